What follows belongs to an exercise in optimizing a design on an open flow for small area, a short achievable clock period and few clock cycles; a production flow would make more cautious choices. In this exercise RTL edits were held to simulation tests only and were not proved equivalent to the original. Runs are listed by start time; runs that overlapped did not see each other's results, and the first one shown may already differ from the original design. Not every run is shown, and edits may drop behaviour that the tests do not exercise.

--- flow/design.v ---
`timescale 1ns / 1ps
module mux2_32(
	 input [31:0] In1,
	 input [31:0] In2,
	 input Op,
	 output [31:0] Out
	 );
	 assign Out=(Op==0)? In1 :In2;
endmodule
module mux3_5(
	 input [4:0] In1,
	 input [4:0] In2,
	 input [4:0] In3,
	 input [1:0] Op,
	 output [4:0] Out
	 );
	 assign Out=(Op==0)? In1 :
					(Op==1)? In2 : In3;
endmodule
module mux3_32(
	 input [31:0] In1,
	 input [31:0] In2,
	 input [31:0] In3,
	 input [1:0] Op,
	 output [31:0] Out
	 );
	 assign Out=(Op==0)? In1 :
					(Op==1)? In2 : In3;
endmodule
module mux4_32(
	 input [31:0] In1,
	 input [31:0] In2,
	 input [31:0] In3,
	 input [31:0] In4,
	 input [1:0] Op,
	 output [31:0] Out
	 );
	 assign Out=(Op==0)? In1 :
					(Op==1)? In2 :
					(Op==2)? In3 : In4;
endmodule
module mux5_32(
	 input [31:0] In1,
	 input [31:0] In2,
	 input [31:0] In3,
	 input [31:0] In4,
	 input [31:0] In5,
	 input [2:0] Op,
	 output [31:0] Out
	 );
	 assign Out=(Op==0)? In1 :
					(Op==1)? In2 :
					(Op==2)? In3 :
					(Op==3)? In4 : In5;
endmodule
`timescale 1ns / 1ps
module ext(
	 input [15:0] In,
    input SignOp,
    output [31:0] Out
    );
	 assign Out = (SignOp==1'b0) ? {{16{1'b0}},In}:{{16{In[15]}},In};
endmodule
`timescale 1ns / 1ps
module ext_dm(
    input [1:0] Addrlow,
    input [31:0] Din,
    input [2:0] LDsel,
    output [31:0] Dout
    );
	 wire [7:0] Byte;
	 wire [15:0] Half;
	 assign Byte= (Addrlow==2'b11) ? Din[31:24] :
					  (Addrlow==2'b10) ? Din[23:16] :
					  (Addrlow==2'b01) ? Din[15:8]  :
					  Din[7:0];
	 assign Half= (Addrlow==2'b10) ? Din[31:16] : Din[15:0];
	 assign Dout= (LDsel==3'b100) ? {{16{Half[15]}},Half} :
					  (LDsel==3'b011) ? {16'b0,Half} :
					  (LDsel==3'b010) ? {{24{Byte[7]}},Byte} :
					  (LDsel==3'b001) ? {24'b0,Byte} :
					  Din;
endmodule
`timescale 1ns / 1ps
module alu(
    input [31:0] A,
    input [31:0] B,
    input [3:0] ALUOp,
    output reg [31:0] C
    );
	 always @(*) begin
		 case(ALUOp)
			4'b0000: C = A + B;
			4'b0001: C = A - B;
			4'b0010: C = A & B;
			4'b0011: C = A | B;
			4'b0100: C = A ^ B;
			4'b0101: C = ~(A | B);
			4'b0110: C = B << 32'd16;
			4'b0111: C = B << A[4:0];
			4'b1000: C = B >> A[4:0];
			4'b1001: C = $signed(B) >>> A[4:0];
			4'b1010: C = $signed(A)<$signed(B) ? 32'b1 : 32'b0;
			4'b1011: C = A < B ? 32'b1 : 32'b0;
			default: C = 32'b0;
		 endcase
	 end
endmodule
`timescale 1ns / 1ps
module cmp(
    input [31:0] Instr,
    input [31:0] Data1,
    input [31:0] Data2,
    output reg cmpout
    );
	 wire [5:0]op;
	 assign op = Instr[31:26];
	 always @(*) begin 
		case(op)
			6'b000100: cmpout <= Data1==Data2; 
			6'b000101: cmpout <= Data1!=Data2;
			6'b000110: cmpout <= (Data1[31]==1'b1 || Data1==32'b0);
			6'b000111: cmpout <= (Data1[31]==1'b0 &&  Data1!=32'b0);
			6'b000001: begin
				case(Instr[20:16])
					5'b10001: cmpout <= Data1[31]==1'b0;
					5'b00001: cmpout <= Data1[31]==1'b0;
					5'b00000: cmpout <= Data1[31]==1'b1;
					default: cmpout <=0;
				endcase
			end
			6'b000000:begin
				case(Instr[5:0])
					6'b001010: cmpout <= Data2==32'b0;
					default: cmpout <= 0;
				endcase
			end
			default: cmpout <= 0;
		endcase
	 end	
endmodule
`timescale 1ns / 1ps
module npc(
    input [31:0] Instr,
    input [31:0] PC4,
    input NPCsel,
	 input cmpout,
    output [31:0] npcout
    );
	 assign npcout = (NPCsel==1)? {{PC4[31:28]},Instr[25:0],2'b00}:
						  (cmpout==1)?	(PC4 + {{14{Instr[15]}},Instr[15:0],2'b00}):
											(PC4+4); 
endmodule
`timescale 1ns / 1ps
module grf(
    input clk,
	 input reset,
	 input [31:0] PrePC,
    input [31:0] busW,
    input WE,
    input [4:0] RA,
    input [4:0] RB,
    input [4:0] RW,
    output [31:0] busA,
    output [31:0] busB
    );
	 reg [31:0] rf[31:0];
	 integer i;
	 assign busA = rf[RA];
	 assign busB = rf[RB];
	 always @(posedge clk) begin
		if (reset) begin
			for(i=0;i<=31;i=i+1) begin
				rf[i]<=0;
			end
		end
		else if (WE && RW!=5'b0) begin
			rf[RW] <= busW;
		end
	 end
endmodule
`timescale 1ns / 1ps
module mdpart(
	 input clk,
	 input reset,
	 input [31:0] A,
	 input [31:0] B,
	 input Start,
	 input [2:0] MDOp,
	 output Busy,
	 output reg [31:0] hi,
	 output reg [31:0] lo
    );
	 reg [3:0] state;
	 assign Busy= state > 0;
	 always @(posedge clk) begin
		if(reset) begin 
			hi <= 32'b0;
			lo <= 32'b0;
			state <= 4'b0;
		end
		else if (Start) begin 
			case(MDOp)
				3'b000:begin
					state <= 4'd5;
					{hi,lo} <= A * B;
				end
				3'b001:begin
					state <= 4'd5;
					{hi,lo} <= $signed(A) * $signed(B);
				end
				3'b010:begin
					state <=4'd10;
					if(B!=32'b0) {hi,lo} <= {A % B,A / B};
				end
				3'b011:begin
					state <=4'd10;
					if(B!=32'b0) {hi,lo} <= {$signed(A)%$signed(B),$signed(A)/$signed(B)};
				end
				3'b110:begin
					state <=4'd5;
					{hi,lo} <= $signed({hi,lo}) + $signed(A) * $signed(B);
				end
				default: {hi,lo} <= 64'b0;
			endcase
		end
		else if (MDOp==3'b100) hi <= A;
		else if (MDOp==3'b101) lo <= A;
		else if (Busy) state <= state -4'b0001;
	 end
endmodule
`timescale 1ns / 1ps
module dmport(
    input MemWrite,
    input [1:0] SDsel,
    input [31:0] Address,
    input [31:0] Din,
    output [31:0] m_addr,
    output reg [3:0] m_be,
    output reg [31:0] m_wdata
    );
    assign m_addr = Address;
    always @(*) begin
        m_be = 4'b0000;
        m_wdata = Din;
        if (MemWrite) begin
            if (SDsel == 2'b10) begin
                case (Address[1:0])
                    2'b00: begin m_be = 4'b0011; m_wdata = {2{Din[15:0]}}; end
                    2'b10: begin m_be = 4'b1100; m_wdata = {2{Din[15:0]}}; end
                    default: begin m_be = 4'b1111; m_wdata = 32'b0; end
                endcase
            end
            else if (SDsel == 2'b01) begin
                m_wdata = {4{Din[7:0]}};
                case (Address[1:0])
                    2'b00: m_be = 4'b0001;
                    2'b01: m_be = 4'b0010;
                    2'b10: m_be = 4'b0100;
                    default: m_be = 4'b1000;
                endcase
            end
            else begin
                m_be = 4'b1111;
                m_wdata = Din;
            end
        end
    end
endmodule
`timescale 1ns / 1ps
module ifu(
    input clk,
    input reset,
	 input Branch,
    input [31:0] nextPC,
	 input Stall,
	 input NPCsel,
	 input CMPout,
    output [31:0] Instr,
    output [31:0] ADD4,
    output [31:0] i_addr,
    input [31:0] i_data
    );
	 reg [31:0] PC;
	 assign i_addr = PC;
	 assign Instr = i_data;
	 assign ADD4 = PC+4;
	 always @(posedge clk) begin
		if(reset) begin
			PC <= 32'h00003000;
		end
		else if(Stall) PC <= PC;
		else if(Branch) begin
			if(NPCsel==1'b0 && CMPout==1'b0) begin
				PC <= PC+4;
			end
			else begin 
				PC <= nextPC;
			end
		end
		else PC <= PC+4;
	 end
endmodule
`timescale 1ns / 1ps
module D_pipe(
    input clk,
	 input reset,
    input [31:0] Instr,
    input [31:0] ADD4,
	 input Stall,
    output reg [31:0] IR_D,
    output reg [31:0] PC4_D,
    output reg [31:0] PC8_D
    );
	 always @(posedge clk) begin
		if(reset) begin
			IR_D <= 32'b0;
			PC4_D <= 32'b0;
			PC8_D <= 32'b0;
		 end
		else if(Stall) begin
			IR_D <= IR_D;
			PC4_D <= PC4_D;
			PC8_D <= PC8_D;
		end
		else begin 
			IR_D <= Instr;
			PC4_D <= ADD4;
			PC8_D <= ADD4+4;
		end
	 end
endmodule
`timescale 1ns / 1ps
module E_pipe(
    input clk,
	 input reset,
    input [31:0] IR_D,
    input [31:0] PC4_D,
    input [31:0] PC8_D,
	 input [4:0] A3_D,
    input [31:0] RF_RD1,
    input [31:0] RF_RD2,
    input [31:0] EXT,
	 input RegWrite_D,
	 input MemWrite_D,
	 input cmpout,
	 input Stall,
    output reg [31:0] IR_E,
    output reg [31:0] PC4_E,
    output reg [31:0] PC8_E,
	 output reg [4:0] A3_E,
    output reg [31:0] RS_E,
    output reg [31:0] RT_E,
    output reg [31:0] EXT_E,
	 output reg RegWrite_E,
	 output reg MemWrite_E	 
    );
	 always @(posedge clk) begin
		if (reset) begin
			IR_E <= 32'b0;
			PC4_E <= 32'b0;
			PC8_E <= 32'b0;
			A3_E <= 5'b0;
			RS_E <= 32'b0;
			RT_E <= 32'b0;
			EXT_E <= 32'b0;
			RegWrite_E <= 1'b0;
			MemWrite_E <= 1'b0;
		end
		else if (Stall) begin
			IR_E <= 32'b0;
			PC4_E <= 32'b0;
			PC8_E <= 32'b0;
			A3_E <= 5'b0;
			RS_E <= 32'b0;
			RT_E <= 32'b0;
			EXT_E <= 32'b0;
			RegWrite_E <= 1'b0;
			MemWrite_E <= 1'b0;
		end
		else begin
			IR_E <= IR_D;
			PC4_E <= PC4_D;
			if(IR_D[31:26]==6'b000000 && IR_D[5:0]==6'b001010 && cmpout==1)begin 
				PC8_E <= RF_RD1;
			end
			else PC8_E <= PC8_D;
			if((IR_D[31:26]==6'b000000 && IR_D[5:0]==6'b001010) && cmpout==0) begin 
				A3_E <= 5'b0;
				RegWrite_E <= 1'b0;
			end
			else begin
				A3_E <= A3_D;
				RegWrite_E <= RegWrite_D;
			end
			RS_E <= RF_RD1;
			RT_E <= RF_RD2;
			EXT_E <= EXT;
			MemWrite_E <= MemWrite_D;
		end
	 end
endmodule
`timescale 1ns / 1ps
module M_pipe(
    input clk,
	 input reset,
    input [31:0] IR_E,
    input [31:0] PC4_E,
    input [31:0] PC8_E,
	 input [4:0] A3_E,
    input [31:0] AO,
	 input [31:0] HI,
	 input [31:0] LO,
    input [31:0] RT_E,
	 input RegWrite_E,
	 input MemWrite_E,
    output reg [31:0] IR_M,
    output reg [31:0] PC4_M,
    output reg [31:0] PC8_M,
	 output reg [4:0] A3_M,
    output reg [31:0] AO_M,
    output reg [31:0] RT_M,
	 output reg RegWrite_M,
	 output reg MemWrite_M	 
    );
	 always @(posedge clk) begin
		 if(reset) begin
			IR_M <= 32'b0;
			PC4_M <= 32'b0;
			PC8_M <= 32'b0;
			A3_M <= 5'b0;
			AO_M <= 32'b0;
			RT_M <= 32'b0;
			RegWrite_M <= 1'b0;
			MemWrite_M <= 1'b0;
		 end
		 else begin
			IR_M <= IR_E;
			PC4_M <= PC4_E;
			PC8_M <= PC8_E;
			A3_M <= A3_E;
			if(IR_E[31:26]==6'b000000 && IR_E[5:0]==6'b010000) AO_M <= HI;
			else if(IR_E[31:26]==6'b000000 && IR_E[5:0]==6'b010010) AO_M <= LO;
			else AO_M <= AO;
			RT_M <= RT_E;
			RegWrite_M <= RegWrite_E;
			MemWrite_M <= MemWrite_E;
		 end
	 end
endmodule
`timescale 1ns / 1ps
module W_pipe(
    input clk,
	 input reset,
    input [31:0] IR_M,
    input [31:0] PC4_M,
    input [31:0] PC8_M,
	 input [4:0] A3_M,
    input [31:0] AO_M,
    input [31:0] DM,
	 input RegWrite_M,
    output reg [31:0] IR_W,
    output reg [31:0] PC4_W,
    output reg [31:0] PC8_W,
	 output reg [4:0] A3_W,
    output reg [31:0] AO_W,
    output reg [31:0] DM_W,
	 output reg RegWrite_W
    );
	 always @(posedge clk) begin
		if (reset) begin
			IR_W <= 32'b0;
			PC4_W <= 32'b0;
			PC8_W <= 32'b0;
			A3_W <= 5'b0;
			AO_W <= 32'b0;
			DM_W <= 32'b0;
			RegWrite_W <= 1'b0;
		end
		else begin 
			IR_W <= IR_M;
			PC4_W <= PC4_M;
			PC8_W <= PC8_M;
			A3_W <= A3_M;
			AO_W <= AO_M;
			DM_W <= DM;
			RegWrite_W <= RegWrite_M;
		end
	 end
endmodule
`timescale 1ns / 1ps
module decoder(
	 input [31:0]Instr,
	 output Tuse_rs0,
	 output Tuse_rs1,
	 output Tuse_rt0,
	 output Tuse_rt1,
	 output Tuse_rt2,
	 output reg [1:0]res,
	 output [4:0]A1,
	 output [4:0]A2,
	 output mdFlag 
    );
	 wire [5:0]Op;
	 wire [5:0]Func;
	 wire Add,Addu,Sub,Subu,And,Or,Xor,Nor;
	 wire Mult,Multu,Div,Divu,Mfhi,Mflo,Mthi,Mtlo,Madd;
	 wire Sll,Srl,Sra,Sllv,Srlv,Srav;
	 wire Slt,Sltu;
	 wire Jr,Jalr;
	 wire Movz;
	 wire Addi,Addiu,Andi,Ori,Xori,Lui;
	 wire Slti,Sltiu;
	 wire Lw,Lb,Lbu,Lh,Lhu,Sw,Sb,Sh;
	 wire Beq,Bne,Blez,Bgtz;
	 wire Bgezal,Bltz,Bgez;
	 wire J,Jal;
	 assign Op=Instr[31:26];
	 assign Func=Instr[5:0];
	 assign Add= Op==6'b000000 && Func==6'b100000;
	 assign Addu= Op==6'b000000 && Func==6'b100001;
	 assign Sub= Op==6'b000000 && Func==6'b100010;
	 assign Subu= Op==6'b000000 && Func==6'b100011;
	 assign And= Op==6'b000000 && Func==6'b100100;
	 assign Or= Op==6'b000000 && Func==6'b100101;
	 assign Xor= Op==6'b000000 && Func==6'b100110;
	 assign Nor= Op==6'b000000 && Func==6'b100111;
	 assign Mult= Op==6'b000000 && Func==6'b011000;
	 assign Multu= Op==6'b000000 && Func==6'b011001;
	 assign Div= Op==6'b000000 && Func==6'b011010;
	 assign Divu= Op==6'b000000 && Func==6'b011011;
	 assign Mfhi= Op==6'b000000 && Func==6'b010000;
	 assign Mflo= Op==6'b000000 && Func==6'b010010;
	 assign Mthi= Op==6'b000000 && Func==6'b010001;
	 assign Mtlo= Op==6'b000000 && Func==6'b010011;
	 assign Madd= Op==6'b011100 && Func==6'b000000;
	 assign Sll= Op==6'b000000 && Func==6'b000000;
	 assign Srl= Op==6'b000000 && Func==6'b000010;
	 assign Sra= Op==6'b000000 && Func==6'b000011;
	 assign Sllv= Op==6'b000000 && Func==6'b000100;
	 assign Srlv= Op==6'b000000 && Func==6'b000110;
	 assign Srav= Op==6'b000000 && Func==6'b000111;
	 assign Slt= Op==6'b000000 && Func==6'b101010;
	 assign Sltu= Op==6'b000000 && Func==6'b101011;
	 assign Addi= Op==6'b001000;
	 assign Addiu= Op==6'b001001;
	 assign Andi= Op==6'b001100;
	 assign Ori= Op==6'b001101;
	 assign Xori= Op==6'b001110;
	 assign Lui= Op==6'b001111;
	 assign Slti= Op==6'b001010;
	 assign Sltiu= Op==6'b001011;
	 assign Beq= Op==6'b000100;
	 assign Bne= Op==6'b000101;
	 assign Blez= Op==6'b000110;
	 assign Bgtz= Op==6'b000111;
	 assign Bgezal= Op==6'b000001 && Instr[20:16]==5'b10001;
	 assign Bgez= Op==6'b000001 && Instr[20:16]==5'b00001;
	 assign Bltz= Op==6'b000001 && Instr[20:16]==5'b00000;
	 assign J= Op==6'b000010;
	 assign Jal= Op==6'b000011;
	 assign Jr= Op==6'b000000 && Func==6'b001000;
	 assign Jalr= Op==6'b000000 && Func==6'b001001;
	 assign Lw= Op==6'b100011;
	 assign Lb= Op==6'b100000;
	 assign Lbu= Op==6'b100100;
	 assign Lh= Op==6'b100001;
	 assign Lhu= Op==6'b100101;
	 assign Sw= Op==6'b101011;
	 assign Sb= Op==6'b101000;
	 assign Sh= Op==6'b101001;
	 assign Movz= Op==6'b000000 && Func==6'b001010;
	 assign Tuse_rs0= Beq || Jr || Jalr || Bgezal || Movz || Bltz || Bne || Blez || Bgtz || Bgez || Bltz;
	 assign Tuse_rs1= Addu || Subu || Ori || Lw || Sw || Slt || Sltu || Sb || Sh || Mult || Multu || Div || Divu || Mthi || Mtlo ||
							Sllv || Srlv || Srav || Add || Sub || And || Or || Xor || Nor || Addi || Addiu || Andi || Xori || Slti || Sltiu||
							Lb || Lbu || Lh || Lhu || Madd;
	 assign Tuse_rt0= Beq || Movz || Bne;
	 assign Tuse_rt1= Addu || Subu || Slt || Sltu || Mult || Multu || Div || Divu || Sll || Srl || Sra || Sllv || Srlv || Srav ||
							Add || Sub || And || Or || Xor || Nor || Madd;
	 assign Tuse_rt2= Sw || Sb || Sh;
	 assign mdFlag= Mult || Multu || Div || Divu || Mthi || Mtlo || Mfhi || Mflo || Madd;
	 assign A1=Instr[25:21];
	 assign A2=Instr[20:16];
	 always @(*) begin
		 case(Op)
			6'b000000: begin
				case(Func)
					6'b100000: res <= 2'b01;
					6'b100001: res <= 2'b01;
					6'b100010: res <= 2'b01;
					6'b100011: res <= 2'b01;
					6'b100100: res <= 2'b01;
					6'b100101: res <= 2'b01;
					6'b100110: res <= 2'b01;
					6'b100111: res <= 2'b01;
					6'b000000: res <= 2'b01;
					6'b000010: res <= 2'b01;
					6'b000011: res <= 2'b01;
					6'b000100: res <= 2'b01;
					6'b000110: res <= 2'b01;
					6'b000111: res <= 2'b01;
					6'b001001: res <= 2'b11;
					6'b001010: res <= 2'b11;
					6'b101010: res <= 2'b01;
					6'b101011: res <= 2'b01;
					6'b010000: res <= 2'b01;
					6'b010010: res <= 2'b01;
					default: res <= 2'b00;
				endcase
			end
			6'b000001: begin
				case(Instr[20:16])
					5'b10001: res <= 2'b11;
					default: res <= 2'b00;
				endcase
			end
			6'b001000: res <= 2'b01;
			6'b001001: res <= 2'b01;
			6'b001100: res <= 2'b01;
			6'b001110: res <= 2'b01;
			6'b001101: res <= 2'b01;
			6'b100011: res <= 2'b10;
			6'b000011: res <= 2'b11;
			6'b001111: res <= 2'b01;
			6'b100000: res <= 2'b10;
			6'b100100: res <= 2'b10;
			6'b100001: res <= 2'b10;
			6'b100101: res <= 2'b10;
			6'b001010: res <= 2'b01;
			6'b001011: res <= 2'b01;
			default: res <= 2'b00;
		 endcase
	 end
endmodule
`timescale 1ns / 1ps
module controller(
	 input [31:0] Instr,
	 output RegWrite,
	 output [1:0] RFAsel,
	 output [1:0] RFWDsel,
	 output MemWrite,
	 output Branch,
	 output NPCsel,
	 output Branchsel,
	 output EXTOp,
	 output ALUasel,
	 output ALUbsel,
	 output reg [3:0] ALUOp,
	 output [2:0] LDsel,
	 output [1:0] SDsel,
	 output Start,
	 output [2:0] MDOp
    );
	 wire [5:0]Op;
	 wire [5:0]Func;
	 wire Add,Addu,Sub,Subu,And,Or,Xor,Nor;
	 wire Mult,Multu,Div,Divu,Mfhi,Mflo,Mthi,Mtlo,Madd;
	 wire Sll,Srl,Sra,Sllv,Srlv,Srav;
	 wire Slt,Sltu;
	 wire Jr,Jalr;
	 wire Movz;
	 wire Addi,Addiu,Andi,Ori,Xori,Lui;
	 wire Slti,Sltiu;
	 wire Lw,Lb,Lbu,Lh,Lhu,Sw,Sb,Sh;
	 wire Beq,Bne,Blez,Bgtz;
	 wire Bgezal,Bltz,Bgez;
	 wire J,Jal;
	 assign Op=Instr[31:26];
	 assign Func=Instr[5:0];
	 assign Add= Op==6'b000000 && Func==6'b100000;
	 assign Addu= Op==6'b000000 && Func==6'b100001;
	 assign Sub= Op==6'b000000 && Func==6'b100010;
	 assign Subu= Op==6'b000000 && Func==6'b100011;
	 assign And= Op==6'b000000 && Func==6'b100100;
	 assign Or= Op==6'b000000 && Func==6'b100101;
	 assign Xor= Op==6'b000000 && Func==6'b100110;
	 assign Nor= Op==6'b000000 && Func==6'b100111;
	 assign Mult= Op==6'b000000 && Func==6'b011000;
	 assign Multu= Op==6'b000000 && Func==6'b011001;
	 assign Div= Op==6'b000000 && Func==6'b011010;
	 assign Divu= Op==6'b000000 && Func==6'b011011;
	 assign Mfhi= Op==6'b000000 && Func==6'b010000;
	 assign Mflo= Op==6'b000000 && Func==6'b010010;
	 assign Mthi= Op==6'b000000 && Func==6'b010001;
	 assign Mtlo= Op==6'b000000 && Func==6'b010011;
	 assign Madd= Op==6'b011100 && Func==6'b000000;
	 assign Sll= Op==6'b000000 && Func==6'b000000;
	 assign Srl= Op==6'b000000 && Func==6'b000010;
	 assign Sra= Op==6'b000000 && Func==6'b000011;
	 assign Sllv= Op==6'b000000 && Func==6'b000100;
	 assign Srlv= Op==6'b000000 && Func==6'b000110;
	 assign Srav= Op==6'b000000 && Func==6'b000111;
	 assign Slt= Op==6'b000000 && Func==6'b101010;
	 assign Sltu= Op==6'b000000 && Func==6'b101011;
	 assign Addi= Op==6'b001000;
	 assign Addiu= Op==6'b001001;
	 assign Andi= Op==6'b001100;
	 assign Ori= Op==6'b001101;
	 assign Xori= Op==6'b001110;
	 assign Lui= Op==6'b001111;
	 assign Slti= Op==6'b001010;
	 assign Sltiu= Op==6'b001011; 
	 assign Beq= Op==6'b000100;
	 assign Bne= Op==6'b000101;
	 assign Blez= Op==6'b000110;
	 assign Bgtz= Op==6'b000111;
	 assign Bgezal= Op==6'b000001 && Instr[20:16]==5'b10001;
	 assign Bgez= Op==6'b000001 && Instr[20:16]==5'b00001;
	 assign Bltz= Op==6'b000001 && Instr[20:16]==5'b00000;
	 assign J= Op==6'b000010;
	 assign Jal= Op==6'b000011;
	 assign Jr= Op==6'b000000 && Func==6'b001000;
	 assign Jalr= Op==6'b000000 && Func==6'b001001;
	 assign Lw= Op==6'b100011;
	 assign Lb= Op==6'b100000;
	 assign Lbu= Op==6'b100100;
	 assign Lh= Op==6'b100001;
	 assign Lhu= Op==6'b100101;
	 assign Sw= Op==6'b101011;
	 assign Sb= Op==6'b101000;
	 assign Sh= Op==6'b101001;
	 assign Movz= Op==6'b000000 && Func==6'b001010;
	 assign RegWrite= Addu || Subu || Ori || Lw || Lui || Jal || Jalr || Bgezal || Movz || Mfhi || Mflo || 
							Sll || Srl || Sra || Sllv || Srlv || Srav || Add || Sub || And  || Or || Xor || Nor || Addi ||
							Addiu || Andi || Xori || Slt || Sltu || Slti || Sltiu || Lb || Lbu || Lh || Lhu;
	 assign RFAsel= (Jal | Bgezal) ? 2'b10 : 
						 (Addu | Subu | Jalr | Movz | Mfhi | Mflo | Sll | Srl | Sra | Sllv | Srlv | Srav |
						  Add | Sub | And | Or | Xor | Nor | Slt | Sltu) ? 2'b01 : 
						 2'b00; 
	 assign RFWDsel= (Jal | Jalr | Bgezal) ? 2'b10 : 
						  (Lw | Lb | Lbu | Lh | Lhu) ? 2'b01: 
						  2'b00; 
	 assign MemWrite= Sw || Sb || Sh;
	 assign Branch= Beq || J || Jal || Jr || Jalr || Bgezal || Bne || Blez || Bgtz || Bgez || Bltz;
	 assign NPCsel= J || Jal || Jr || Jalr;
	 assign Branchsel= Jr || Jalr;
	 assign EXTOp= Lw || Sw || Beq || Bgezal || Lb || Lbu || Lh || Lhu || Sb || Sh || Addi || Addiu || Slti || Sltiu ||
						Bne || Blez || Bgtz || Bgez || Bltz;
	 assign ALUasel= Sll || Srl || Sra;
	 assign ALUbsel= Ori || Lw || Sw || Lui || Lb || Lbu || Lh || Lhu || Sb || Sh || Addi || Addiu || Andi || Xori || Slti || Sltiu;
	 assign LDsel= Lh ? 3'b100 :
						Lhu? 3'b011 :
						Lb ? 3'b010 :
						Lbu? 3'b001 :
						3'b000; 
	 assign SDsel= Sh ? 2'b10 :
						Sb ? 2'b01 : 
						2'b00; 
    assign Start= Mult || Multu || Div || Divu || Madd;
	 assign MDOp= Madd ? 3'b110 :
					  Mtlo ? 3'b101 :
					  Mthi ? 3'b100 :
					  Div  ? 3'b011 :
					  Divu ? 3'b010 :
					  Mult ? 3'b001 : 
					  3'b000; 
	 always @(*) begin
		 case(Op)
			6'b000000: begin
				case(Func)
					6'b100000: ALUOp <= 4'b0000;
					6'b100001: ALUOp <= 4'b0000;
					6'b100010: ALUOp <= 4'b0001;
					6'b100011: ALUOp <= 4'b0001;
					6'b100100: ALUOp <= 4'b0010;
					6'b100101: ALUOp <= 4'b0011;
					6'b100110: ALUOp <= 4'b0100;
					6'b100111: ALUOp <= 4'b0101;
					6'b001000: ALUOp <=4'b0000;
					6'b000000: ALUOp <= 4'b0111;
					6'b000010: ALUOp <= 4'b1000;
					6'b000011: ALUOp <= 4'b1001;
					6'b000100: ALUOp <= 4'b0111;
					6'b000110: ALUOp <= 4'b1000;
					6'b000111: ALUOp <= 4'b1001;
					6'b101010: ALUOp <= 4'b1010;
					6'b101011: ALUOp <= 4'b1011;
					default: ALUOp <=4'b0000;
				endcase
			end
			6'b001000: ALUOp <= 4'b0000;
			6'b001001: ALUOp <= 4'b0000;
			6'b001100: ALUOp <= 4'b0010;
			6'b001110: ALUOp <= 4'b0100;
			6'b001101: ALUOp <= 4'b0011;
			6'b001111: ALUOp <= 4'b0110;
			6'b001010: ALUOp <= 4'b1010;
			6'b001011: ALUOp <= 4'b1011;
			default: ALUOp <=4'b0000;
		 endcase
	 end
endmodule
`timescale 1ns / 1ps
module hazardunit(
	 input [31:0] InstrD,
	 input [31:0] InstrE,
	 input [31:0] InstrM,
	 input [31:0] InstrW,
	 input [4:0] A3_M,
	 input [4:0] A3_E,
	 input [4:0] A3_W,
	 input StartE,
	 input Busy,
	 output Stall,
	 output [2:0] ForwardRSD,
	 output [2:0] ForwardRTD,
	 output [1:0] ForwardRSE,
	 output [1:0] ForwardRTE,
	 output ForwardRTM
    );
	 wire DTuse_rs0,DTuse_rs1,DTuse_rt0,DTuse_rt1,DTuse_rt2;
	 wire Stall_rs0_E1,Stall_rs0_E2,Stall_rs1_E2,Stall_rs0_M1,Stall_rs,Stall_rt0_E1, Stall_rt0_E2,Stall_rt1_E2,Stall_rt0_M1, Stall_rt;
	 wire Stall_md,mdFlagD;
	 wire [1:0]res_E,res_M,res_W;
	 wire [4:0]A1_D,A2_D;
	 wire [4:0]A1_E,A2_E;
	 wire [4:0]A2_M;
	 decoder u_decoderD(.Instr(InstrD), .Tuse_rs0(DTuse_rs0), .Tuse_rs1(DTuse_rs1), .Tuse_rt0(DTuse_rt0), .Tuse_rt1(DTuse_rt1),.Tuse_rt2(DTuse_rt2),
							  .A1(A1_D), .A2(A2_D), .mdFlag(mdFlagD));
	 decoder u_decoderE(.Instr(InstrE), .res(res_E), .A1(A1_E), .A2(A2_E));
	 decoder u_decoderM(.Instr(InstrM), .res(res_M), .A2(A2_M));
	 decoder u_decoderW(.Instr(InstrW), .res(res_W));
	 assign Stall_rs0_E1=DTuse_rs0 & (res_E==2'b01) & (A1_D!=5'b0) & (A1_D==A3_E);
	 assign Stall_rs0_E2=DTuse_rs0 & (res_E==2'b10)  & (A1_D!=5'b0) & (A1_D==A3_E);
	 assign Stall_rs1_E2=DTuse_rs1 & (res_E==2'b10)  & (A1_D!=5'b0) & (A1_D==A3_E);
	 assign Stall_rs0_M1=DTuse_rs0 & (res_M==2'b10)  & (A1_D!=5'b0) & (A1_D==A3_M);
	 assign Stall_rs=Stall_rs0_E1 | Stall_rs0_E2 | Stall_rs1_E2 | Stall_rs0_M1;
	 assign Stall_rt0_E1=DTuse_rt0 & (res_E==2'b01) & (A2_D!=5'b0) & (A2_D==A3_E);
	 assign Stall_rt0_E2=DTuse_rt0 & (res_E==2'b10)  & (A2_D!=5'b0) & (A2_D==A3_E);
	 assign Stall_rt1_E2=DTuse_rt1 & (res_E==2'b10)  & (A2_D!=5'b0) & (A2_D==A3_E);
	 assign Stall_rt0_M1=DTuse_rt0 & (res_M==2'b10)  & (A2_D!=5'b0) & (A2_D==A3_M);
	 assign Stall_rt=Stall_rt0_E1 | Stall_rt0_E2 | Stall_rt1_E2 | Stall_rt0_M1;
	 assign Stall_md=(StartE || Busy) && (mdFlagD);
	 assign Stall= Stall_rs | Stall_rt | Stall_md;
	 assign ForwardRSD= ((A1_D!=5'b0) & (A1_D==A3_E) & (res_E==2'b11))  ? 3'b100 :
							  ((A1_D!=5'b0) & (A1_D==A3_M) & (res_M==2'b11))  ? 3'b011 :
							  ((A1_D!=5'b0) & (A1_D==A3_M) & (res_M==2'b01)) ? 3'b010 :
							  ((A1_D!=5'b0) & (A1_D==A3_W) & (res_W==2'b11))  ? 3'b001 :
							  ((A1_D!=5'b0) & (A1_D==A3_W) & (res_W==2'b10))  ? 3'b001 :
							  ((A1_D!=5'b0) & (A1_D==A3_W) & (res_W==2'b01)) ? 3'b001 : 3'b000;
	 assign ForwardRTD= ((A2_D!=5'b0) & (A2_D==A3_E) & (res_E==2'b11))  ? 3'b100 :
							  ((A2_D!=5'b0) & (A2_D==A3_M) & (res_M==2'b11))  ? 3'b011 :
							  ((A2_D!=5'b0) & (A2_D==A3_M) & (res_M==2'b01)) ? 3'b010 :
							  ((A2_D!=5'b0) & (A2_D==A3_W) & (res_W==2'b11))  ? 3'b001 :
							  ((A2_D!=5'b0) & (A2_D==A3_W) & (res_W==2'b10))  ? 3'b001 :
							  ((A2_D!=5'b0) & (A2_D==A3_W) & (res_W==2'b01)) ? 3'b001 : 3'b000;
	 assign ForwardRSE= ((A1_E!=5'b0) & (A1_E==A3_M) & (res_M==2'b11))  ? 2'b11 :
							  ((A1_E!=5'b0) & (A1_E==A3_M) & (res_M==2'b01)) ? 2'b10 :
							  ((A1_E!=5'b0) & (A1_E==A3_W) & (res_W==2'b11))  ? 2'b01 :
							  ((A1_E!=5'b0) & (A1_E==A3_W) & (res_W==2'b10))  ? 2'b01 :
							  ((A1_E!=5'b0) & (A1_E==A3_W) & (res_W==2'b01)) ? 2'b01 : 2'b00;
	 assign ForwardRTE= ((A2_E!=5'b0) & (A2_E==A3_M) & (res_M==2'b11))  ? 2'b11 :
							  ((A2_E!=5'b0) & (A2_E==A3_M) & (res_M==2'b01)) ? 2'b10 :
							  ((A2_E!=5'b0) & (A2_E==A3_W) & (res_W==2'b11))  ? 2'b01 :
							  ((A2_E!=5'b0) & (A2_E==A3_W) & (res_W==2'b10))  ? 2'b01 :
							  ((A2_E!=5'b0) & (A2_E==A3_W) & (res_W==2'b01)) ? 2'b01 : 2'b00;
    assign ForwardRTM= ((A2_M!=5'b0) & (A2_M==A3_W) & (res_W==2'b11))  ? 1'b1 :
							  ((A2_M!=5'b0) & (A2_M==A3_W) & (res_W==2'b10))  ? 1'b1 :
							  ((A2_M!=5'b0) & (A2_M==A3_W) & (res_W==2'b01)) ? 1'b1 : 1'b0;
endmodule
`timescale 1ns / 1ps
module controlunit(
	 input [31:0]InstrD,
	 input [31:0]InstrE,
	 input [31:0]InstrM,
	 input [31:0]InstrW,
	 input [4:0] A3_M,
	 input [4:0] A3_E,
	 input [4:0] A3_W,
	 input Busy,
	 output RegWriteD,
	 output [1:0] RFAselD,
	 output [1:0] RFWDselW,
	 output MemWriteD,
	 output BranchD,
	 output NPCselD,
	 output BranchselD,
	 output EXTOpD,
	 output ALUaselE,
	 output ALUbselE,
	 output [3:0] ALUOpE,
	 output [2:0] LDselW,
	 output [1:0] SDselM,
	 output StartE,
	 output [2:0] MDOpE,
	 output Stall,
	 output [2:0] ForwardRSD,
	 output [2:0] ForwardRTD,
	 output [1:0] ForwardRSE,
	 output [1:0] ForwardRTE,
	 output ForwardRTM
    );
	 controller u_controller_D(.Instr(InstrD),
										.RegWrite(RegWriteD),
										.RFAsel(RFAselD),
										.MemWrite(MemWriteD),
										.Branch(BranchD),
										.NPCsel(NPCselD),
										.Branchsel(BranchselD),
										.EXTOp(EXTOpD)
										);
	 controller u_controller_E(.Instr(InstrE),
										.ALUasel(ALUaselE),
										.ALUbsel(ALUbselE),
										.ALUOp(ALUOpE),
										.Start(StartE),
										.MDOp(MDOpE)
										);
	 controller u_controller_M(.Instr(InstrM),
										.SDsel(SDselM)
										);
	 controller u_controller_W(.Instr(InstrW),
										.RFWDsel(RFWDselW),
										.LDsel(LDselW)
										);
	 hazardunit u_hazardunit(.InstrD(InstrD),
									 .InstrE(InstrE),
									 .InstrM(InstrM),
									 .InstrW(InstrW),
									 .A3_E(A3_E),
									 .A3_M(A3_M),
									 .A3_W(A3_W),
									 .StartE(StartE),
									 .Busy(Busy),
									 .Stall(Stall),
									 .ForwardRSD(ForwardRSD),
									 .ForwardRTD(ForwardRTD),
									 .ForwardRSE(ForwardRSE),
									 .ForwardRTE(ForwardRTE),
									 .ForwardRTM(ForwardRTM)
									 );
endmodule
`timescale 1ns / 1ps
module datapath(
	 input clk,
	 input reset,
	 input RegWriteD,
	 input [1:0] RFAselD,
	 input [1:0] RFWDselW,
	 input MemWriteD,
	 input BranchD,
	 input NPCselD,
	 input BranchselD,
	 input EXTOpD,
	 input ALUaselE,
	 input ALUbselE,
	 input [3:0]ALUOpE,
	 input [2:0]LDselW,
	 input [1:0]SDselM,
	 input StartE, 
	 input [2:0]MDOpE,
	 input Stall,
	 input [2:0] ForwardRSD,
	 input [2:0] ForwardRTD,
	 input [1:0] ForwardRSE,
	 input [1:0] ForwardRTE,
	 input ForwardRTM,
	 output [31:0] IR_D,
	 output [31:0] IR_E,
	 output [31:0] IR_M,
	 output [31:0] IR_W,
	 output [4:0] A3_M,
	 output [4:0] A3_E,
	 output [4:0] A3_W,
	 output [31:0] i_addr,
	 input [31:0] i_data,
	 output [31:0] m_addr,
	 output [3:0] m_be,
	 output [31:0] m_wdata,
	 input [31:0] m_rdata,
	 output w_we,
	 output [4:0] w_addr,
	 output [31:0] w_data,
	 output [31:0] w_pc,
	 output Busy
    );
	 wire CMPout;
	 wire [31:0]IR_D_in,ADD4,nextPC,PC4_D,PC8_D;
	 wire [31:0]PC4_E,PC8_E,RS_E,RT_E,EXT_E,HI,LO;
	 wire [31:0]PC4_M,PC8_M,AO_M,RT_M,DMdata;
	 wire [31:0]PC4_W,PC8_W,AO_W,DM_W,DM_EXT;
	 wire [31:0]WD,RF_RD1,RF_RD2,EXTout,NPCout,ALUout;
	 wire [31:0]RFWD,ALUb,ALUa;
	 wire [31:0]MFRSD,MFRTD,MFRSE,MFRTE,MFRTM;
	 wire [4:0]RFA;
	 wire RegWrite_E,RegWrite_M,RegWrite_W;
	 wire MemWrite_E,MemWrite_M;
	 mux2_32 u_mux2_32_Branchsel(.In1(NPCout),
										  .In2(MFRSD),
										  .Op(BranchselD),
										  .Out(nextPC)
										  );
	 ifu u_ifu(.clk(clk), 
				  .reset(reset), 
				  .Branch(BranchD), 
				  .nextPC(nextPC),  
				  .Stall(Stall),
				  .NPCsel(NPCselD),
				  .CMPout(CMPout),
				  .Instr(IR_D_in), 
				  .ADD4(ADD4),
				  .i_addr(i_addr),
				  .i_data(i_data)
				  );
	 D_pipe u_D_pipe(.clk(clk), 
						  .reset(reset),
						  .Instr(IR_D_in),
						  .ADD4(ADD4),
						  .Stall(Stall),
						  .IR_D(IR_D),
						  .PC4_D(PC4_D),
						  .PC8_D(PC8_D)
						  );
	 grf u_grf(.clk(clk),
				  .reset(reset),
				  .PrePC(PC4_W-4),
				  .busW(RFWD), 
				  .WE(RegWrite_W),
				  .RA(IR_D[25:21]),
				  .RB(IR_D[20:16]),
				  .RW(A3_W),
				  .busA(RF_RD1),
				  .busB(RF_RD2)
				  );
	 ext u_ext(.In(IR_D[15:0]),
				  .SignOp(EXTOpD),
				  .Out(EXTout)
				  );
	 mux5_32 u_mux5_32_ForwardRSD(.In1(RF_RD1),
										 .In2(RFWD),
										 .In3(AO_M),
										 .In4(PC8_M),
										 .In5(PC8_E),
										 .Op(ForwardRSD),
										 .Out(MFRSD)
										 );
	 mux5_32 u_mux5_32_ForwardRTD(.In1(RF_RD2),
										 .In2(RFWD),
										 .In3(AO_M),
										 .In4(PC8_M),
										 .In5(PC8_E),
										 .Op(ForwardRTD),
										 .Out(MFRTD)
										 );
	 cmp u_cmp(.Instr(IR_D),
				  .Data1(MFRSD),  
				  .Data2(MFRTD),  
				  .cmpout(CMPout)
				  );
	 npc u_npc(.Instr(IR_D),
				  .PC4(PC4_D),
				  .NPCsel(NPCselD),
				  .cmpout(CMPout),
				  .npcout(NPCout)
				  );
	 mux3_5 u_mux3_5_RFAsel(.In1(IR_D[20:16]),
									.In2(IR_D[15:11]),
									.In3(5'b11111),
									.Op(RFAselD),
									.Out(RFA)
									);
	 E_pipe u_E_pipe(.clk(clk),
						  .reset(reset),
						  .IR_D(IR_D),
						  .PC4_D(PC4_D),
						  .PC8_D(PC8_D),
						  .A3_D(RFA),
						  .RF_RD1(MFRSD),
						  .RF_RD2(MFRTD),
						  .EXT(EXTout),
						  .RegWrite_D(RegWriteD),
						  .MemWrite_D(MemWriteD),
						  .cmpout(CMPout),
						  .Stall(Stall),
						  .IR_E(IR_E),
						  .PC4_E(PC4_E),
						  .PC8_E(PC8_E),
						  .A3_E(A3_E),
						  .RS_E(RS_E),
						  .RT_E(RT_E),
						  .EXT_E(EXT_E),
						  .RegWrite_E(RegWrite_E),
						  .MemWrite_E(MemWrite_E)
						  );
	 mux4_32 u_mux4_32_ForwardRSE(.In1(RS_E),
										 .In2(RFWD),
										 .In3(AO_M),
										 .In4(PC8_M),
										 .Op(ForwardRSE),
										 .Out(MFRSE)
										 ); 
	 mux4_32 u_mux4_32_ForwardRTE(.In1(RT_E),
										 .In2(RFWD),
										 .In3(AO_M),
										 .In4(PC8_M),
										 .Op(ForwardRTE),
										 .Out(MFRTE)
										 ); 
	 mux2_32 u_mux2_32_ALUasel(.In1(MFRSE),
										.In2({{27'b0},IR_E[10:6]}),
										.Op(ALUaselE),
										.Out(ALUa)
										);
	 mux2_32 u_mux2_32_ALUbsel(.In1(MFRTE), 
										.In2(EXT_E),
										.Op(ALUbselE),
										.Out(ALUb)
										);
	 alu u_alu(.A(ALUa), 
				  .B(ALUb), 
				  .ALUOp(ALUOpE),
				  .C(ALUout)
				  );
	 mdpart u_mdpart(.clk(clk),
						  .reset(reset),
						  .A(MFRSE),
						  .B(MFRTE),
						  .Start(StartE),
						  .MDOp(MDOpE),
			           .Busy(Busy),
						  .hi(HI),
						  .lo(LO)
						  );
	 M_pipe u_M_pipe(.clk(clk),
						  .reset(reset),
						  .IR_E(IR_E),
						  .PC4_E(PC4_E),
						  .PC8_E(PC8_E),
						  .A3_E(A3_E),
						  .AO(ALUout),
						  .HI(HI),
						  .LO(LO),
						  .RT_E(MFRTE),
						  .RegWrite_E(RegWrite_E),
						  .MemWrite_E(MemWrite_E),
						  .IR_M(IR_M),
						  .PC4_M(PC4_M),
						  .PC8_M(PC8_M),
						  .A3_M(A3_M),
						  .AO_M(AO_M),
						  .RT_M(RT_M),
						  .RegWrite_M(RegWrite_M),
						  .MemWrite_M(MemWrite_M)
						  );
	 mux2_32 u_mux2_32_ForwardRTM(.In1(RT_M),
											.In2(RFWD),
											.Op(ForwardRTM),
											.Out(MFRTM)
											);
	 dmport u_dmport(.MemWrite(MemWrite_M),
				.SDsel(SDselM),
				.Address(AO_M),
				.Din(MFRTM),
				.m_addr(m_addr),
				.m_be(m_be),
				.m_wdata(m_wdata)
				);
	 assign DMdata = m_rdata;
	 W_pipe u_W_pipe(.clk(clk),
						  .reset(reset),
						  .IR_M(IR_M),
						  .PC4_M(PC4_M),
						  .PC8_M(PC8_M),
						  .A3_M(A3_M),
						  .AO_M(AO_M),
						  .DM(DMdata),
						  .RegWrite_M(RegWrite_M),
						  .IR_W(IR_W),
						  .PC4_W(PC4_W),
						  .PC8_W(PC8_W),
						  .A3_W(A3_W),
						  .AO_W(AO_W),
						  .DM_W(DM_W),
						  .RegWrite_W(RegWrite_W)
						  );
	 ext_dm u_ext_dm(.Addrlow(AO_W[1:0]),
						  .Din(DM_W),
						  .LDsel(LDselW),
						  .Dout(DM_EXT)
						  );
	 mux3_32 u_mux3_32_RFWDsel(.In1(AO_W),
										.In2(DM_EXT),
										.In3(PC8_W),
										.Op(RFWDselW),
										.Out(RFWD)
										);
	 assign w_we = RegWrite_W && (A3_W != 5'b0);
	 assign w_addr = A3_W;
	 assign w_data = RFWD;
	 assign w_pc = PC4_W - 32'd4;
endmodule
`timescale 1ns / 1ps
module mips(
    input clk,
    input reset,
    output [31:0] i_addr,
    input [31:0] i_data,
    output [31:0] m_addr,
    output [3:0] m_be,
    output [31:0] m_wdata,
    input [31:0] m_rdata,
    output w_we,
    output [4:0] w_addr,
    output [31:0] w_data,
    output [31:0] w_pc
    );
	 wire [31:0]InstrD,InstrE,InstrM,InstrW;
	 wire [4:0]A3_E,A3_M,A3_W;
	 wire [3:0]ALUOpE;
	 wire [2:0]ForwardRSD,ForwardRTD,LDselW,MDOpE;
	 wire [1:0]RFAselD,RFWDselW,ForwardRSE,ForwardRTE,SDselM;
	 wire RegWriteD,MemWriteD,BranchD,NPCselD,BranchselD,ALUaselE,ALUbselE,EXTOpD,Stall,ForwardRTM,StartE,Busy;
	 controlunit u_controlunit(.InstrD(InstrD),
										.InstrE(InstrE),
										.InstrM(InstrM),
										.InstrW(InstrW),
										.A3_E(A3_E),
										.A3_M(A3_M),
										.A3_W(A3_W),
										.Busy(Busy),
										.RegWriteD(RegWriteD),
										.RFAselD(RFAselD),
										.RFWDselW(RFWDselW),
										.MemWriteD(MemWriteD),
										.BranchD(BranchD),
										.NPCselD(NPCselD),
										.BranchselD(BranchselD),
										.EXTOpD(EXTOpD),
										.ALUaselE(ALUaselE),
										.ALUbselE(ALUbselE),
										.ALUOpE(ALUOpE),
										.LDselW(LDselW),
										.SDselM(SDselM),
										.StartE(StartE),
										.MDOpE(MDOpE),
										.Stall(Stall),
										.ForwardRSD(ForwardRSD),
										.ForwardRTD(ForwardRTD),
										.ForwardRSE(ForwardRSE),
										.ForwardRTE(ForwardRTE),
										.ForwardRTM(ForwardRTM)
										);
	 datapath u_datapath(.clk(clk),
								.reset(reset),					
								.RegWriteD(RegWriteD),
								.RFAselD(RFAselD),
								.RFWDselW(RFWDselW),
								.MemWriteD(MemWriteD),
								.BranchD(BranchD),
								.NPCselD(NPCselD),
								.BranchselD(BranchselD),
								.EXTOpD(EXTOpD),
								.ALUaselE(ALUaselE),
								.ALUbselE(ALUbselE),
								.ALUOpE(ALUOpE),
								.LDselW(LDselW),
								.SDselM(SDselM),
								.StartE(StartE),
								.MDOpE(MDOpE),
								.Stall(Stall),
								.ForwardRSD(ForwardRSD),
								.ForwardRTD(ForwardRTD),
								.ForwardRSE(ForwardRSE),
								.ForwardRTE(ForwardRTE),
								.ForwardRTM(ForwardRTM),
								.IR_D(InstrD),
								.IR_E(InstrE),
								.IR_M(InstrM),
								.IR_W(InstrW),
								.A3_E(A3_E),
								.A3_M(A3_M),
								.A3_W(A3_W),
								.Busy(Busy),
								.i_addr(i_addr),
								.i_data(i_data),
								.m_addr(m_addr),
								.m_be(m_be),
								.m_wdata(m_wdata),
								.m_rdata(m_rdata),
								.w_we(w_we),
								.w_addr(w_addr),
								.w_data(w_data),
								.w_pc(w_pc)
								);
endmodule
--- flow/run.sh ---
#!/bin/bash
# synth_recipe.tcl (not shown) runs the flow's synth.tcl, then flattens the netlist and writes it again
# the make line also repeats each setting of config.mk as NAME=value (left out here)
make -C /OpenROAD-flow-scripts/flow DESIGN_CONFIG=/design/flow/config.mk WORK_HOME=/design/flow/orfs CLKGATE_MAP_FILE= SYNTH_SCRIPT=/design/flow/synth_recipe.tcl finish
--- flow/config.mk ---
export PLATFORM = sky130hd
export DESIGN_NAME = mips
export DESIGN_NICKNAME = mips
export VERILOG_FILES = /design/flow/design.v
export SDC_FILE = /design/flow/constraint.sdc
export NUM_CORES = 4
export LEC_CHECK = 0
export CAP_MARGIN = 20
export CORE_MARGIN = 2
export CORE_UTILIZATION = 40
export PLACE_DENSITY = 0.6
export SLEW_MARGIN = 20
--- flow/constraint.sdc ---
create_clock -name core_clock -period 110.0 [get_ports {clk}]
set_input_delay 22.0000 -clock core_clock [delete_from_list [all_inputs] [get_ports {clk}]]
set_output_delay 22.0000 -clock core_clock [all_outputs]
set_load 0.01 [all_outputs]
==> results of run 1 <==
## logic make-up after synthesis
kind of cell / share of synthesized area
other: 0.0000182
AO/OA/AOI/OAI: 0.158
buffers and inverters: 0.0611
XOR/XNOR: 0.0457
AND/OR/NAND/NOR: 0.182
multiplexers: 0.0938
flip-flops: 0.216
adder cells (fa/ha/maj): 0.244
## per-layer routing
layer  up-vias  routed length, um
met4        52              82300
met3      2780             149000
met1    100223             429000
li1      86191                  -
met2     14142             428000
met5         -                350
## cell usage after synthesis, drive strengths merged, types with 641 or more instances
library cell	n	area, um2
a21oi	1359	6830
clkbuf	1023	3840
dfxtp	685	13700
edfxtp	1024	30700
fa	1478	29600
ha	1651	20700
inv	2002	7510
mux4	648	14600
nand2	2404	9030
nor2	3119	11700
nor3	641	3290
o21ai	1109	5550
xnor2	656	5750
## stage by stage
step	hold WS, ps	setup TNS, ps	utilization
final	438	0	0.467
after global routing	454	-372	0.466
after CTS	438	0	0.464
after detailed placement	423	0	0.452
after global placement	415	0	0.452
after floorplan	414	0	-
## worst min path at each step
stage / startpoint / end / slack [ps] / cells past startpoint
after detailed placement: u_datapath.u_E_pipe.PC4_E[17] / u_datapath.u_M_pipe.PC4_M[17] / 420 / 1
after global placement: u_datapath.u_M_pipe.RegWrite_M / u_datapath.u_W_pipe.RegWrite_W / 420 / 1
after floorplan: u_datapath.u_E_pipe.MemWrite_E / u_datapath.u_M_pipe.MemWrite_M / 410 / 1
## final cells by class
class,instances,area [um2],share of cell area
antenna,87,218,0.000909
clock buffer,236,5010,0.0209
clock inverter,104,1210,0.00506
inverter,2017,7590,0.0317
multi-input combinational,18645,152000,0.632
sequential,1709,44500,0.186
tap,6757,8450,0.0353
timing repair buffer,2657,21100,0.0880
## timing repair
| action | CTS | global route |
|---|---|---|
| resized for setup | 0 | 177 |
| setup buffers | 0 | 49 |
| endpoints found under the setup margin | 0 | 64 |
==> impl_metrics.xml, run 1 <==
<?xml version="1.0" encoding="UTF-8"?>
<metrics>
  <group name="worst_setup_path">
    <metric name="worst_setup_path_end_kind" unit="">flip-flop</metric>
    <metric name="regToRegStartpoint" unit="">u_datapath.u_M_pipe.A3_M[4]</metric>
    <metric name="slowest_stage_cell_crit_path" unit="">sky130_fd_sc_hd__a2111oi_1</metric>
    <metric name="worstSetupEndpoint" unit="">u_datapath.u_mdpart.lo[26]</metric>
    <metric name="worst_path_largest_cell_delay" unit="ps">1140</metric>
    <metric name="critical_path_launch_point" unit="">u_datapath.u_M_pipe.A3_M[4]</metric>
    <metric name="cpLargestDelayFamily" unit="">compound AO/OA/AOI/OAI gates</metric>
    <metric name="cp-start-kind" unit="">flip-flop</metric>
    <metric name="worst_r2r_endpoint" unit="">u_datapath.u_mdpart.lo[26]</metric>
    <metric name="required" unit="ps">110830</metric>
    <metric name="worst-setup-path-type" unit="">flip-flop to flip-flop</metric>
    <metric name="r2r_cells" unit="">500</metric>
    <metric name="timing.critical_path.buf_inv" unit="">75</metric>
    <metric name="worst_ep_arrival_time" unit="ps">105160</metric>
    <metric name="worst-r2r-setup-slack" unit="ps">5670</metric>
    <metric name="cp_max_fo" unit="">26</metric>
    <metric name="total_stage_count_of_the_critical_path" unit="">500</metric>
    <metric name="cpMostUsedCell" unit="">sky130_fd_sc_hd__buf_4</metric>
  </group>
  <group name="layout">
    <metric name="num-nets-final" unit="">28413</metric>
    <metric name="largest_register_ffs" unit="">1024</metric>
    <metric name="post_route_cells_drive_above_1_share" unit="">0.167</metric>
    <metric name="layout_commonest_cell" unit="">sky130_fd_sc_hd__nor2_1</metric>
    <metric name="fin_area" unit="mm2">0.240</metric>
    <metric name="mostFrequentLayoutCells" unit="">3089 x sky130_fd_sc_hd__nor2_1, 2364 x sky130_fd_sc_hd__nand2_1, 2364 x sky130_fd_sc_hd__buf_4</metric>
    <metric name="fillCellCount" unit="">49656</metric>
    <metric name="area_growth_syn_to_layout" unit="%">16.2</metric>
    <metric name="finalNonFillerCells" unit="">32212</metric>
    <metric name="max_flop_register" unit="">u_datapath.u_grf.rf</metric>
  </group>
  <group name="sta">
    <metric name="fin_crit" unit="ps">104330</metric>
    <metric name="slew-limit-headroom" unit="">0.0442</metric>
    <metric name="fin_crit_sh" unit="">0.948</metric>
    <metric name="setup_slack_after_layout" unit="ps">5670</metric>
    <metric name="fmax" unit="MHz">9.59</metric>
    <metric name="worst_clock_skew" unit="ps">133</metric>
    <metric name="max_slew.worst_pin.slew" unit="ps">1430</metric>
    <metric name="final_hold_vio_count" unit="">0</metric>
    <metric name="maxSlewViolCount" unit="">0</metric>
    <metric name="finalSetupViolCount" unit="">0</metric>
  </group>
  <group name="placement">
    <metric name="placement.setup.worst_slack" unit="ps">2330</metric>
    <metric name="dp_hpwl" unit="mm">837</metric>
    <metric name="buffers_on_ports" unit="">235</metric>
    <metric name="place.detailed.instances" unit="">31729</metric>
    <metric name="dpl-instance-area" unit="mm2">0.232</metric>
    <metric name="gpl.final_weighted_congestion" unit="">1.09</metric>
  </group>
  <group name="drt">
    <metric name="routed-via-count" unit="">203388</metric>
    <metric name="first_pass_iters" unit="">14</metric>
    <metric name="wire_per_inst" unit="um">33.8</metric>
    <metric name="drtIter0Drc" unit="">30367</metric>
    <metric name="post_route_antenna_net_violation_count" unit="">0</metric>
    <metric name="wl" unit="mm">1090</metric>
    <metric name="via_per_inst" unit="">6.31</metric>
    <metric name="detail_route.drc_violations" unit="">0</metric>
  </group>
  <group name="yosys">
    <metric name="ys_seq_elements" unit="">1709</metric>
    <metric name="synthArstFlopShare" unit="">0</metric>
    <metric name="syn_area_per_cell" unit="um2">8.72</metric>
    <metric name="yosysWarningCount" unit="">12</metric>
    <metric name="synthesis.area" unit="mm2">0.206</metric>
    <metric name="synthCells" unit="">23636</metric>
    <metric name="ys_types" unit="">131</metric>
    <metric name="synth-edff-count" unit="">1024</metric>
    <metric name="synth_top_flop_cell" unit="">sky130_fd_sc_hd__edfxtp_1</metric>
    <metric name="yosysSeqAreaShare" unit="">0.216</metric>
  </group>
  <group name="clock_network">
    <metric name="ctsHoldBuffers" unit="">0</metric>
    <metric name="cts.root.buffer_cell" unit="">sky130_fd_sc_hd__clkbuf_16</metric>
    <metric name="h-tree-depth" unit="">4</metric>
    <metric name="path_clk_slew" unit="ps">70</metric>
    <metric name="tritoncts" unit="">built</metric>
    <metric name="clk_path_buf_depth" unit="">4</metric>
    <metric name="clkLatencyLatePin" unit="ps">960</metric>
    <metric name="number_of_sinks_on_the_clock_net" unit="">1709</metric>
    <metric name="numCtsBuffers" unit="">188</metric>
  </group>
  <group name="grt">
    <metric name="gr-usage-met2" unit="">0.560</metric>
    <metric name="antenna_violations_before_repair" unit="">130</metric>
    <metric name="grt.busiest_layer" unit="">met2</metric>
    <metric name="globalRouteMet1Util" unit="">0.547</metric>
    <metric name="grt_overflow" unit="">0</metric>
    <metric name="grtUsageTotal" unit="">0.405</metric>
    <metric name="grt_first_pass_wirelength" unit="mm">1500</metric>
    <metric name="pin_count_of_the_biggest_net_entering_global_routing" unit="">125</metric>
    <metric name="via_count_of_the_first_global_routing_pass" unit="">192362</metric>
    <metric name="global_route.usage.met3" unit="">0.131</metric>
  </group>
  <group name="min_path">
    <metric name="min_path_type" unit="">flip-flop to flip-flop</metric>
    <metric name="hp-start" unit="">u_datapath.u_M_pipe.PC4_M[23]</metric>
    <metric name="endpoint_worst_hold" unit="">u_datapath.u_W_pipe.PC4_W[23]</metric>
    <metric name="holdPathStages" unit="">1</metric>
  </group>
  <group name="floorplanning">
    <metric name="core_region_area" unit="mm2">0.513</metric>
    <metric name="floorplan.initialDensity" unit="">0.402</metric>
    <metric name="num_rows" unit="">263</metric>
    <metric name="ios" unit="">236</metric>
    <metric name="chipWidth" unit="um">722</metric>
    <metric name="design.die.area" unit="mm2">0.521</metric>
    <metric name="dieHeight" unit="um">722</metric>
  </group>
  <group name="status">
    <metric name="run_status" unit="">timing/DRC/antenna clean</metric>
  </group>
  <group name="run">
    <metric name="max_cap_violations" unit="">0</metric>
  </group>
</metrics>
Testbench counts, summed over its fixed seeds: cycles 22,616.
Power of run 1 is not shown: the default activity estimate is doubtful for this run.
==> run 2, diff against run 1 <==
==> flow/design.v (replaced) <==
`timescale 1ns / 1ps
module mdpart(
    input clk,
    input reset,
    input start,
    input [2:0] kind,       
    input wr_hi,
    input wr_lo,
    input [31:0] a,
    input [31:0] b,
    output busy,
    output reg [31:0] hi,
    output reg [31:0] lo
    );
  reg        run;           
  reg        prep;          
  reg        dv;            
  reg        sg;            
  reg        ma;            
  reg        qn, rn;        
  reg [4:0]  cnt;
  reg [34:0] H;             
  reg [32:0] M;             
  assign busy = run;
  wire k_div = kind[1] & ~kind[2];
  wire k_sgn = kind[0] | kind[2];             
  wire a_neg = k_sgn & a[31];
  wire b_neg = k_sgn & b[31];
  wire a_z = a == 32'd0;
  wire b_z = b == 32'd0;
  wire last = cnt == 5'd0;
  wire [3:0] ch = lo[3:0];
  wire [38:0] Ms = {{6{M[32]}}, M};
  wire [38:0] pp0 = ch[0] ? Ms : 39'd0;
  wire [38:0] pp1 = ch[1] ? {Ms[37:0], 1'b0} : 39'd0;
  wire [38:0] pp2 = ch[2] ? {Ms[36:0], 2'b0} : 39'd0;
  wire neg3 = sg & last & ch[3];              
  wire [38:0] pp3 = ch[3] ? ({Ms[35:0], 3'b0} ^ {39{neg3}}) : 39'd0;
  wire [38:0] hx = {{4{H[34]}}, H};
  wire [38:0] hadd = (ma & last) ? {3'b0, hi, 4'b0} : 39'd0;
  wire [38:0] s1, c1, s2, c2, s3, c3, s4, c4;
  csa #(39) u_c1(.x(hx), .y(pp0), .z(pp1), .s(s1), .c(c1));
  csa #(39) u_c2(.x(pp2), .y(pp3), .z(hadd), .s(s2), .c(c2));
  csa #(39) u_c3(.x(s1), .y({c1[37:0], 1'b0}), .z(s2), .s(s3), .c(c3));
  csa #(39) u_c4(.x(s3), .y({c3[37:0], 1'b0}), .z({c2[37:0], 1'b0}), .s(s4), .c(c4));
  wire [38:0] msum;
  wire mco;
  rca #(39) u_ma(.x(s4), .y({c4[37:0], 1'b0}), .ci(neg3), .s(msum), .co(mco));
  wire [32:0] r2 = {H[31:0], lo[31]};
  wire [32:0] dsub;
  wire dco;
  rca #(33) u_ds(.x(r2), .y(~M), .ci(1'b1), .s(dsub), .co(dco));
  wire qb = dco;                               
  wire [32:0] rnext = qb ? dsub : r2;
  wire [31:0] qnext = {lo[30:0], qb};
  wire [31:0] nM = ~M[31:0];
  wire ge32, ge24, ge16, ge8;                  
  cmpge #(32) u_g32(.x(lo), .ny(nM), .ge(ge32));
  cmpge #(24) u_g24(.x(lo[31:8]), .ny(nM[23:0]), .ge(ge24));
  cmpge #(16) u_g16(.x(lo[31:16]), .ny(nM[15:0]), .ge(ge16));
  cmpge #(8)  u_g8 (.x(lo[31:24]), .ny(nM[7:0]), .ge(ge8));
  wire lt32 = ~ge32;
  wire lt24 = (M[31:24] != 8'd0) | ~ge24;
  wire lt16 = (M[31:16] != 16'd0) | ~ge16;
  wire lt8  = (M[31:8] != 24'd0) | ~ge8;
  wire [31:0] n1_in = start ? a : prep ? lo : rnext[31:0];
  wire [31:0] n2_in = start ? b : qnext;
  wire n1_neg = start ? a_neg : rn;
  wire n2_neg = start ? b_neg : qn;
  wire [31:0] n1_out, n2_out;
  cneg u_n1(.x(n1_in), .n(n1_neg), .y(n1_out));
  cneg u_n2(.x(n2_in), .n(n2_neg), .y(n2_out));
  always @(posedge clk) begin
    if (reset) begin
      run <= 1'b0;
      hi <= 32'd0;
      lo <= 32'd0;
    end else if (start) begin
      dv <= k_div;
      sg <= k_sgn;
      ma <= kind[2];
      qn <= a_neg ^ b_neg;
      rn <= a_neg;
      prep <= k_div;
      cnt <= 5'd7;
      if (k_div) begin
        M <= {1'b0, n2_out};
        H <= 35'd0;
        if (!b_z) begin
          lo <= n1_out;
          run <= 1'b1;
        end
      end else begin
        M <= {k_sgn & a[31], a};
        H <= kind[2] ? {3'b0, lo} : 35'd0;
        if (a_z | b_z) begin
          if (!kind[2]) begin
            hi <= 32'd0;
            lo <= 32'd0;
          end
        end else begin
          lo <= b;
          run <= 1'b1;
        end
      end
    end else if (run) begin
      if (prep) begin
        prep <= 1'b0;
        if (lt32) begin
          hi <= n1_out;
          lo <= 32'd0;
          run <= 1'b0;
        end else if (lt24) begin
          H <= {11'd0, lo[31:8]};
          lo <= {lo[7:0], 24'd0};
          cnt <= 5'd7;
        end else if (lt16) begin
          H <= {19'd0, lo[31:16]};
          lo <= {lo[15:0], 16'd0};
          cnt <= 5'd15;
        end else if (lt8) begin
          H <= {27'd0, lo[31:24]};
          lo <= {lo[23:0], 8'd0};
          cnt <= 5'd23;
        end else
          cnt <= 5'd31;
      end else begin
        cnt <= cnt - 5'd1;
        if (last) run <= 1'b0;
        if (dv) begin
          H <= {2'b0, rnext};
          if (last) begin
            hi <= n1_out;
            lo <= n2_out;
          end else
            lo <= qnext;
        end else begin
          H <= msum[38:4];
          lo <= {msum[3:0], lo[31:4]};
          if (last) hi <= msum[35:4];
        end
      end
    end else begin
      if (wr_hi) hi <= a;
      if (wr_lo) lo <= a;
    end
  end
endmodule
module csa #(parameter W = 8) (
    input [W-1:0] x,
    input [W-1:0] y,
    input [W-1:0] z,
    output [W-1:0] s,
    output [W-1:0] c
    );
  assign s = x ^ y ^ z;
  assign c = (x & y) | (x & z) | (y & z);
endmodule
module rca #(parameter W = 8) (
    input [W-1:0] x,
    input [W-1:0] y,
    input ci,
    output [W-1:0] s,
    output co
    );
  wire [W:0] c;
  assign c[0] = ci;
  genvar i;
  generate
    for (i = 0; i < W; i = i + 1) begin : b
      wire p = x[i] ^ y[i];
      assign s[i] = p ^ c[i];
      assign c[i+1] = (x[i] & y[i]) | (p & c[i]);
    end
  endgenerate
  assign co = c[W];
endmodule
module cmpge #(parameter W = 8) (
    input [W-1:0] x,
    input [W-1:0] ny,
    output ge
    );
  wire [W:0] c;
  assign c[0] = 1'b1;
  genvar i;
  generate
    for (i = 0; i < W; i = i + 1) begin : b
      assign c[i+1] = (x[i] & ny[i]) | ((x[i] | ny[i]) & c[i]);
    end
  endgenerate
  assign ge = c[W];
endmodule
module cneg (
    input [31:0] x,
    input n,
    output [31:0] y
    );
  assign y[0] = x[0];
  genvar i;
  generate
    for (i = 1; i < 32; i = i + 1) begin : b
      assign y[i] = x[i] ^ (n & (|x[i-1:0]));
    end
  endgenerate
endmodule
`timescale 1ns / 1ps
module mips(
    input clk,
    input reset,
    output [31:0] i_addr,
    input [31:0] i_data,
    output [31:0] m_addr,
    output [3:0] m_be,
    output [31:0] m_wdata,
    input [31:0] m_rdata,
    output w_we,
    output [4:0] w_addr,
    output [31:0] w_data,
    output [31:0] w_pc
    );
  reg [31:0] pcF;                  
  reg        vX;                   
  reg [31:0] irX, pcX;
  reg        weM, ldM;             
  reg [4:0]  dM;
  reg [2:0]  lsM;                  
  reg [31:0] resM, pcM;
  reg [3:0]  beM;
  reg [31:0] wdM;
  reg        weW;
  reg [4:0]  dW;
  reg [31:0] valW, pcW;
  reg        rstq;                 
  wire [32*32-1:0] rfv;            
  wire [5:0] op = irX[31:26];
  wire [5:0] fn = irX[5:0];
  wire [4:0] rs = irX[25:21];
  wire [4:0] rt = irX[20:16];
  wire [4:0] rd = irX[15:11];
  wire special = op == 6'h00;
  wire regimm  = op == 6'h01;
  wire r_alu   = special & (fn[5:3] == 3'b100);           
  wire r_shift = special & (fn[5:3] == 3'b000) & (fn[1:0] != 2'b01);
  wire r_slt   = special & (fn[5:1] == 5'b10101);         
  wire i_jr    = special & (fn == 6'h08);
  wire i_jalr  = special & (fn == 6'h09);
  wire i_movz  = special & (fn == 6'h0a);
  wire i_mfhi  = special & (fn == 6'h10);
  wire i_mthi  = special & (fn == 6'h11);
  wire i_mflo  = special & (fn == 6'h12);
  wire i_mtlo  = special & (fn == 6'h13);
  wire i_muldiv= special & (fn[5:2] == 4'b0110);          
  wire i_madd  = (op == 6'h1c) & (fn == 6'h00);
  wire i_bltz  = regimm & (rt == 5'b00000);
  wire i_bgez  = regimm & (rt == 5'b00001);
  wire i_bgezal= regimm & (rt == 5'b10001);
  wire i_j     = op == 6'h02;
  wire i_jal   = op == 6'h03;
  wire i_beq   = op == 6'h04;
  wire i_bne   = op == 6'h05;
  wire i_blez  = op == 6'h06;
  wire i_bgtz  = op == 6'h07;
  wire i_arith = (op[5:1] == 5'b00100);                   
  wire i_slti  = (op[5:1] == 5'b00101);                   
  wire i_logic = (op[5:2] == 4'b0011) & (op[1:0] != 2'b11);  
  wire i_lui   = op == 6'h0f;
  wire i_load  = (op == 6'h23) | (op == 6'h20) | (op == 6'h24) | (op == 6'h21) | (op == 6'h25);
  wire i_store = (op == 6'h2b) | (op == 6'h28) | (op == 6'h29);
  wire md_op   = i_muldiv | i_madd | i_mfhi | i_mflo | i_mthi | i_mtlo;
  wire uses_rs = ~(i_j | i_jal);
  wire uses_rt = special | i_beq | i_bne | i_store | (op == 6'h1c);
  reg [31:0] rf_rs, rf_rt;
  integer k;
  always @(*) begin
    rf_rs = 32'd0;
    rf_rt = 32'd0;
    for (k = 1; k < 32; k = k + 1) begin
      rf_rs = rf_rs | (rfv[k*32 +: 32] & {32{rs == k}});
      rf_rt = rf_rt | (rfv[k*32 +: 32] & {32{rt == k}});
    end
  end
  wire fwdM_rs = weM & (dM == rs);
  wire fwdM_rt = weM & (dM == rt);
  wire fwdW_rs = weW & (dW == rs);
  wire fwdW_rt = weW & (dW == rt);
  wire [31:0] a = fwdM_rs ? resM : fwdW_rs ? valW : rf_rs;
  wire [31:0] b = fwdM_rt ? resM : fwdW_rt ? valW : rf_rt;
  wire md_busy;
  wire [31:0] hi, lo;
  wire stall = vX & ((ldM & ((fwdM_rs & uses_rs) | (fwdM_rt & uses_rt))) |
                     (md_op & md_busy));
  wire go = vX & ~stall;
  wire [31:0] imm_s = {{16{irX[15]}}, irX[15:0]};
  wire [31:0] imm_z = {16'b0, irX[15:0]};
  wire use_imm = i_arith | i_slti | i_load | i_store;
  wire [31:0] opb = use_imm ? imm_s : i_logic ? imm_z : b;
  wire is_sub = (r_alu & fn[1]) | r_slt | i_slti;
  wire [31:0] sum;
  wire sum_co;
  rca #(32) u_alu_add(.x(a), .y(opb ^ {32{is_sub}}), .ci(is_sub), .s(sum), .co(sum_co));
  wire lt_s = (a[31] ^ opb[31]) ? a[31] : sum[31];
  wire lt_u = ~sum_co;
  wire slt_unsigned = r_slt ? fn[0] : op[0];
  wire [31:0] slt_res = {31'd0, slt_unsigned ? lt_u : lt_s};
  wire [1:0] lsel = r_alu ? fn[1:0] : op[1:0];            
  reg [31:0] log_res;
  always @(*) begin
    case (lsel)
      2'd0: log_res = a & opb;
      2'd1: log_res = a | opb;
      2'd2: log_res = a ^ opb;
      default: log_res = ~(a | opb);
    endcase
  end
  wire [4:0] shamt = fn[2] ? a[4:0] : irX[10:6];
  wire sh_left = ~fn[1];
  wire [31:0] b_rev, sh_r, sh_res;
  genvar gi;
  generate
    for (gi = 0; gi < 32; gi = gi + 1) begin : rev
      assign b_rev[gi] = b[31 - gi];
      assign sh_res[gi] = sh_left ? sh_r[31 - gi] : sh_r[gi];
    end
  endgenerate
  wire [31:0] sh_in = sh_left ? b_rev : b;
  wire sh_fill = fn[0] & b[31];                           
  wire [63:0] sh_ext = {{32{sh_fill}}, sh_in} >> shamt;
  assign sh_r = sh_ext[31:0];
  wire [29:0] pcX_inc;                                    
  inc #(30) u_incx(.x(pcX[31:2]), .s(pcX_inc));
  wire [28:0] pcX_inc8;                                   
  inc #(29) u_incx8(.x(pcX[31:3]), .s(pcX_inc8));
  wire [31:0] pc4X = {pcX_inc, pcX[1:0]};
  wire [31:0] pc8X = {pcX_inc8, pcX[2:0]};
  wire [29:0] pcF_inc;
  inc #(30) u_incf(.x(pcF[31:2]), .s(pcF_inc));
  wire [31:0] pc4F = {pcF_inc, pcF[1:0]};
  wire link = i_jal | i_jalr | i_bgezal;
  reg [31:0] resX;
  always @(*) begin
    if (link) resX = pc8X;
    else if (i_movz) resX = a;
    else if (i_mfhi) resX = hi;
    else if (i_mflo) resX = lo;
    else if (i_lui) resX = {irX[15:0], 16'd0};
    else if (r_shift) resX = sh_res;
    else if (r_slt | i_slti) resX = slt_res;
    else if ((r_alu & fn[2]) | i_logic) resX = log_res;
    else resX = sum;
  end
  wire b_zero = b == 32'd0;
  wire writes = r_alu | r_shift | r_slt | i_arith | i_slti | i_logic | i_lui | i_load |
                i_mfhi | i_mflo | i_jal | i_jalr | i_bgezal | (i_movz & b_zero);
  wire [4:0] dest = (i_jal | i_bgezal) ? 5'd31 :
                    (special) ? rd : rt;
  wire weX = go & writes & (dest != 5'd0);
  wire eq = a == b;
  wire a_zero = a == 32'd0;
  wire taken_b = (i_beq & eq) | (i_bne & ~eq) | (i_blez & (a[31] | a_zero)) |
                 (i_bgtz & ~a[31] & ~a_zero) | (i_bltz & a[31]) |
                 ((i_bgez | i_bgezal) & ~a[31]);
  wire [29:0] br_hi;
  wire br_co;
  rca #(30) u_br(.x(pc4X[31:2]), .y(imm_s[29:0]), .ci(1'b0), .s(br_hi), .co(br_co));
  wire [31:0] br_tgt = {br_hi, pc4X[1:0]};
  wire [31:0] npc = ~vX ? pc4F :
                    (i_jr | i_jalr) ? a :
                    (i_j | i_jal) ? {pc4X[31:28], irX[25:0], 2'b00} :
                    taken_b ? br_tgt : pc4F;
  reg [3:0] beX;
  reg [31:0] wdX;
  always @(*) begin
    beX = 4'b0000;
    wdX = b;
    if (i_store) begin
      if (op[1:0] == 2'b01) begin                        
        case (sum[1:0])
          2'b00: begin beX = 4'b0011; wdX = {2{b[15:0]}}; end
          2'b10: begin beX = 4'b1100; wdX = {2{b[15:0]}}; end
          default: begin beX = 4'b1111; wdX = 32'd0; end
        endcase
      end else if (op[1:0] == 2'b00) begin               
        wdX = {4{b[7:0]}};
        case (sum[1:0])
          2'b00: beX = 4'b0001;
          2'b01: beX = 4'b0010;
          2'b10: beX = 4'b0100;
          default: beX = 4'b1000;
        endcase
      end else beX = 4'b1111;                            
    end
  end
  wire [2:0] md_kind = i_madd ? 3'd6 : {1'b0, fn[1], ~fn[0]};   
  mdpart u_md(.clk(clk), .reset(rstq),
              .start(go & (i_muldiv | i_madd)), .kind(md_kind),
              .wr_hi(go & i_mthi), .wr_lo(go & i_mtlo),
              .a(a), .b(b), .busy(md_busy), .hi(hi), .lo(lo));
  always @(posedge clk) begin
    rstq <= reset;
    if (reset | rstq) vX <= 1'b0;
    else if (~stall) vX <= 1'b1;
    if (rstq) pcF <= 32'h00003000;
    else if (~stall) pcF <= npc;
    if (~stall) begin
      irX <= i_data;
      pcX <= pcF;
    end
  end
  always @(posedge clk) begin
    if (reset) begin
      weM <= 1'b0;
      beM <= 4'b0;
      ldM <= 1'b0;
    end else begin
      weM <= weX;
      beM <= go ? beX : 4'b0;
      ldM <= go & i_load;
    end
    dM <= dest;
    resM <= resX;
    pcM <= pcX;
    wdM <= wdX;
    lsM <= (op[2:0] == 3'b100) ? 3'd1 : (op[2:0] == 3'b000) ? 3'd2 :
           (op[2:0] == 3'b101) ? 3'd3 : (op[2:0] == 3'b001) ? 3'd4 : 3'd0;
  end
  assign i_addr = pcF;
  assign m_addr = resM;
  assign m_be = beM;
  assign m_wdata = wdM;
  wire [7:0] ld_byte = (resM[1:0] == 2'b11) ? m_rdata[31:24] :
                       (resM[1:0] == 2'b10) ? m_rdata[23:16] :
                       (resM[1:0] == 2'b01) ? m_rdata[15:8] : m_rdata[7:0];
  wire [15:0] ld_half = (resM[1:0] == 2'b10) ? m_rdata[31:16] : m_rdata[15:0];
  reg [31:0] ld_val;
  always @(*) begin
    case (lsM)
      3'd1: ld_val = {24'd0, ld_byte};
      3'd2: ld_val = {{24{ld_byte[7]}}, ld_byte};
      3'd3: ld_val = {16'd0, ld_half};
      3'd4: ld_val = {{16{ld_half[15]}}, ld_half};
      default: ld_val = m_rdata;
    endcase
  end
  always @(posedge clk) begin
    if (reset) weW <= 1'b0;
    else weW <= weM;
    dW <= dM;
    valW <= ldM ? ld_val : resM;
    pcW <= pcM;
  end
  wire [31:0] rf_wd = valW & {32{~rstq}};
  assign rfv[31:0] = 32'd0;
  genvar g;
  generate
    for (g = 1; g < 32; g = g + 1) begin : grf
      reg [31:0] r;
      always @(posedge clk)
        if (rstq | (weW & (dW == g))) r <= rf_wd;
      assign rfv[g*32 +: 32] = r;
    end
  endgenerate
  assign w_we = weW;
  assign w_addr = dW;
  assign w_data = valW;
  assign w_pc = pcW;
endmodule
module inc #(parameter W = 8) (
    input [W-1:0] x,
    output [W-1:0] s
    );
  wire [W:0] c;
  assign c[0] = 1'b1;
  genvar i;
  generate
    for (i = 0; i < W; i = i + 1) begin : b
      assign s[i] = x[i] ^ c[i];
      assign c[i+1] = x[i] & c[i];
    end
  endgenerate
endmodule
==> flow/flow/run.sh (new file) <==
#!/bin/bash
# Layout: the standard flow (standard synthesis unchanged) with two changes to
# how the layout is made:
#  - the port buffers are buf_4 cells instead of the buffer_ports default;
#  - repair_timing aims below the period that the fixed input/output delays allow,
#    so it sizes the flip-flops and buffers on the port paths.
# The constraints (SDC) and the clock period are the standard flow's, unchanged.
set -euo pipefail
bash standard.sh "BUFFER_PORTS_ARGS=-buffer_cell sky130_fd_sc_hd__buf_4" SETUP_SLACK_MARGIN=87 finish > standard_flow.log 2>&1
==> flow/standard.sh (new file) <==
#!/bin/bash
# synth_recipe.tcl (not shown) runs the flow's synth.tcl, then flattens the netlist and writes it again
# the make line also repeats each setting of config.mk as NAME=value (left out here)
make -C /OpenROAD-flow-scripts/flow DESIGN_CONFIG=/design/flow/config.mk WORK_HOME=/design/flow/orfs CLKGATE_MAP_FILE= SYNTH_SCRIPT=/design/flow/synth_recipe.tcl "${@:-finish}"
--- a/flow/config.mk
+++ b/flow/config.mk
@@ -9,4 +9,6 @@
 export CORE_MARGIN = 2
 export CORE_UTILIZATION = 40
+export CTS_CLUSTER_DIAMETER = 100
+export CTS_CLUSTER_SIZE = 25
 export PLACE_DENSITY = 0.6
 export SLEW_MARGIN = 20
removed: flow/run.sh
==> impl_metrics.xml, run 2 <==
<?xml version="1.0" encoding="UTF-8"?>
<metrics>
  <group name="placement">
    <metric name="placement.setup.worst_slack" unit="ps">86150</metric>
    <metric name="dp_hpwl" unit="mm">318</metric>
    <metric name="buffers_on_ports" unit="">235</metric>
    <metric name="gpl.final_weighted_congestion" unit="">1.07</metric>
  </group>
  <group name="floorplanning">
    <metric name="design.die.area" unit="mm2">0.211</metric>
    <metric name="chipWidth" unit="um">460</metric>
    <metric name="num_rows" unit="">167</metric>
    <metric name="dieHeight" unit="um">460</metric>
    <metric name="core_region_area" unit="mm2">0.207</metric>
    <metric name="ios" unit="">236</metric>
    <metric name="floorplan.initialDensity" unit="">0.402</metric>
  </group>
  <group name="clock_network">
    <metric name="path_clk_slew" unit="ps">100</metric>
    <metric name="clkLatencyLatePin" unit="ps">870</metric>
    <metric name="clk_path_buf_depth" unit="">3</metric>
    <metric name="h-tree-depth" unit="">3</metric>
    <metric name="numCtsBuffers" unit="">77</metric>
    <metric name="cts.root.buffer_cell" unit="">sky130_fd_sc_hd__clkbuf_16</metric>
    <metric name="tritoncts" unit="">built</metric>
    <metric name="number_of_sinks_on_the_clock_net" unit="">1414</metric>
  </group>
  <group name="yosys">
    <metric name="synth_top_flop_cell" unit="">sky130_fd_sc_hd__edfxtp_1</metric>
    <metric name="synthDominantAreaCellType" unit="">sky130_fd_sc_hd__edfxtp_1</metric>
    <metric name="synth-edff-count" unit="">1135</metric>
    <metric name="yosys.cell_count.top_type" unit="">sky130_fd_sc_hd__edfxtp_1</metric>
    <metric name="synth.mux.area_fraction" unit="">0.0419</metric>
    <metric name="yosysSeqAreaShare" unit="">0.477</metric>
    <metric name="syn_area_per_cell" unit="um2">10.7</metric>
    <metric name="ys_types" unit="">106</metric>
    <metric name="yosys.area.top_type_share" unit="">0.410</metric>
    <metric name="synth_compound_gate_area_share" unit="">0.184</metric>
    <metric name="synth_top_cells_by_area" unit="">sky130_fd_sc_hd__edfxtp_1 41%, sky130_fd_sc_hd__dfxtp_1 6.7%, sky130_fd_sc_hd__fa_1 6.4%</metric>
    <metric name="synthesis.area" unit="mm2">0.0831</metric>
    <metric name="synthesized_area_fraction_occupied_by_xor_and_xnor_cells" unit="">0.0237</metric>
    <metric name="synthArstFlopShare" unit="">0</metric>
    <metric name="yosysWarningCount" unit="">2</metric>
    <metric name="ys_seq_elements" unit="">1414</metric>
    <metric name="synthCells" unit="">7738</metric>
    <metric name="synth.top_cells.by_count" unit="">1135 x sky130_fd_sc_hd__edfxtp_1, 663 x sky130_fd_sc_hd__a22oi_1, 488 x sky130_fd_sc_hd__clkbuf_1, 475 x sky130_fd_sc_hd__nand2_1, 453 x sky130_fd_sc_hd__nor2_1</metric>
    <metric name="synth_top_family_by_area" unit="">compound AO/OA/AOI/OAI gates</metric>
    <metric name="synthAdderAreaFrac" unit="">0.0896</metric>
    <metric name="synthSimpleGateAreaFrac" unit="">0.138</metric>
  </group>
  <group name="layout">
    <metric name="layout_commonest_cell" unit="">sky130_fd_sc_hd__edfxtp_1</metric>
    <metric name="largest_register_ffs" unit="">992</metric>
    <metric name="num-nets-final" unit="">8435</metric>
    <metric name="max_flop_register" unit="">grf.r</metric>
    <metric name="biggestRegsByFlops" unit="">grf.r x992, u_md.H x35, u_md.M x33</metric>
    <metric name="post_route_cells_drive_above_1_share" unit="">0.173</metric>
    <metric name="mostFrequentLayoutCells" unit="">1135 x sky130_fd_sc_hd__edfxtp_1, 663 x sky130_fd_sc_hd__a22oi_1, 591 x sky130_fd_sc_hd__buf_4</metric>
    <metric name="area_growth_syn_to_layout" unit="%">13.9</metric>
  </group>
  <group name="drt">
    <metric name="post_route_antenna_net_violation_count" unit="">0</metric>
    <metric name="first_pass_iters" unit="">15</metric>
    <metric name="wl" unit="mm">492</metric>
    <metric name="routed-via-count" unit="">82185</metric>
    <metric name="via_per_inst" unit="">7.61</metric>
    <metric name="detail_route.drc_violations" unit="">0</metric>
    <metric name="drtIter0Drc" unit="">18417</metric>
    <metric name="wire_per_inst" unit="um">45.5</metric>
  </group>
  <group name="grt">
    <metric name="grt_first_pass_wirelength" unit="mm">652</metric>
    <metric name="via_count_of_the_first_global_routing_pass" unit="">75125</metric>
    <metric name="grtUsageTotal" unit="">0.450</metric>
    <metric name="grt_overflow" unit="">0</metric>
    <metric name="antenna_violations_before_repair" unit="">79</metric>
    <metric name="pin_count_of_the_biggest_net_entering_global_routing" unit="">95</metric>
  </group>
  <group name="sta">
    <metric name="fin_setup_tns" unit="ps">0</metric>
    <metric name="slew-limit-headroom" unit="">0.129</metric>
    <metric name="fmax" unit="MHz">42.6</metric>
    <metric name="maxSlewViolCount" unit="">0</metric>
    <metric name="fin_crit" unit="ps">23490</metric>
    <metric name="worst_clock_skew" unit="ps">89.8</metric>
    <metric name="setup_slack_after_layout" unit="ps">86510</metric>
    <metric name="rsz0062_at_grt" unit="">true</metric>
    <metric name="final_hold_vio_count" unit="">0</metric>
    <metric name="finalSetupViolCount" unit="">0</metric>
    <metric name="finalHoldWorstSlack" unit="ps">330</metric>
    <metric name="max_slew.worst_pin.slew" unit="ps">1300</metric>
    <metric name="fin_crit_sh" unit="">0.214</metric>
  </group>
  <group name="worst_setup_path">
    <metric name="r2r_cells" unit="">51</metric>
    <metric name="slowest_stage_cell_crit_path" unit="">sky130_fd_sc_hd__dfxtp_4</metric>
    <metric name="timing.critical_path.buf_inv" unit="">1</metric>
    <metric name="cp-start-kind" unit="">flip-flop</metric>
    <metric name="worst_r2r_endpoint" unit="">resM[31]</metric>
    <metric name="worst-r2r-setup-slack" unit="ps">89320</metric>
    <metric name="required" unit="ps">88000</metric>
    <metric name="cpLargestDelayFamily" unit="">flip-flops</metric>
    <metric name="worst_setup_path_end_kind" unit="">primary output</metric>
    <metric name="worst_path_largest_cell_delay" unit="ps">520</metric>
    <metric name="worst_ep_arrival_time" unit="ps">1490</metric>
    <metric name="cp_max_fo" unit="">4</metric>
    <metric name="worst-setup-path-type" unit="">flip-flop to primary output</metric>
    <metric name="critical_path.cell_chain" unit="">buf_6</metric>
    <metric name="regToRegStartpoint" unit="">irX[23]</metric>
  </group>
  <group name="min_path">
    <metric name="holdPathStages" unit="">0</metric>
    <metric name="endpoint_worst_hold" unit="">pcW[8]</metric>
    <metric name="hp-start" unit="">pcM[8]</metric>
    <metric name="min_path_type" unit="">flip-flop to flip-flop</metric>
  </group>
  <group name="run">
    <metric name="max_cap_violations" unit="">0</metric>
  </group>
  <group name="status">
    <metric name="run_status" unit="">timing/DRC/antenna clean</metric>
  </group>
</metrics>
run 2: changes by cell type in the layout (fill, tap and decap cells not counted), sizes merged, moves of 612 or more:
cell and change:
inv -1681, nand2 -1928, fa -1214, nor2 -2666, o21ai -744, a22oi +612
ha -1491, buf -1655, a21oi -1040
run 2: area by class of cell:
type	count	area, um2
Antenna cell	105	263
Clock buffer	89	1970
Clock inverter	32	569
Fill cell	19119	112000
Inverter	318	1200
Multi-Input combinational cell	5366	40800
Sequential cell	1414	40000
Tap cell	2704	3380
Timing Repair Buffer	768	6470
run 2: cells by family after synthesis:
family | after synthesis
adders and majority gates | 440
muxes | 290
AOI/OAI and AO/OA | 2183
DFF | 1414
and+or+nand+nor | 2228
buffers and inverters | 958
xor gates and xnor gates | 225
run 2: per-stage QoR:
| step | instance area, um2 | utilization | instances |
|---|---|---|---|
| floorplan | 83100 | - | 7738 |
| global placement | 90000 | 0.435 | 10470 |
| detailed placement | 90000 | 0.435 | 10470 |
| CTS | 94200 | 0.455 | 10680 |
| global route | 94400 | 0.456 | 10709 |
| finish | 94600 | 0.457 | 10796 |
run 2: routing by layer:
metal	track usage	share of wire	vias to the layer above	wire length, um
met1	0.512	0.32	39493	156000
met4	0.404	0.13	72	61500
li1	-	-	30057	-
met3	0.230	0.17	3260	83200
met2	0.608	0.39	9303	190000
met5	0.0234	0.0024	-	1180
run 2: what timing repair did:
item | in CTS | in global routing
cloned | 0 | 0
endpoints found under the setup margin | 171 | 186
setup buffers | 89 | 10
gates resized for setup | 373 | 22
pin swaps | 0 | 0
hold buffers | 0 | 0
run 2: worst max path at each step:
| stage | start | end | slack (ps) | cells past startpoint |
|---|---|---|---|---|
| after global routing | valW[7] | w_data[7] | 86520 | 2 |
| after detailed placement | m_rdata[31] | valW[11] | 86150 | 7 |
| after CTS | valW[7] | w_data[7] | 86540 | 2 |
| final | valW[10] | w_data[10] | 86510 | 1 |
| after global placement | m_rdata[31] | valW[11] | 86160 | 7 |
| after floorplan | m_rdata[31] | valW[21] | 86800 | 6 |
Testbench counts for the RTL of run 2, summed over its fixed seeds: cycles 21,046.
Power of run 2 is not shown: the default activity estimate is doubtful for this run.
==> run 3, diff against run 2 <==
==> flow/flow/run.sh (replaced) <==
#!/bin/bash
# Layout: the standard flow (standard synthesis unchanged) with two changes to
# how the layout is made:
#  - the port buffers are buf_2 cells instead of the buffer_ports default;
#  - repair_timing aims below the period that the fixed input/output delays allow,
#    so it sizes the flip-flops and buffers on the port paths.
# The constraints (SDC) and the clock period are the standard flow's, unchanged.
set -euo pipefail
bash standard.sh "BUFFER_PORTS_ARGS=-buffer_cell sky130_fd_sc_hd__buf_2" SETUP_SLACK_MARGIN=87 finish > standard_flow.log 2>&1
--- a/flow/config.mk
+++ b/flow/config.mk
@@ -8,7 +8,7 @@
 export CAP_MARGIN = 20
 export CORE_MARGIN = 2
-export CORE_UTILIZATION = 40
+export CORE_UTILIZATION = 45
 export CTS_CLUSTER_DIAMETER = 100
 export CTS_CLUSTER_SIZE = 25
-export PLACE_DENSITY = 0.6
+export PLACE_DENSITY = 0.62
 export SLEW_MARGIN = 20
==> impl_metrics.xml, run 3 <==
<?xml version="1.0" encoding="UTF-8"?>
<metrics>
  <group name="sta">
    <metric name="max_slew.worst_pin.slew" unit="ps">1410</metric>
    <metric name="finalSetupViolCount" unit="">0</metric>
    <metric name="fmax" unit="MHz">42.5</metric>
    <metric name="fin_setup_tns" unit="ps">0</metric>
    <metric name="fin_crit" unit="ps">23520</metric>
    <metric name="slew-limit-headroom" unit="">0.0531</metric>
    <metric name="final_hold_vio_count" unit="">0</metric>
    <metric name="fin_crit_sh" unit="">0.214</metric>
    <metric name="rsz0062_at_grt" unit="">true</metric>
    <metric name="worst_clock_skew" unit="ps">74.7</metric>
    <metric name="maxSlewViolCount" unit="">0</metric>
  </group>
  <group name="yosys">
    <metric name="synth.top_cells.by_count" unit="">1135 x sky130_fd_sc_hd__edfxtp_1, 663 x sky130_fd_sc_hd__a22oi_1, 488 x sky130_fd_sc_hd__clkbuf_1, 475 x sky130_fd_sc_hd__nand2_1, 453 x sky130_fd_sc_hd__nor2_1</metric>
    <metric name="ys_seq_elements" unit="">1414</metric>
    <metric name="yosys.area.top_type_share" unit="">0.410</metric>
    <metric name="syn_area_per_cell" unit="um2">10.7</metric>
    <metric name="synthArstFlopShare" unit="">0</metric>
    <metric name="synth-edff-count" unit="">1135</metric>
    <metric name="synthDominantAreaCellType" unit="">sky130_fd_sc_hd__edfxtp_1</metric>
    <metric name="yosys.cell_count.top_type" unit="">sky130_fd_sc_hd__edfxtp_1</metric>
    <metric name="synth_top_flop_cell" unit="">sky130_fd_sc_hd__edfxtp_1</metric>
    <metric name="yosysSeqAreaShare" unit="">0.477</metric>
    <metric name="synthCells" unit="">7738</metric>
    <metric name="synth_top_cells_by_area" unit="">sky130_fd_sc_hd__edfxtp_1 41%, sky130_fd_sc_hd__dfxtp_1 6.7%, sky130_fd_sc_hd__fa_1 6.4%</metric>
    <metric name="yosysWarningCount" unit="">2</metric>
    <metric name="synthesis.area" unit="mm2">0.0831</metric>
    <metric name="ys_types" unit="">106</metric>
  </group>
  <group name="floorplanning">
    <metric name="core_region_area" unit="mm2">0.183</metric>
    <metric name="chipWidth" unit="um">434</metric>
    <metric name="dieHeight" unit="um">434</metric>
    <metric name="floorplan.initialDensity" unit="">0.453</metric>
    <metric name="ios" unit="">236</metric>
    <metric name="design.die.area" unit="mm2">0.188</metric>
    <metric name="num_rows" unit="">157</metric>
  </group>
  <group name="clock_network">
    <metric name="numCtsBuffers" unit="">74</metric>
    <metric name="path_clk_slew" unit="ps">100</metric>
    <metric name="clk_path_buf_depth" unit="">3</metric>
    <metric name="cts.root.buffer_cell" unit="">sky130_fd_sc_hd__clkbuf_16</metric>
    <metric name="tritoncts" unit="">built</metric>
    <metric name="ctsHoldBuffers" unit="">0</metric>
    <metric name="h-tree-depth" unit="">3</metric>
    <metric name="number_of_sinks_on_the_clock_net" unit="">1414</metric>
    <metric name="clkLatencyLatePin" unit="ps">860</metric>
  </group>
  <group name="worst_setup_path">
    <metric name="cp-start-kind" unit="">flip-flop</metric>
    <metric name="worst_setup_path_end_kind" unit="">primary output</metric>
    <metric name="slowest_stage_cell_crit_path" unit="">sky130_fd_sc_hd__dfxtp_4</metric>
    <metric name="timing.critical_path.buf_inv" unit="">1</metric>
    <metric name="critical_path.cell_chain" unit="">buf_6</metric>
    <metric name="cpLargestDelayFamily" unit="">flip-flops</metric>
    <metric name="worst_ep_arrival_time" unit="ps">1520</metric>
    <metric name="cp_max_fo" unit="">4</metric>
    <metric name="regToRegStartpoint" unit="">irX[18]</metric>
    <metric name="worst-r2r-setup-slack" unit="ps">89160</metric>
    <metric name="required" unit="ps">88000</metric>
    <metric name="worst_path_largest_cell_delay" unit="ps">550</metric>
    <metric name="critical_path_launch_point" unit="">valW[7]</metric>
    <metric name="worst-setup-path-type" unit="">flip-flop to primary output</metric>
    <metric name="r2r_cells" unit="">52</metric>
    <metric name="worst_r2r_endpoint" unit="">resM[31]</metric>
  </group>
  <group name="drt">
    <metric name="wl" unit="mm">502</metric>
    <metric name="post_route_antenna_net_violation_count" unit="">0</metric>
    <metric name="first_pass_iters" unit="">13</metric>
    <metric name="via_per_inst" unit="">7.86</metric>
    <metric name="wire_per_inst" unit="um">47.3</metric>
    <metric name="routed-via-count" unit="">83392</metric>
    <metric name="detail_route.drc_violations" unit="">0</metric>
    <metric name="drtIter0Drc" unit="">18598</metric>
  </group>
  <group name="min_path">
    <metric name="min_path_type" unit="">flip-flop to flip-flop</metric>
    <metric name="endpoint_worst_hold" unit="">pcW[5]</metric>
    <metric name="holdPathStages" unit="">0</metric>
    <metric name="hp-start" unit="">pcM[5]</metric>
  </group>
  <group name="grt">
    <metric name="grt_overflow" unit="">0</metric>
    <metric name="grt_first_pass_wirelength" unit="mm">666</metric>
    <metric name="antenna_violations_before_repair" unit="">96</metric>
    <metric name="pin_count_of_the_biggest_net_entering_global_routing" unit="">128</metric>
    <metric name="via_count_of_the_first_global_routing_pass" unit="">76495</metric>
    <metric name="grtUsageTotal" unit="">0.523</metric>
  </group>
  <group name="placement">
    <metric name="place.detailed.instances" unit="">10275</metric>
    <metric name="gpl.final_weighted_congestion" unit="">1.09</metric>
    <metric name="buffers_on_ports" unit="">235</metric>
    <metric name="dp_hpwl" unit="mm">325</metric>
    <metric name="dpl-instance-area" unit="mm2">0.0894</metric>
  </group>
  <group name="layout">
    <metric name="layout_commonest_cell" unit="">sky130_fd_sc_hd__edfxtp_1</metric>
    <metric name="num-nets-final" unit="">8485</metric>
    <metric name="finalNonFillerCells" unit="">10614</metric>
    <metric name="post_route_cells_drive_above_1_share" unit="">0.171</metric>
    <metric name="largest_register_ffs" unit="">992</metric>
    <metric name="area_growth_syn_to_layout" unit="%">13.2</metric>
    <metric name="postLayoutCoreUtil" unit="">0.513</metric>
    <metric name="mostFrequentLayoutCells" unit="">1135 x sky130_fd_sc_hd__edfxtp_1, 663 x sky130_fd_sc_hd__a22oi_1, 573 x sky130_fd_sc_hd__buf_4</metric>
    <metric name="biggestRegsByFlops" unit="">grf.r x992, u_md.H x35, u_md.M x33</metric>
    <metric name="fin_area" unit="mm2">0.0940</metric>
    <metric name="max_flop_register" unit="">grf.r</metric>
  </group>
  <group name="run">
    <metric name="max_cap_violations" unit="">0</metric>
  </group>
  <group name="status">
    <metric name="run_status" unit="">timing/DRC/antenna clean</metric>
  </group>
</metrics>
## run 3: metrics by stage
stage               worst slack [ps]  hold slack [ps]
finish                         86480              331
global route                   86480              338
CTS                            86540              328
detailed placement             86250              312
global placement               86230              311
floorplan                      86800              310
## run 3: metal layers
| metal | track usage | up-vias | wire [um] |
|---|---|---|---|
| li1 | - | 30153 | - |
| met1 | 0.574 | 39942 | 156000 |
| met2 | 0.709 | 9705 | 195000 |
| met3 | 0.279 | 3532 | 84600 |
| met4 | 0.492 | 60 | 65400 |
| met5 | 0.0601 | - | 1640 |
## run 3: kinds of logic (layout without fill, tap and decap cells)
family / after synthesis / count (layout) / synth area share
flops: 1414 / 1414 / 0.477
fa+ha+maj: 440 / 440 / 0.0896
buf+inv: 958 / 1253 / 0.0455
xor+xnor: 225 / 225 / 0.0237
other cells: 0 / 117 / 0
compound gates: 2183 / 2183 / 0.184
simple gates: 2228 / 2228 / 0.138
mux: 290 / 290 / 0.0419
## run 3: worst max-delay path by stage
stage	cells past startpoint	slack, ps	to
after floorplan	6	86800	valW[21]
after global placement	6	86230	valW[16]
after detailed placement	6	86250	valW[22]
final	1	86480	w_data[7]
after CTS	1	86540	w_data[7]
after global routing	1	86480	w_data[7]
## run 3: area by class of cell
class	count	area [um2]
multi-input combinational	5366	40700
antenna	117	293
tap	2464	3080
timing repair buffer	821	6520
inverter	318	1200
fill	16397	89200
clock inverter	27	408
clock buffer	87	1920
sequential	1414	39900
## run 3: repair_timing
item | 4_1_cts | 5_1_grt
gates resized for setup | 317 | 39
gates cloned | 0 | 0
endpoints found under the setup margin | 170 | 171
setup buffers | 95 | 11
Power of run 3 is not shown: the default activity estimate is doubtful for this run.

==> re-timing with driven ports <==
No port has a modelled driver above. Below, the same layouts with a new extraction and two added sets of constraints. Step 1, drivers: a clkbuf_16 drives clk and a buf_2 each remaining input, both assumed. Step 2 times the ports against the registers' clock, not the clock port: input delays grow and output delays shrink by t, the midpoint of the rising clock arrivals with the driver on. Three values: ideal, step 1, step 2; two values: the first two.
run | shift t [ns] | setup slack, ns | hold WS [ns] | worst setup path after step 2 | latest minus earliest clock arrival (ns)
run 1 | 1.004 | 5.671 / 5.671 / 5.671 | 0.438 / 0.438 / 0.438 | register to register | 0.166 / 0.166
run 2 | 0.907 | 86.511 / 86.426 / 86.198 | 0.330 / 0.330 / 0.330 | input to register | 0.090 / 0.090
run 3 | 0.918 | 86.478 / 86.379 / 86.178 | 0.331 / 0.331 / 0.331 | input to register | 0.074 / 0.074
After both steps every run listed still meets setup and hold. The setup slack of run 2, which loses most, moves by -0.085 ns with the drivers and by -0.313 ns with both steps.
